From an optimization exercise on the open Yosys and OpenROAD flow, aimed at a short achievable clock period and few clock cycles; shortcuts taken in it are not production practice. RTL that was checked went through simulation tests only; none was proved equivalent to the original. The runs stand in the order in which they began. Some may have run side by side, so a run need not build on the results above it, and the first need not be the original design. Not every run is shown, and edits may drop behaviour that the tests do not exercise. The RTL of run 2 was laid out without a check of its function. No activity file was given, so power comes from the tool's default toggle rates.

$ cat design/flow/design.v
`timescale 1ns / 1ps
module PC (
    input  wire         clk_i  ,
    input  wire         rst_i ,
    input  wire [31:0]  npc_i,
    input  wire         back_i,
    input  wire         keep_i,
    output reg  [31:0]   pc_o,
    output wire [31:0]   pc4_o
);
wire [31:0]   din;
assign  din = back_i ? npc_i : pc_o + 4;
assign  pc4_o = pc_o + 4;
    always @ (posedge clk_i or posedge rst_i) begin
        if (rst_i) begin
            pc_o <= -4;
        end else if (keep_i == 0) begin
            pc_o <= din;
        end
    end
endmodule
`timescale 1ns / 1ps
module IFETCH(
    input  wire         clk_i,
    input  wire         rst_i,
    input  wire [31:0]  npc_i,
    input  wire         back_i,
    input  wire         keep_i,
    output wire [31:0]  pc4_if_o,
    output wire [31:0]  pc_if_o
);
PC U_pc(
    .clk_i(clk_i),
    .rst_i(rst_i),
    .npc_i(npc_i),
    .back_i(back_i),
    .keep_i(keep_i),
    .pc_o(pc_if_o),
    .pc4_o(pc4_if_o)
);
endmodule
`timescale 1ns / 1ps
module IF_ID(
    input  wire         clk_i  ,
    input  wire         rst_i ,
    input  wire [1:0]   data_ctrl_i,
    input  wire [31:0]  pc4_i,
    input  wire [31:0]  inst_i,
    output reg  [31:0]  inst_o,
    output reg  [31:0]  pc4_o
);
always @(posedge clk_i or posedge rst_i) begin
    if (rst_i) begin
        inst_o <= 32'b0;
        pc4_o <= 32'b0;
    end else begin
        case(data_ctrl_i)
            2'b00: begin
                inst_o <= inst_i;
                pc4_o <= pc4_i;
            end
            2'b10: begin
                inst_o <= 32'b0;
                pc4_o <= 32'b0;
            end
            2'b01: begin
            end
            default: begin
                inst_o <= 32'b0;
                pc4_o <= 32'b0;
            end
        endcase
    end
end
endmodule
`timescale 1ns / 1ps
module CONTROLLER(
    input wire [31:0] irom_i,  
    output reg [2:0] npc_op_o, 
    output reg rf_we_o, 
    output reg [1:0] rf_sel_o, 
    output reg [3:0] ext_op_o,  
    output reg [3:0] alu_op_o,  
    output reg [1:0] alu_b_sel_o,  
    output reg ram_op_o  
);
wire [2:0] fun3;
wire [6:0] fun7;
wire [6:0] opcode;
assign fun3 = irom_i[14:12];
assign fun7 = irom_i[31:25];
assign opcode = irom_i[6:0];
always @(*) begin
    if (opcode == 7'b0110011) begin
        alu_op_o = {fun7[5], fun3};
    end else if (opcode == 7'b0010011) begin
        if (fun3 == 3'b101 | fun3 == 3'b001)   alu_op_o = {fun7[5], fun3};
        else alu_op_o = {1'b0, fun3};
    end else if (opcode == 7'b1100011) begin
        alu_op_o = 4'b1000;
    end else begin
        alu_op_o = 4'b0000;
    end 
    case (opcode)
        7'b0110011: begin
            npc_op_o = 3'b000;
            rf_we_o = 1'b1;
            rf_sel_o = 2'b00;
            ext_op_o = 4'b1111;
            alu_b_sel_o = 2'b00;
            ram_op_o = 1'b0;
        end
        7'b0010011: begin
            npc_op_o = 3'b000;
            rf_we_o = 1'b1;
            rf_sel_o = 2'b00;
            ext_op_o = 4'b0000;
            alu_b_sel_o = 2'b01;
            ram_op_o = 1'b0;
        end
        7'b0000011: begin
            npc_op_o = 3'b000;
            rf_we_o = 1'b1;
            rf_sel_o = 2'b01;
            ext_op_o = 4'b0000;
            alu_b_sel_o = 2'b01;
            ram_op_o = 1'b0;
        end
        7'b1100111: begin
            npc_op_o = 3'b011;
            rf_we_o = 1'b1;
            rf_sel_o = 2'b10;
            ext_op_o = 4'b0000;
            alu_b_sel_o = 2'b01;
            ram_op_o = 1'b0;
        end
        7'b0100011: begin
            npc_op_o = 3'b000;
            rf_we_o = 1'b0;
            rf_sel_o = 2'b11;
            ext_op_o = 4'b0001;
            alu_b_sel_o = 2'b01;
            ram_op_o = 1'b1;
        end
        7'b1100011: begin
            case(fun3)
                3'b000: begin
                    npc_op_o = 3'b100;
                end
                3'b001: begin
                    npc_op_o = 3'b101;
                end
                3'b100: begin
                    npc_op_o = 3'b110;
                end
                3'b101: begin
                    npc_op_o = 3'b111;
                end
                default: begin
                    npc_op_o = 3'b000;
                end
            endcase
            rf_we_o = 1'b0;
            rf_sel_o = 2'b11;
            ext_op_o = 4'b0010;
            alu_b_sel_o = 2'b00;
            ram_op_o = 1'b0;
        end
        7'b0110111: begin
            npc_op_o = 3'b000;
            rf_we_o = 1'b1;
            rf_sel_o = 2'b11;
            ext_op_o = 4'b0011;
            alu_b_sel_o = 2'b01;
            ram_op_o = 1'b0;
        end
        7'b1101111: begin
            npc_op_o = 3'b001;
            rf_we_o = 1'b1;
            rf_sel_o = 2'b10;
            ext_op_o = 4'b0100;
            alu_b_sel_o = 2'b01;
            ram_op_o = 1'b0;
        end
        default: begin
            npc_op_o = 3'b000;
            rf_we_o = 1'b0;
            rf_sel_o = 2'b11;
            ext_op_o = 4'b1111;
            alu_b_sel_o = 2'b00;
            ram_op_o = 1'b0;
        end
    endcase
end
endmodule
`timescale 1ns / 1ps
module RF(
    input  wire  [4:0]  rR1_i,
    input  wire  [4:0]  rR2_i, 
    input  wire  [4:0]  wR_i,
    input  wire  WE_i,
    input  wire [31:0]  Wd_i,
    input  wire  clk_i,
    output reg [31:0]  rD1_o,
    output reg [31:0]  rD2_o
);
reg [31:0] rf [31:0]; 
always @(*) begin
    case (rR1_i)
        5'b00000: rD1_o = 32'b0;
        5'b00001: rD1_o = rf[1];
        5'b00010: rD1_o = rf[2];
        5'b00011: rD1_o = rf[3];
        5'b00100: rD1_o = rf[4];
        5'b00101: rD1_o = rf[5];
        5'b00110: rD1_o = rf[6];
        5'b00111: rD1_o = rf[7];
        5'b01000: rD1_o = rf[8];
        5'b01001: rD1_o = rf[9];
        5'b01010: rD1_o = rf[10];
        5'b01011: rD1_o = rf[11];
        5'b01100: rD1_o = rf[12];
        5'b01101: rD1_o = rf[13];
        5'b01110: rD1_o = rf[14];
        5'b01111: rD1_o = rf[15];
        5'b10000: rD1_o = rf[16];
        5'b10001: rD1_o = rf[17];
        5'b10010: rD1_o = rf[18];
        5'b10011: rD1_o = rf[19];
        5'b10100: rD1_o = rf[20];
        5'b10101: rD1_o = rf[21];
        5'b10110: rD1_o = rf[22];
        5'b10111: rD1_o = rf[23];
        5'b11000: rD1_o = rf[24];
        5'b11001: rD1_o = rf[25];
        5'b11010: rD1_o = rf[26];
        5'b11011: rD1_o = rf[27];
        5'b11100: rD1_o = rf[28];
        5'b11101: rD1_o = rf[29];
        5'b11110: rD1_o = rf[30];
        5'b11111: rD1_o = rf[31];
        default: rD1_o = 32'b0;  
    endcase
    case (rR2_i)
        5'b00000: rD2_o = 32'b0;
        5'b00001: rD2_o = rf[1];
        5'b00010: rD2_o = rf[2];
        5'b00011: rD2_o = rf[3];
        5'b00100: rD2_o = rf[4];
        5'b00101: rD2_o = rf[5];
        5'b00110: rD2_o = rf[6];
        5'b00111: rD2_o = rf[7];
        5'b01000: rD2_o = rf[8];
        5'b01001: rD2_o = rf[9];
        5'b01010: rD2_o = rf[10];
        5'b01011: rD2_o = rf[11];
        5'b01100: rD2_o = rf[12];
        5'b01101: rD2_o = rf[13];
        5'b01110: rD2_o = rf[14];
        5'b01111: rD2_o = rf[15];
        5'b10000: rD2_o = rf[16];
        5'b10001: rD2_o = rf[17];
        5'b10010: rD2_o = rf[18];
        5'b10011: rD2_o = rf[19];
        5'b10100: rD2_o = rf[20];
        5'b10101: rD2_o = rf[21];
        5'b10110: rD2_o = rf[22];
        5'b10111: rD2_o = rf[23];
        5'b11000: rD2_o = rf[24];
        5'b11001: rD2_o = rf[25];
        5'b11010: rD2_o = rf[26];
        5'b11011: rD2_o = rf[27];
        5'b11100: rD2_o = rf[28];
        5'b11101: rD2_o = rf[29];
        5'b11110: rD2_o = rf[30];
        5'b11111: rD2_o = rf[31];
        default: rD2_o = 32'b0;  
    endcase
end
always @(posedge clk_i) begin
    if (WE_i && wR_i != 0) begin 
        case (wR_i)
            5'b00000: ;  
            5'b00001: rf[1] <= Wd_i;
            5'b00010: rf[2] <= Wd_i;
            5'b00011: rf[3] <= Wd_i;
            5'b00100: rf[4] <= Wd_i;
            5'b00101: rf[5] <= Wd_i;
            5'b00110: rf[6] <= Wd_i;
            5'b00111: rf[7] <= Wd_i;
            5'b01000: rf[8] <= Wd_i;
            5'b01001: rf[9] <= Wd_i;
            5'b01010: rf[10] <= Wd_i;
            5'b01011: rf[11] <= Wd_i;
            5'b01100: rf[12] <= Wd_i;
            5'b01101: rf[13] <= Wd_i;
            5'b01110: rf[14] <= Wd_i;
            5'b01111: rf[15] <= Wd_i;
            5'b10000: rf[16] <= Wd_i;
            5'b10001: rf[17] <= Wd_i;
            5'b10010: rf[18] <= Wd_i;
            5'b10011: rf[19] <= Wd_i;
            5'b10100: rf[20] <= Wd_i;
            5'b10101: rf[21] <= Wd_i;
            5'b10110: rf[22] <= Wd_i;
            5'b10111: rf[23] <= Wd_i;
            5'b11000: rf[24] <= Wd_i;
            5'b11001: rf[25] <= Wd_i;
            5'b11010: rf[26] <= Wd_i;
            5'b11011: rf[27] <= Wd_i;
            5'b11100: rf[28] <= Wd_i;
            5'b11101: rf[29] <= Wd_i;
            5'b11110: rf[30] <= Wd_i;
            5'b11111: rf[31] <= Wd_i;
            default:;
        endcase
    end
end
endmodule
`timescale 1ns / 1ps
module SEXT(
    input  wire [31:0]  din_i, 
    input  wire [3:0]   sext_op_i, 
    output reg  [31:0]  ext_o 
);
always @(*) begin
    case (sext_op_i)
        4'b0000: begin
            ext_o = {{20{din_i[31]}}, din_i[31:20]};  
        end
        4'b0001: begin
            ext_o = {{20{din_i[31]}}, din_i[31:25], din_i[11:7]}; 
        end
        4'b0010: begin
            ext_o = {{20{din_i[31]}},din_i[7],din_i[30:25], din_i[11:8], 1'b0}; 
        end
        4'b0011: begin
            ext_o = {din_i[31:12], 12'b0}; 
        end
        4'b0100: begin
            ext_o = {{12{din_i[31]}}, din_i[19:12], din_i[20], din_i[30:21], 1'b0}; 
        end
        default: begin
            ext_o = 32'b0;  
        end
    endcase
end
endmodule
`timescale 1ns / 1ps
module IDECODE(
    input wire WE_i,
    input wire clk_i,
    input wire [31:0] inst_i,
    input wire [31:0] Wd_i,
    input wire [4:0] wR_i,
    output wire [31:0] rA_o,
    output wire [31:0] rB_o,
    output wire [31:0] imm_o,
    output wire [1:0] rf_sel_o,
    output wire [2:0] npc_op_o,
    output wire rf_we_o,
    output wire dram_we_o,
    output wire [3:0] alu_op_i,
    output wire [4:0] wR_o,
    output wire [31:0] rD2_o
);
wire [1:0] alu_b_sel;
wire [3:0] sext_op;
assign wR_o = inst_i[11:7];
assign rB_o = (alu_b_sel == 2'b00) ? rD2_o : imm_o;
CONTROLLER U_CTRL(
    .irom_i(inst_i),
    .alu_b_sel_o(alu_b_sel),
    .rf_we_o(rf_we_o),
    .rf_sel_o(rf_sel_o),
    .ram_op_o(dram_we_o),
    .alu_op_o(alu_op_i),
    .ext_op_o(sext_op),
    .npc_op_o(npc_op_o)
);
RF U_rf(
    .rR1_i(inst_i[19:15]),
    .rR2_i(inst_i[24:20]),
    .wR_i(wR_i),
    .WE_i(WE_i),
    .Wd_i(Wd_i),
    .clk_i(clk_i),
    .rD1_o(rA_o),
    .rD2_o(rD2_o)
);
SEXT U_ext(
    .din_i(inst_i),
    .sext_op_i(sext_op),
    .ext_o(imm_o)
);
endmodule
`timescale 1ns / 1ps
module ID_EX(
    input  wire         clk_i  ,
    input  wire         rst_i ,
    input  wire [1:0]   data_ctrl_i,
    input  wire [31:0]  pc4_i,
    input  wire [1:0]   rf_sel_i,
    input  wire         rf_we_i,
    input  wire         dram_we_i,
    input  wire [3:0]   alu_op_i,
    input  wire [31:0]  rA_i,
    input  wire [31:0]  rB_i,
    input  wire [31:0]  rD2_i,
    input  wire [31:0]  imm_i,
    input  wire [2:0] npc_op_i,
    input  wire [4:0]  wR_i,
    output reg  [31:0]  pc4_o,
    output reg  [1:0]   rf_sel_o,
    output reg          rf_we_o,
    output reg          dram_we_o,
    output reg  [3:0]   alu_op_o,
    output reg  [31:0]  rA_o,
    output reg  [31:0]  rB_o,
    output reg  [31:0]  rD2_o,
    output reg  [31:0]  imm_o,
    output reg  [2:0]   npc_op_o,
    output reg  [4:0]   wR_o
);
always @(posedge clk_i or posedge rst_i) begin
    if (rst_i) begin
        pc4_o <= 32'b0;
        rf_sel_o <= 2'b11;
        rf_we_o <= 1'b0;
        dram_we_o <= 1'b0;
        alu_op_o <= 4'b0;
        rA_o <= 32'b0;
        rB_o <= 32'b0;
        rD2_o <= 32'b0;
        imm_o <= 32'b0;
        npc_op_o <= 3'b000;
        wR_o <= 5'b0;
    end else begin
        case(data_ctrl_i)
            2'b00: begin
                pc4_o <= pc4_i;
                rf_sel_o <= rf_sel_i;
                rf_we_o <= rf_we_i;
                dram_we_o <= dram_we_i;
                alu_op_o <= alu_op_i;
                rA_o <= rA_i;
                rB_o <= rB_i;
                rD2_o <= rD2_i;
                imm_o <= imm_i;
                npc_op_o <= npc_op_i;
                wR_o <= wR_i;
            end
            2'b10: begin
                pc4_o <= 32'b0;
                rf_sel_o <= 2'b11;
                rf_we_o <= 1'b0;
                dram_we_o <= 1'b0;
                alu_op_o <= 4'b0;
                rA_o <= 32'b0;
                rB_o <= 32'b0;
                rD2_o <= 32'b0;
                imm_o <= 32'b0;
                npc_op_o <= 3'b000;
                wR_o <= 5'b0;
            end
            2'b01: begin
            end
            default: begin
                pc4_o <= 32'b0;
                rf_sel_o <= 2'b11;
                rf_we_o <= 1'b0;
                dram_we_o <= 1'b0;
                alu_op_o <= 4'b0;
                rA_o <= 32'b0;
                rB_o <= 32'b0;
                rD2_o <= 32'b0;
                imm_o <= 32'b0; 
                npc_op_o <= 3'b000;
                wR_o <= 5'b0;
            end
        endcase
    end
end
endmodule
`timescale 1ns / 1ps
module ALU(
    input wire [31:0] alu_a_i,
    input wire [31:0] alu_b_i,
    input wire [3:0] alu_op_i,
    output reg [31:0] alu_c_o,
    output reg zero_o,  
    output reg neg_o    
);
always @(*) begin
    case (alu_op_i)
        4'b0000: begin
            alu_c_o = alu_a_i + alu_b_i; 
        end
        4'b1000: begin
            alu_c_o = alu_a_i - alu_b_i; 
        end
        4'b0111: begin
            alu_c_o = alu_a_i & alu_b_i;  
        end
        4'b0110: begin
            alu_c_o = alu_a_i | alu_b_i;  
        end
        4'b0100: begin
            alu_c_o = alu_a_i ^ alu_b_i; 
        end
        4'b0001: begin
            alu_c_o = alu_a_i << alu_b_i[4:0]; 
        end
        4'b0101: begin
            alu_c_o = alu_a_i >> alu_b_i[4:0]; 
        end
        4'b1101:begin
            alu_c_o = ($signed(alu_a_i)) >>> alu_b_i[4:0]; 
        end
        default: begin
            alu_c_o = 32'b0;  
        end
    endcase
    zero_o = (alu_c_o == 32'b0); 
    neg_o = alu_c_o[31]; 
end
endmodule
`timescale 1ns / 1ps
module NPC(
    input wire [3:0] npc_op_i,
    input wire [31:0] pc4_i,
    input wire [31:0] jalr_i,
    input wire [31:0] offset_i,
    input wire zero_i,
    input wire neg_i,
    output wire [31:0] npc_o,
    output wire back_o
);
wire [31:0] pc;
assign pc = pc4_i - 4;
assign back_o = (npc_op_i == 3'b011) ? 1'b1 :
                 (npc_op_i == 3'b001) ? 1'b1 : 
                 (npc_op_i == 3'b100 && zero_i) ? 1'b1 :
                 (npc_op_i == 3'b101 && !zero_i) ? 1'b1 :
                 (npc_op_i == 3'b110 && neg_i) ? 1'b1 :
                 (npc_op_i == 3'b111 && !neg_i) ? 1'b1 : 1'b0;
assign npc_o = (npc_op_i == 3'b011) ? jalr_i :
                (npc_op_i == 3'b001) ? offset_i+pc :
                (npc_op_i == 3'b100 && zero_i) ? offset_i+pc :
                (npc_op_i == 3'b101 && !zero_i) ? offset_i+pc :
                (npc_op_i == 3'b110 && neg_i) ? offset_i+pc :
                (npc_op_i == 3'b111 && !neg_i) ? offset_i+pc :
                32'b0;
endmodule
`timescale 1ns / 1ps
module EX(
    input wire [31:0] rA_i,
    input wire [31:0] rB_i,
    input wire [2:0] npc_op_i,
    input wire [3:0] alu_op_i,
    input wire [31:0] pc4_i,
    input wire [31:0] imm_i,
    output wire [31:0] npc_o,
    output wire back_o,
    output wire [31:0] alu_c_o
);
wire zero;
wire neg;
NPC U_npc(
    .npc_op_i(npc_op_i),
    .pc4_i(pc4_i),
    .jalr_i(alu_c_o),
    .offset_i(imm_i),
    .zero_i(zero),
    .neg_i(neg),
    .npc_o(npc_o),
    .back_o(back_o)
);
ALU U_alu(
    .alu_a_i(rA_i),
    .alu_b_i(rB_i),
    .alu_op_i(alu_op_i),
    .alu_c_o(alu_c_o),
    .zero_o(zero),
    .neg_o(neg)
);
endmodule
`timescale 1ns / 1ps
module EX_MEM(
    input  wire         clk_i  ,
    input  wire         rst_i ,
    input  wire [1:0]   data_ctrl_i,
    input  wire [31:0]  pc4_i,
    input  wire [1:0]   rf_sel_i,
    input  wire rf_we_i,
    input  wire         dram_we_i,
    input  wire [31:0]  alu_c_i,
    input  wire [31:0]  rD2_i,
    input  wire [31:0]  imm_i,
    input  wire [4:0]   wR_i,
    output reg  [31:0]  pc4_o,
    output reg  [1:0]   rf_sel_o,
    output reg          rf_we_o,
    output reg          dram_we_o,
    output reg [31:0]  alu_c_o,
    output reg [31:0]  rD2_o,
    output reg [31:0]  imm_o,
    output reg [4:0]   wR_o
);
always @(posedge clk_i or posedge rst_i) begin
    if (rst_i) begin
        pc4_o <= 32'b0;
        rf_sel_o <= 2'b0;
        rf_we_o <= 1'b0;
        dram_we_o <= 1'b0;
        alu_c_o <= 32'b0;
        rD2_o <= 32'b0;
        imm_o <= 32'b0;
        wR_o <= 5'b0;
    end else begin
        case(data_ctrl_i)
            2'b00: begin
                pc4_o <= pc4_i;
                rf_sel_o <= rf_sel_i;
                rf_we_o <= rf_we_i;
                dram_we_o <= dram_we_i;
                alu_c_o <= alu_c_i;
                rD2_o <= rD2_i;
                imm_o <= imm_i;
                wR_o <= wR_i;
            end
            2'b10: begin
                pc4_o <= 32'b0;
                rf_sel_o <= 2'b0;
                rf_we_o <= 1'b0;
                dram_we_o <= 1'b0;
                alu_c_o <= 32'b0;
                rD2_o <= 32'b0;
                imm_o <= 32'b0;
                wR_o <= 5'b0;
            end
            2'b01: begin
            end
            default: begin
                pc4_o <= 32'b0;
                rf_sel_o <= 2'b0;
                rf_we_o <= 1'b0;
                dram_we_o <= 1'b0;
                alu_c_o <= 32'b0;
                rD2_o <= 32'b0;
                imm_o <= 32'b0;
                wR_o <= 5'b0;
            end
        endcase
    end
end
endmodule
`timescale 1ns / 1ps
module MEM_WB(
    input  wire         clk_i  ,
    input  wire         rst_i ,
    input  wire [1:0]   data_ctrl_i,
    input  wire [31:0]  pc4_i,
    input  wire [1:0]   rf_sel_i,
    input  wire         rf_we_i,
    input  wire [31:0]  dram_rdata_i,
    input  wire [31:0]  alu_c_i,
    input  wire [31:0]  imm_i,
    input  wire [4:0]   wR_i,
    output reg  [31:0]  pc4_o,
    output reg  [1:0]   rf_sel_o,
    output reg          rf_we_o,
    output reg [31:0]  dram_rdata_o,
    output reg [31:0]  alu_c_o,
    output reg [31:0]  imm_o,
    output reg [4:0]   wR_o
);
always @(posedge clk_i or posedge rst_i) begin
    if (rst_i) begin
        pc4_o <= 32'b0;
        rf_sel_o <= 2'b0;
        rf_we_o <= 1'b0;
        dram_rdata_o <= 32'b0;
        alu_c_o <= 32'b0;
        imm_o <= 32'b0;
        wR_o <= 5'b0;
    end else begin
        case(data_ctrl_i)
            2'b00: begin
                pc4_o <= pc4_i;
                rf_sel_o <= rf_sel_i;
                rf_we_o <= rf_we_i;
                dram_rdata_o <= dram_rdata_i;
                alu_c_o <= alu_c_i;
                imm_o <= imm_i;
                wR_o <= wR_i;
            end
            2'b10: begin
                pc4_o <= 32'b0;
                rf_sel_o <= 2'b0;
                rf_we_o <= 1'b0;
                dram_rdata_o <= 32'b0;
                alu_c_o <= 32'b0;
                imm_o <= 32'b0;
                wR_o <= 5'b0;
            end
            2'b01: begin
            end
            default: begin
                pc4_o <= 32'b0;
                rf_sel_o <= 2'b0;
                rf_we_o <= 1'b0;
                dram_rdata_o <= 32'b0;
                alu_c_o <= 32'b0;
                imm_o <= 32'b0;
                wR_o <= 5'b0; 
            end
        endcase
    end
end
endmodule
`timescale 1ns / 1ps
module WB(
    input wire [1:0] rf_sel_i,
    input wire       rf_we_i,
    input wire [31:0] pc4_i,
    input wire [31:0] dram_rdata_i,
    input wire [31:0] alu_c_i,
    input wire [31:0] imm_i,
    output wire [31:0] we_data_o
);
assign we_data_o = (rf_sel_i == 2'b00) ? alu_c_i :
                   (rf_sel_i == 2'b01) ? dram_rdata_i :
                   (rf_sel_i == 2'b10) ? pc4_i :
                   (rf_sel_i == 2'b11) ? imm_i : 32'b0;
endmodule
`timescale 1ns / 1ps
module PIPE_CTRL(
    input  wire [4:0]   WB_wR_i,
    input  wire [4:0]   EX_wR_i,
    input  wire [4:0]   MEM_wR_i,
    input  wire [31:0]  ID_irom_i,
    input  wire         back_i,
    input  wire         WB_rf_we_i,
    input  wire         EX_rf_we_i,
    input  wire         MEM_rf_we_i,
    output reg  [1:0]  IF_ID_data_ctrl_o,
    output reg  [1:0]  ID_EX_data_ctrl_o,
    output reg  [1:0]  EX_MEM_data_ctrl_o,
    output reg  [1:0]  MEM_WB_data_ctrl_o,
    output reg         keep_o
);
wire [4:0] rR1 , rR2;
assign rR1 = ID_irom_i[19:15];
assign rR2 = ID_irom_i[24:20];
always @(*) begin
    if (back_i) begin
        keep_o = 1'b0;
        IF_ID_data_ctrl_o = 2'b10;
        ID_EX_data_ctrl_o = 2'b10;
        EX_MEM_data_ctrl_o = 2'b00;
        MEM_WB_data_ctrl_o = 2'b00;
    end else if ((rR1 == WB_wR_i || rR2 == WB_wR_i) && WB_wR_i != 5'b0 && WB_rf_we_i) begin
        keep_o = 1'b1;
        IF_ID_data_ctrl_o = 2'b01;
        ID_EX_data_ctrl_o = 2'b01;
        EX_MEM_data_ctrl_o = 2'b01;
        MEM_WB_data_ctrl_o = 2'b10;
    end else if ((rR1 == MEM_wR_i || rR2 == MEM_wR_i) && MEM_wR_i != 5'b0 && MEM_rf_we_i) begin
        keep_o = 1'b1;
        IF_ID_data_ctrl_o = 2'b01;
        ID_EX_data_ctrl_o = 2'b01;
        EX_MEM_data_ctrl_o = 2'b10;
        MEM_WB_data_ctrl_o = 2'b00;
    end else if ((rR1 == EX_wR_i || rR2 == EX_wR_i) && EX_wR_i != 5'b0 && EX_rf_we_i) begin
        keep_o = 1'b1;
        IF_ID_data_ctrl_o = 2'b01;
        ID_EX_data_ctrl_o = 2'b10;
        EX_MEM_data_ctrl_o = 2'b00;
        MEM_WB_data_ctrl_o = 2'b00;
    end else begin
        keep_o = 1'b0;
        IF_ID_data_ctrl_o = 2'b00;
        ID_EX_data_ctrl_o = 2'b00;
        EX_MEM_data_ctrl_o = 2'b00;
        MEM_WB_data_ctrl_o = 2'b00;
    end
end
endmodule
`timescale 1ns / 1ps
module myCPU (
    input  wire         cpu_rst,
    input  wire         cpu_clk,
    output wire [15:0]  inst_addr,
    input  wire [31:0]  inst,
    output wire [31:0]  Bus_addr,
    input  wire [31:0]  Bus_rdata,
    output wire         Bus_we,
    output wire [31:0]  Bus_wdata
    , 
    output wire         debug_wb_have_inst,
    output wire [31:0]  debug_wb_pc,
    output              debug_wb_ena,
    output wire [ 4:0]  debug_wb_reg,
    output wire [31:0]  debug_wb_value
);
wire [31:0] IF_pc;
wire [31:0] IF_inst;
wire back;
wire [31:0] npc;
wire [31:0] IF_pc4;
wire keep;
wire [31:0] ID_pc4;
wire [31:0] ID_inst;
wire [1:0] ID_rf_sel;
wire ID_rf_we;
wire ID_dram_we;
wire [3:0] ID_alu_op;
wire [4:0] ID_wR;
wire [31:0] ID_rA;
wire [31:0] ID_rB;
wire [31:0] ID_rD2;
wire [31:0] ID_imm;
wire [2:0] ID_npc_op;
wire [31:0] EX_pc4;
wire [1:0] EX_rf_sel;
wire EX_rf_we;
wire EX_dram_we;
wire [3:0] EX_alu_op;
wire [4:0] EX_wR;
wire [31:0] EX_rA;
wire [31:0] EX_rB;
wire [31:0] EX_rD2;
wire [31:0] EX_imm;
wire [2:0] EX_npc_op;
wire [31:0] Ex_alu_c;
wire [31:0] MEM_pc4;
wire [1:0] MEM_rf_sel;
wire MEM_rf_we;
wire MEM_dram_we;
wire [31:0] MEM_alu_c;
wire [31:0] MEM_rD2;
wire [31:0] MEM_imm;
wire [4:0] MEM_wR;
wire [31:0] MEM_rdata;
wire [31:0]  WB_pc4;
wire [1:0] WB_rf_sel;
wire WB_rf_we;
wire [31:0] WB_dram_rdata;
wire [31:0] WB_alu_c;
wire [31:0] WB_imm;
wire [4:0] WB_wR;
wire [31:0] WB_data;
wire [1:0]    IF_ID_data_ctrl;
wire [1:0]    ID_EX_data_ctrl;
wire [1:0]    EX_MEM_data_ctrl;
wire [1:0]    MEM_WB_data_ctrl;
assign IF_inst = inst;
assign inst_addr = IF_pc[15:2]; 
assign Bus_addr = MEM_alu_c;
assign Bus_wdata = MEM_rD2;
assign Bus_we = MEM_dram_we;
assign MEM_rdata = Bus_rdata;
IFETCH U_ifetch(
    .clk_i(cpu_clk),
    .rst_i(cpu_rst),
    .npc_i(npc),
    .back_i(back),
    .keep_i(keep),
    .pc4_if_o(IF_pc4),
    .pc_if_o(IF_pc)
);
IF_ID U_if_id(
    .clk_i(cpu_clk),
    .rst_i(cpu_rst),
    .data_ctrl_i(IF_ID_data_ctrl),
    .pc4_i(IF_pc4),
    .inst_i(IF_inst),
    .inst_o(ID_inst),
    .pc4_o(ID_pc4)
);
IDECODE U_idecode(
    .WE_i(WB_rf_we),
    .clk_i(cpu_clk),
    .inst_i(ID_inst),
    .Wd_i(WB_data),
    .wR_i(WB_wR),
    .rA_o(ID_rA),
    .rB_o(ID_rB),
    .imm_o(ID_imm),
    .rf_sel_o(ID_rf_sel),
    .rf_we_o(ID_rf_we),
    .dram_we_o(ID_dram_we),
    .alu_op_i(ID_alu_op),
    .wR_o(ID_wR),
    .rD2_o(ID_rD2),
    .npc_op_o(ID_npc_op)
);
ID_EX U_id_ex(
    .clk_i(cpu_clk),
    .rst_i(cpu_rst),
    .data_ctrl_i(ID_EX_data_ctrl),
    .pc4_i(ID_pc4),
    .rf_sel_i(ID_rf_sel),
    .rf_we_i(ID_rf_we),
    .dram_we_i(ID_dram_we),
    .alu_op_i(ID_alu_op),
    .rA_i(ID_rA),
    .rB_i(ID_rB),
    .rD2_i(ID_rD2),
    .imm_i(ID_imm),
    .wR_i(ID_wR),
    .npc_op_i(ID_npc_op),
    .pc4_o(EX_pc4),
    .rf_sel_o(EX_rf_sel),
    .rf_we_o(EX_rf_we),
    .dram_we_o(EX_dram_we),
    .alu_op_o(EX_alu_op),
    .rA_o(EX_rA),
    .rB_o(EX_rB),
    .rD2_o(EX_rD2),
    .imm_o(EX_imm),
    .wR_o(EX_wR),
    .npc_op_o(EX_npc_op)
);
EX U_ex(
    .rA_i(EX_rA),
    .rB_i(EX_rB),
    .npc_op_i(EX_npc_op),
    .alu_op_i(EX_alu_op),
    .pc4_i(EX_pc4),
    .imm_i(EX_imm),
    .npc_o(npc),
    .back_o(back),
    .alu_c_o(Ex_alu_c)
);
EX_MEM U_ex_mem(
    .clk_i(cpu_clk),
    .rst_i(cpu_rst),
    .data_ctrl_i(EX_MEM_data_ctrl),
    .pc4_i(EX_pc4),
    .rf_sel_i(EX_rf_sel),
    .rf_we_i(EX_rf_we),
    .dram_we_i(EX_dram_we),
    .alu_c_i(Ex_alu_c),
    .rD2_i(EX_rD2),
    .imm_i(EX_imm),
    .wR_i(EX_wR),
    .pc4_o(MEM_pc4),
    .rf_sel_o(MEM_rf_sel),
    .rf_we_o(MEM_rf_we),
    .dram_we_o(MEM_dram_we),
    .alu_c_o(MEM_alu_c),
    .rD2_o(MEM_rD2),
    .imm_o(MEM_imm),
    .wR_o(MEM_wR)
);
MEM_WB U_mem_wb(
    .clk_i(cpu_clk),
    .rst_i(cpu_rst),
    .data_ctrl_i(MEM_WB_data_ctrl),
    .pc4_i(MEM_pc4),
    .rf_sel_i(MEM_rf_sel),
    .rf_we_i(MEM_rf_we),
    .dram_rdata_i(MEM_rdata),
    .alu_c_i(MEM_alu_c),
    .imm_i(MEM_imm),
    .wR_i(MEM_wR),
    .pc4_o(WB_pc4),
    .rf_sel_o(WB_rf_sel),
    .rf_we_o(WB_rf_we),
    .dram_rdata_o(WB_dram_rdata),
    .alu_c_o(WB_alu_c),
    .imm_o(WB_imm),
    .wR_o(WB_wR)
);
WB U_wb(
    .rf_sel_i(WB_rf_sel),
    .pc4_i(WB_pc4),
    .dram_rdata_i(WB_dram_rdata),
    .alu_c_i(WB_alu_c),
    .imm_i(WB_imm),
    .rf_we_i(WB_rf_we),
    .we_data_o(WB_data)
);
PIPE_CTRL U_pipe_ctrl(
    .WB_wR_i(WB_wR),
    .WB_rf_we_i(WB_rf_we),
    .EX_wR_i(EX_wR),
    .EX_rf_we_i(EX_rf_we),
    .MEM_wR_i(MEM_wR),
    .MEM_rf_we_i(MEM_rf_we),
    .back_i(back),
    .ID_irom_i(ID_inst),
    .IF_ID_data_ctrl_o(IF_ID_data_ctrl),
    .ID_EX_data_ctrl_o(ID_EX_data_ctrl),
    .EX_MEM_data_ctrl_o(EX_MEM_data_ctrl),
    .MEM_WB_data_ctrl_o(MEM_WB_data_ctrl),
    .keep_o(keep)
);
    assign debug_wb_have_inst = (WB_pc4 == 32'b0) ? ((WB_wR == 5'b0) ? 1'b0 : 1'b1) : 1'b1;
    assign debug_wb_pc        = WB_pc4-4;
    assign debug_wb_ena       = WB_rf_we;
    assign debug_wb_reg       = WB_wR;
    assign debug_wb_value     = WB_data;
endmodule
$ cat design/flow/config.mk
export PLATFORM = sky130hd
export DESIGN_NAME = myCPU
export DESIGN_NICKNAME = myCPU
export VERILOG_FILES = /design/flow/design.v
export SDC_FILE = /design/flow/constraint.sdc
export NUM_CORES = 4
export LEC_CHECK = 0
export CAP_MARGIN = 20
export CORE_MARGIN = 2
export CORE_UTILIZATION = 30
export PLACE_DENSITY = 0.5
export SLEW_MARGIN = 20
$ cat design/flow/run.sh
#!/bin/bash
# synth_recipe.tcl (not shown) runs the flow's synth.tcl, then flattens the netlist and writes it again
# the make line also repeats each setting of config.mk as NAME=value (left out here)
make -C /OpenROAD-flow-scripts/flow DESIGN_CONFIG=/design/flow/config.mk WORK_HOME=/design/flow/orfs CLKGATE_MAP_FILE= SYNTH_SCRIPT=/design/flow/synth_recipe.tcl finish
$ cat design/flow/constraint.sdc
create_clock -name core_clock -period 9.0 [get_ports {cpu_clk}]
set_input_delay 1.8000 -clock core_clock [delete_from_list [all_inputs] [get_ports {cpu_clk}]]
set_output_delay 1.8000 -clock core_clock [all_outputs]
set_load 0.01 [all_outputs]
==> results of run 1 <==
## cell type report
| type | count | area [sq um] |
|---|---|---|
| inverter | 214 | 807 |
| multi-input combinational | 3936 | 30200 |
| tap | 3348 | 4190 |
| clock buffer | 208 | 4460 |
| clock inverter | 93 | 1160 |
| fill | 24300 | 163000 |
| antenna | 13 | 32.5 |
| sequential | 1537 | 43500 |
| timing repair buffer | 441 | 4080 |
## cell usage after synthesis (13+ instances only)
cell type                   count  area [sq um]
sky130_fd_sc_hd__and3_1        42           263
sky130_fd_sc_hd__a211o_1       14           123
sky130_fd_sc_hd__dfrtp_1      513         12800
sky130_fd_sc_hd__dfstp_2       32           841
sky130_fd_sc_hd__mux2_2        21           236
sky130_fd_sc_hd__mux4_2       104          2340
sky130_fd_sc_hd__o22ai_1       95           594
sky130_fd_sc_hd__xor2_1        79           692
sky130_fd_sc_hd__a222oi_1      67           671
sky130_fd_sc_hd__a2111oi_0     16           140
sky130_fd_sc_hd__o31ai_1       21           158
sky130_fd_sc_hd__o21ai_0      161           806
sky130_fd_sc_hd__ha_1         161          2010
sky130_fd_sc_hd__or2_2         19           119
sky130_fd_sc_hd__nand4_1      137           857
sky130_fd_sc_hd__edfxtp_1     992         29800
sky130_fd_sc_hd__nand2b_1      28           175
sky130_fd_sc_hd__xnor2_1      100           876
sky130_fd_sc_hd__o211ai_1      20           150
sky130_fd_sc_hd__nor3_1        95           475
sky130_fd_sc_hd__a21oi_1      182           911
sky130_fd_sc_hd__nor4_1        31           194
sky130_fd_sc_hd__or3_1         28           175
sky130_fd_sc_hd__and2_1       154           963
sky130_fd_sc_hd__a22o_1       391          3420
sky130_fd_sc_hd__nand3_1      173           866
sky130_fd_sc_hd__a22oi_1      476          3570
sky130_fd_sc_hd__o21a_1        14           105
sky130_fd_sc_hd__nor2b_1       15          93.8
sky130_fd_sc_hd__nand3b_1      16           120
sky130_fd_sc_hd__inv_1        211           792
sky130_fd_sc_hd__a31oi_1       31           194
sky130_fd_sc_hd__o2bb2ai_1     15           131
sky130_fd_sc_hd__buf_1         30           113
sky130_fd_sc_hd__buf_2        112           561
sky130_fd_sc_hd__or4_1         39           293
sky130_fd_sc_hd__nor2_1       349          1310
sky130_fd_sc_hd__a221oi_1     224          1960
sky130_fd_sc_hd__nand2_1      241           905
sky130_fd_sc_hd__a211oi_1      63           473
sky130_fd_sc_hd__clkbuf_1     333          1250
sky130_fd_sc_hd__o32ai_1       13           114
sky130_fd_sc_hd__a21o_1        25           188
sky130_fd_sc_hd__mux2i_1      108          1080
sky130_fd_sc_hd__buf_4         35           263
## how the worst max path moves through the flow
stage	from	endpoint	slack, ns	depth (start not counted)
2_1_floorplan	cpu_rst	U_ex_mem.alu_c_o[0]$_DFFE_PP0P_	-0.19	1
3_3_place_gp	U_id_ex.rB_o[1]$_DFFE_PP0P_	U_id_ex.rA_o[15]$_DFFE_PP0P_	1.02	22
3_5_place_dp	U_id_ex.rB_o[1]$_DFFE_PP0P_	U_id_ex.rA_o[23]$_DFFE_PP0P_	1.12	22
4_1_cts	U_id_ex.rB_o[1]$_DFFE_PP0P_	U_id_ex.rA_o[6]$_DFFE_PP0P_	1.11	22
5_1_grt	U_id_ex.rB_o[1]$_DFFE_PP0P_	U_id_ex.rA_o[6]$_DFFE_PP0P_	0.40	22
6_report	U_id_ex.rB_o[1]$_DFFE_PP0P_	U_id_ex.rA_o[23]$_DFFE_PP0P_	0.76	22
## per-stage QoR
stage	TNS [ns]	utilization, %	power, uW
after floorplan	-96.33	-	12900
after global placement	0	32.9	16400
after detailed placement	0	32.9	16300
after CTS	0	35.2	23500
after global routing	0	35.2	24400
final	0	35.2	23700
## metal layers
layer | vias to the layer above | GRT usage [%]
met5 | - | 0
met4 | 18 | 15.9
met3 | 1358 | 9.84
met2 | 5410 | 44.3
met1 | 32600 | 39.8
li1 | 24800 | -
## power breakdown
part	switching, uW	leakage, uW	internal, uW
Sequential	1040	0.0157	8260
Combinational	4480	0.0134	2720
Clock	3110	0.00275	4070
## cell families after synthesis
kind of cell	after synthesis	synth area share, %
AND/OR/NAND/NOR	1416	9.57
adder cells (fa/ha/maj)	163	2.71
XOR/XNOR	179	2.07
buffers and inverters	726	3.97
other	1	0.00495
flip-flops	1537	57.4
multiplexers	238	4.90
AO/OA/AOI/OAI	1938	19.4
## critical path, cell delays in order, from the launching register on
cell and delay, ns:
sky130_fd_sc_hd__dfrtp_4 0.49, sky130_fd_sc_hd__inv_2 0.28, sky130_fd_sc_hd__ha_1 0.27, sky130_fd_sc_hd__nand3_1 0.11, sky130_fd_sc_hd__nor4_1 0.41, sky130_fd_sc_hd__nand2_1 0.26
sky130_fd_sc_hd__or3_1 0.39, sky130_fd_sc_hd__o41ai_1 0.48, sky130_fd_sc_hd__xnor2_1 0.22, sky130_fd_sc_hd__ha_1 0.44, sky130_fd_sc_hd__a21oi_1 0.30, sky130_fd_sc_hd__o21a_1 0.27
sky130_fd_sc_hd__o22ai_1 0.11, sky130_fd_sc_hd__a32o_1 0.22, sky130_fd_sc_hd__or4_1 0.38, sky130_fd_sc_hd__nand4b_1 0.35, sky130_fd_sc_hd__or4_1 0.61, sky130_fd_sc_hd__or4_4 0.51
sky130_fd_sc_hd__nor4_4 0.44, sky130_fd_sc_hd__a2111oi_2 0.18, sky130_fd_sc_hd__buf_12 0.26, sky130_fd_sc_hd__o21ai_1 0.73, sky130_fd_sc_hd__o21ai_0 0.20
==> qor_table.md, run 1 <==
| Result | This run | Unit |
|:---|:---|:---|
| Number of endpoints with negative hold slack in the final report | 0 | - |
| Maximum number of pins on one net before global-route repair | 173 | - |
| Synth Area per Inst | 12.2 | sq um |
| Area of the die | 257000 | sq um |
| Number of remaining DRC errors | 0 | - |
| Met2 routed wirelength | 168000 | um |
| Number of clock buffers inserted by TritonCTS | 164 | - |
| Total of hold buffers inserted after clock tree synthesis | 0 | - |
| Terminating pin of the worst hold path | U_mem_wb.rf_sel_o[1]$_DFF_PP0_ | - |
| Commonest non-fill, non-tap cell in the layout | sky130_fd_sc_hd__edfxtp_1 | - |
| Pwr Density | 268 | nW/um^2 |
| Count of vias placed by the detailed router | 64200 | - |
| Via/cell ratio | 6.56 | - |
| Clock-pin slew on the worst setup and hold paths | 0.06 | ns |
| Routability Congestion | 0.971 | - |
| Fin area | 88400 | sq um |
| Count of cells resized by post-cts repair | 0 | - |
| Most flop-heavy register | U_idecode.U_rf.rf | - |
| WHS | 0.455 | ns |
| Relative slew margins | 13.9 | % |
| Latest clock arrival within the worst-skew pair | 0.87 | ns |
| Synth Cell Area | 75800 | sq um |
| Antenna violations before repair | 26 | - |
| WL final | 402000 | um |
| Fraction of synthesis flops using an asynchronous set or reset pin | 35.5 | % |
| Fraction of layout cells with a size suffix above 1 | 12.4 | % |
| Post-Place Cell Area | 82700 | sq um |
| Primary flip-flop cell chosen by synthesis mapping | sky130_fd_sc_hd__edfxtp_1 | - |
| Top routing layer in use | met5 | - |
| I/O pins | 218 | - |
| Share of the clock period used by the worst path after layout | 91.6 | % |
| Number of optimization iterations in the first detailed-route pass | 10 | - |
| Vias in the first global route | 60800 | - |
| Cells after synthesis | 6198 | - |
| Number of buffers on the longest clock path | 3 | - |
| # setup viols final | 0 | - |
| Total number of nets in the final design | 6523 | - |
| HPWL after DPL | 245000 | um |
| CP required | 9.64 | ns |
| Final count of pins violating max slew | 0 | - |
| Yosys synthesis warning count | 12 | - |
| Slew at the pin closest to its max-slew limit | 1.29 | ns |
| Peak supply drop | 0.000228 | V |
| Sequential-to-total area share from yosys stat | 57.4 | % |
| End of the worst register-to-register path | U_id_ex.rA_o[23]$_DFFE_PP0P_ | - |
| Arrival time at the worst endpoint | 8.88 | ns |
| Type of the setup path with the least slack | reg2reg | - |
| Maximum fanout along the worst path | 67 | - |
| Origin of the worst min-delay path | U_ex_mem.rf_sel_o[1]$_DFFE_PP0P_ | - |
| Top library cells by usage in the layout, fill and taps aside | sky130_fd_sc_hd__edfxtp_1 (992), sky130_fd_sc_hd__dfrtp_1 (507), sky130_fd_sc_hd__a22oi_1 (476) | - |
| Max-Cap Viols | 0 | - |
| FF-to-FF setup slack | 0.76 | ns |
| Type of element capturing the critical path | register | - |
| Unrepaired setup endpoints after global routing | no | - |
| Flip-flop count of the largest register after layout | 992 | - |
| Critical Path Start Type | register | - |
| Port Buffers | 215 | - |
| DIE WIDTH | 507 | um |
| Clock tree root buffer cell | sky130_fd_sc_hd__clkbuf_16 | - |
| Clock Skew | 0.106 | ns |
| Metal1 wirelength | 152000 | um |
| Final WS setup | 0.760 | ns |
| Count of standard-cell rows | 184 | - |
| Routed WL per cell | 41.0 | um |
| Number of DRC violations after detailed-routing iteration 0 | 12100 | - |
| Worst min-delay path class | reg2reg | - |
| Number of instances in the placed design | 9474 | - |
| Worst R2R Path Depth | 22 | - |
| Outcome | complete, no violations | - |
| Routed Antenna Nets | 0 | - |
| CTS tree | yes | - |
| Post-layout minimum cycle time | 8.24 | ns |
| Post-Place Setup Slack | 1.12 | ns |
| Core area | 251000 | sq um |
| All-Layer GR Usage | 30.3 | % |
| Number of flops mapped to enable cells by yosys | 992 | - |
| GRT overflow | 0 | - |
| Metal3 WL | 54200 | um |
| Total number of H-tree levels | 4 | - |
| Global-route wire length before repair | 537000 | um |
| Vertical die dimension | 507 | um |
| Clk sinks | 1537 | - |
| Source of the worst register-to-register timing path | U_id_ex.rB_o[1]$_DFFE_PP0P_ | - |
| Layout-stage area growth over the synthesis result | 16.6 | % |
| Yosys cell types | 94 | - |
| Effective utilization at floorplan | 30.2 | % |
| Depth of the worst hold-timing path | 1 | - |
| Post-CTS repair timing setup buffer count | 0 | - |
| Highest attainable clock frequency | 121 | MHz |
| Total of flip-flops plus latches after synthesis | 1537 | - |
| Leak Pwr | 0.0318 | uW |
| Filler-free cell count of the finished design | 9790 | - |
Testbench counts, summed over its fixed seeds: cycles 367,666.
==> run 2: changes to the inputs <==
==> design/flow/design.v (replaced) <==
`timescale 1ns / 1ps
module myCPU (
    input  wire         cpu_rst,
    input  wire         cpu_clk,
    output wire [15:0]  inst_addr,
    input  wire [31:0]  inst,
    output wire [31:0]  Bus_addr,
    input  wire [31:0]  Bus_rdata,
    output wire         Bus_we,
    output wire [31:0]  Bus_wdata
    , 
    output wire         debug_wb_have_inst,
    output wire [31:0]  debug_wb_pc,
    output              debug_wb_ena,
    output wire [ 4:0]  debug_wb_reg,
    output wire [31:0]  debug_wb_value
);
reg  [31:0] pc;
reg         e_valid;
reg  [31:0] e_pc;
reg  [31:0] e_pc4;
reg  [31:0] e_a;         
reg  [31:0] e_b;         
reg  [31:0] e_sd;        
reg  [31:0] e_imm;       
reg  [31:0] e_tgt;       
reg  [4:0]  e_rd;
reg         e_we;        
reg         e_ld, e_st;
reg         e_s_add, e_s_sub, e_s_and, e_s_or, e_s_xor, e_s_sll, e_s_srl, e_s_sra;
reg         e_s_link, e_s_imm;
reg         e_jalr, e_beq, e_bne, e_blt, e_bge;
reg         e_pred;      
reg         m_valid;
reg  [31:0] m_pc;
reg  [31:0] m_res;       
reg  [31:0] m_addr;
reg  [31:0] m_sd;
reg  [4:0]  m_rd;
reg         m_we, m_ld, m_st;
reg  [31:0] rf [1:31];
reg         w_ena;
reg         w_have;
reg  [31:0] w_pc;
reg  [4:0]  w_reg;
reg  [31:0] w_val;
wire [31:0] m_val = m_ld ? Bus_rdata : m_res;
wire        m_wen = m_valid & m_we & (m_rd != 5'd0);
assign Bus_addr  = m_addr;
assign Bus_wdata = m_sd;
assign Bus_we    = m_valid & m_st;
always @(posedge cpu_clk) begin
    if (m_wen) rf[m_rd] <= m_val;
end
wire [31:0] sum  = e_a + e_b;
wire [31:0] diff = e_a - e_b;
wire        eq   = (e_a == e_b);
wire [4:0]  sh   = e_b[4:0];
wire [31:0] sra  = $signed(e_a) >>> sh;
wire [31:0] e_res =
      ({32{e_s_add}} & sum)
    | ({32{e_s_sub}} & diff)
    | ({32{e_s_and}} & (e_a & e_b))
    | ({32{e_s_or }} & (e_a | e_b))
    | ({32{e_s_xor}} & (e_a ^ e_b))
    | ({32{e_s_sll}} & (e_a << sh))
    | ({32{e_s_srl}} & (e_a >> sh))
    | ({32{e_s_sra}} & sra)
    | ({32{e_s_link}} & e_pc4)
    | ({32{e_s_imm }} & e_imm);
wire        e_fwd   = e_valid & e_we & (e_rd != 5'd0);
wire        br_take = (e_beq & eq) | (e_bne & ~eq) | (e_blt & diff[31]) | (e_bge & ~diff[31]);
wire        e_isbr  = e_beq | e_bne | e_blt | e_bge;
wire        e_redir = e_valid & (e_jalr | (e_isbr & (br_take ^ e_pred)));
wire [31:0] e_npc   = e_jalr ? sum : (br_take ? e_tgt : e_pc4);
wire [6:0] opc = inst[6:0];
wire [2:0] f3  = inst[14:12];
wire [4:0] rs1 = inst[19:15];
wire [4:0] rs2 = inst[24:20];
wire [4:0] rd  = inst[11:7];
wire d_r    = (opc == 7'b0110011);
wire d_i    = (opc == 7'b0010011);
wire d_ld   = (opc == 7'b0000011);
wire d_jalr = (opc == 7'b1100111);
wire d_st   = (opc == 7'b0100011);
wire d_br   = (opc == 7'b1100011);
wire d_lui  = (opc == 7'b0110111);
wire d_jal  = (opc == 7'b1101111);
wire [3:0] aop = d_r ? {inst[30], f3} :
                 d_i ? {((f3 == 3'b101) | (f3 == 3'b001)) & inst[30], f3} : 4'b0000;
wire d_alu = d_r | d_i;
wire [31:0] imm_i = {{20{inst[31]}}, inst[31:20]};
wire [31:0] imm_s = {{20{inst[31]}}, inst[31:25], inst[11:7]};
wire [31:0] imm_b = {{20{inst[31]}}, inst[7], inst[30:25], inst[11:8], 1'b0};
wire [31:0] imm_u = {inst[31:12], 12'b0};
wire [31:0] imm_j = {{12{inst[31]}}, inst[19:12], inst[20], inst[30:21], 1'b0};
wire [31:0] imm = (d_i | d_ld | d_jalr) ? imm_i :
                  d_st  ? imm_s :
                  d_br  ? imm_b :
                  d_lui ? imm_u :
                  d_jal ? imm_j : 32'b0;
wire [31:0] d_pc4 = pc + 32'd4;
wire [31:0] d_tgt = pc + imm;
wire        d_brk = d_br & ((f3 == 3'b000) | (f3 == 3'b001) |
                            (f3 == 3'b100) | (f3 == 3'b101));
wire use1 = d_r | d_i | d_ld | d_st | d_br | d_jalr;
wire use2 = d_r | d_st | d_br;
wire stall = e_valid & e_ld & (e_rd != 5'd0) &
             ((use1 & (e_rd == rs1)) | (use2 & (e_rd == rs2)));
wire d_pred  = d_jal | (d_brk & inst[31]);
wire [31:0] rf1 = (rs1 == 5'd0) ? 32'b0 : rf[rs1];
wire [31:0] rf2 = (rs2 == 5'd0) ? 32'b0 : rf[rs2];
wire [31:0] v1  = (e_fwd && e_rd == rs1) ? e_res :
                  (m_wen && m_rd == rs1) ? m_val : rf1;
wire [31:0] v2  = (e_fwd && e_rd == rs2) ? e_res :
                  (m_wen && m_rd == rs2) ? m_val : rf2;
assign inst_addr = {2'b00, pc[15:2]};
always @(posedge cpu_clk or posedge cpu_rst) begin
    if (cpu_rst) begin
        pc      <= 32'b0;
        e_valid <= 1'b0;
        m_valid <= 1'b0;
    end else begin
        pc      <= e_redir ? e_npc : stall ? pc : d_pred ? d_tgt : d_pc4;
        e_valid <= ~e_redir & ~stall;
        m_valid <= e_valid;
    end
end
always @(posedge cpu_clk) begin
    e_pc     <= pc;
    e_pc4    <= d_pc4;
    e_a      <= v1;
    e_b      <= (d_r | d_br) ? v2 : imm;
    e_sd     <= v2;
    e_imm    <= imm;
    e_tgt    <= d_tgt;
    e_rd     <= rd;
    e_we     <= d_alu | d_ld | d_jalr | d_lui | d_jal;
    e_ld     <= d_ld;
    e_st     <= d_st;
    e_s_add  <= d_alu & (aop == 4'b0000);
    e_s_sub  <= d_alu & (aop == 4'b1000);
    e_s_and  <= d_alu & (aop == 4'b0111);
    e_s_or   <= d_alu & (aop == 4'b0110);
    e_s_xor  <= d_alu & (aop == 4'b0100);
    e_s_sll  <= d_alu & (aop == 4'b0001);
    e_s_srl  <= d_alu & (aop == 4'b0101);
    e_s_sra  <= d_alu & (aop == 4'b1101);
    e_s_link <= d_jal | d_jalr;
    e_s_imm  <= d_lui;
    e_jalr   <= d_jalr;
    e_beq    <= d_br & (f3 == 3'b000);
    e_bne    <= d_br & (f3 == 3'b001);
    e_blt    <= d_br & (f3 == 3'b100);
    e_bge    <= d_br & (f3 == 3'b101);
    e_pred   <= d_pred;
end
always @(posedge cpu_clk) begin
    m_pc   <= e_pc;
    m_res  <= e_res;
    m_addr <= sum;
    m_sd   <= e_sd;
    m_rd   <= e_rd;
    m_we   <= e_we;
    m_ld   <= e_ld;
    m_st   <= e_st;
end
always @(posedge cpu_clk or posedge cpu_rst) begin
    if (cpu_rst) begin
        w_ena  <= 1'b0;
        w_have <= 1'b0;
    end else begin
        w_ena  <= m_valid & m_we;
        w_have <= m_valid;
    end
end
always @(posedge cpu_clk) begin
    w_pc  <= m_pc;
    w_reg <= m_rd;
    w_val <= m_val;
end
    assign debug_wb_have_inst = w_have;
    assign debug_wb_pc        = w_pc;
    assign debug_wb_ena       = w_ena;
    assign debug_wb_reg       = w_reg;
    assign debug_wb_value     = w_val;
endmodule
--- a/design/flow/config.mk
+++ b/design/flow/config.mk
@@ -9,4 +9,5 @@
 export CORE_MARGIN = 2
 export CORE_UTILIZATION = 30
 export PLACE_DENSITY = 0.5
+export SETUP_SLACK_MARGIN = 5
 export SLEW_MARGIN = 20
==> run 2 against run 1 <==
Still clean. Maximum frequency rose by 74%. Worst setup slack better by 3.5 ns. Via count decreased by 19%. Cell count down 7.5%. Global-route usage down 5.5 points. Synthesized cell count is 14% lower. Sequential cell count shrank 58. Critical endpoint is now pc[25]$_DFFE_PP0P_.
==> qor_table.md, run 2 <==
| Result | This run | Unit | vs previous |
|:---|:---|:---|:---|
| Clk sinks | 1479 | - | -3.8% |
| # setup viols final | 0 | - | unchanged |
| Fin area | 89300 | sq um | +1.0% |
| Latest clock arrival within the worst-skew pair | 0.86 | ns | about the same |
| Worst min-delay path class | reg2reg | - |  |
| Primary flip-flop cell chosen by synthesis mapping | sky130_fd_sc_hd__edfxtp_1 | - |  |
| Type of element capturing the critical path | register | - |  |
| Synth area leader | sky130_fd_sc_hd__edfxtp_1 | - |  |
| Final count of pins violating max slew | 0 | - | unchanged |
| Clock tree root buffer cell | sky130_fd_sc_hd__clkbuf_16 | - |  |
| Yosys cell types | 109 | - | +16% |
| Number of flops mapped to enable cells by yosys | 992 | - | unchanged |
| Layout-stage area growth over the synthesis result | 24.0 | % |  |
| Port Buffers | 215 | - | unchanged |
| HPWL after DPL | 199000 | um | -19% |
| Largest cells by area after synthesis | sky130_fd_sc_hd__edfxtp_1 (41%), sky130_fd_sc_hd__mux4_2 (15%), sky130_fd_sc_hd__dfxtp_1 (13%) | - |  |
| Vertical die dimension | 494 | um | -2.5% |
| Share of the clock period used by the worst path after layout | 52.5 | % | -39 points |
| Routability Congestion | 0.996 | - | +2.5% |
| Clock power share | 38.2 | % | +7.8 points |
| Core area | 238000 | sq um | -5.1% |
| I/O pins | 218 | - | unchanged |
| Synth Cell Area | 72000 | sq um | -5.0% |
| Kind of cell adding the most delay to the critical path | compound AO/OA/AOI/OAI gates | - |  |
| Switching share of total power | 28.6 | % | -7.9 points |
| Number of buffers on the longest clock path | 3 | - | unchanged |
| Type of the setup path with the least slack | in2reg | - |  |
| Depth of the worst hold-timing path | 0 | - | -1 |
| Pwr Density | 199 | nW/um^2 | -26% |
| Gate power share | 17.4 | % | -13 points |
| Cell types with the highest counts after synthesis | sky130_fd_sc_hd__edfxtp_1 (992), sky130_fd_sc_hd__mux4_2 (465), sky130_fd_sc_hd__dfxtp_1 (451) | - |  |
| Worst Path Buf+Inv | 5 | - | +3 |
| Met2 routed wirelength | 142000 | um | -16% |
| Total number of nets in the final design | 5935 | - | -9.0% |
| Total of flip-flops plus latches after synthesis | 1479 | - | -3.8% |
| Slowest stage delay, CP | 0.30 | ns | -0.43 ns |
| Slew at the pin closest to its max-slew limit | 1.19 | ns | -0.104 ns |
| Commonest non-fill, non-tap cell in the layout | sky130_fd_sc_hd__edfxtp_1 | - |  |
| Leak Pwr | 0.0318 | uW | about the same |
| Total number of H-tree levels | 4 | - | unchanged |
| Area of the die | 244000 | sq um | -5.0% |
| Global-route wire length before repair | 422000 | um | -21% |
| Most flop-heavy register | rf | - |  |
| Post-layout minimum cycle time | 4.72 | ns | -3.52 ns |
| Power after layout | 17800 | uW | -25% |
| Sequential-to-total area share from yosys stat | 55.2 | % | -2.2 points |
| Critical Path Start Type | input pin | - |  |
| Flip-flop and latch area | 39800 | sq um | -8.5% |
| Share of the synthesized area in the top cell type | 41.4 | % | +2.1 points |
| Highest attainable clock frequency | 212 | MHz | +74% |
| All-Layer GR Usage | 24.8 | % | -5.5 points |
| Number of DRC violations after detailed-routing iteration 0 | 6157 | - | -49% |
| Synth Area per Inst | 13.5 | sq um | +11% |
| Cells traversed along the worst timing path | buf_12 -> nand4b_1 -> buf_6 -> nor3_4 -> o21bai_4 -> nor2b_4 -> buf_8 -> buf_6 -> a21oi_4 -> ha_4 -> nand2_2 -> o211ai_1 -> a221oi_2 -> o211ai_1 -> buf_4 -> a41oi_4 -> a21oi_2 -> o21a_1 -> nor2_2 -> xnor2_1 -> mux2_4 -> a221o_1 | - |  |
| Top routing layer in use | met5 | - |  |
| Arrival time at the worst endpoint | 5.43 | ns | -3.45 ns |
| Filler-free cell count of the finished design | 9051 | - | -7.5% |
| Effective utilization at floorplan | 30.2 | % | +0.034 points |
| Via/cell ratio | 5.77 | - | -12% |
| Outcome | complete, no violations | - |  |
| Clock Skew | 0.0530 | ns | -0.0531 ns |
| Routed WL per cell | 34.4 | um | -16% |
| Slowest CP cell | sky130_fd_sc_hd__a221o_1 | - |  |
| Setup TNS | 0 | ns | unchanged |
| WL final | 311000 | um | -23% |
| Unrepaired setup endpoints after global routing | yes | - |  |
| Antenna violations before repair | 29 | - | +12% |
| Cell depth of the worst setup path | 22 | - | unchanged |
| FF-to-FF setup slack | 4.73 | ns | +3.97 ns |
| Peak supply drop | 0.000223 | V | -2.6% |
| DIE WIDTH | 494 | um | -2.5% |
| Cells after synthesis | 5314 | - | -14% |
| Number of remaining DRC errors | 0 | - | unchanged |
| Sequential cell fraction of total power | 44.4 | % | +5.1 points |
| Routed Antenna Nets | 0 | - | unchanged |
| Metal1 wirelength | 125000 | um | -18% |
| Count of vias placed by the detailed router | 52200 | - | -19% |
| Metal3 WL | 25800 | um | -53% |
| Psw | 5080 | uW | -41% |
| WHS | 0.314 | ns | -0.141 ns |
| Maximum number of pins on one net before global-route repair | 57 | - | -67% |
| CTS tree | yes | - |  |
| Cell Int Power | 12700 | uW | -15% |
| Maximum fanout along the worst path | 7 | - | -90% |
| Worst R2R Path Depth | 16 | - | -27% |
| Vias in the first global route | 50600 | - | -17% |
| Fillers | 22700 | - | -6.6% |
| Number of endpoints with negative hold slack in the final report | 0 | - | unchanged |
| Max-Cap Viols | 0 | - | unchanged |
| Number of instances in the placed design | 8459 | - | -11% |
| Fraction of layout cells with a size suffix above 1 | 29.1 | % | +17 points |
| Top-count cell post-synth | sky130_fd_sc_hd__edfxtp_1 | - |  |
| Count of standard-cell rows | 179 | - | -2.7% |
| Top library cells by usage in the layout, fill and taps aside | sky130_fd_sc_hd__edfxtp_1 (992), sky130_fd_sc_hd__mux4_2 (465), sky130_fd_sc_hd__dfxtp_1 (418) | - |  |
| Multi-input combinational cell area | 32600 | sq um | +7.9% |
| Yosys synthesis warning count | 1 | - | -11 |
| Number of clock buffers inserted by TritonCTS | 166 | - | +1.2% |
| Flip-flop count of the largest register after layout | 992 | - | unchanged |
| CP required | 9.71 | ns | +0.07 ns |
| GRT overflow | 0 | - | unchanged |
| Clock-pin slew on the worst setup and hold paths | 0.06 | ns | about the same |
| Fraction of synthesis flops using an asynchronous set or reset pin | 2.43 | % | -33 points |
| Relative slew margins | 20.9 | % | +7.0 points |
| Post-Place Cell Area | 78100 | sq um | -5.5% |
| Number of optimization iterations in the first detailed-route pass | 6 | - | -4 |
[run 2: layout make-up]
cell class,count,area share (%)
diodes,9,0.0252
clock inverters,90,0.932
well taps,3167,4.44
inverters,180,0.821
multi-input cells,3272,36.5
flip-flops and latches,1479,44.6
clock buffers,216,5.10
repair buffers,638,7.63
[run 2: final timing paths]
kind,startpoint,to
worst max-delay path,inst[4],pc[25]$_DFFE_PP0P_
worst min-delay path,m_pc[21]$_DFF_P_,w_pc[21]$_DFF_P_
worst max register to register,e_b[23]$_DFF_P_,pc[14]$_DFFE_PP0P_
worst min register to register,m_pc[21]$_DFF_P_,w_pc[21]$_DFF_P_
max in group asynchronous,cpu_rst,w_have$_DFF_PP0_
min in group asynchronous,cpu_rst,pc[4]$_DFFE_PP0P_
[run 2: stage by stage]
step	worst slack [ns]	utilization (%)
after floorplan	3.70	-
after global placement	1.93	32.8
after detailed placement	1.90	32.8
after CTS	4.35	36.7
after global routing	4.15	37.5
final	4.28	37.5
[run 2: worst register-to-register path: stages, from the launching register on]
cell	delay [ns]
sky130_fd_sc_hd__dfxtp_4	0.40
sky130_fd_sc_hd__inv_4	0.07
sky130_fd_sc_hd__ha_4	0.27
sky130_fd_sc_hd__or4_4	0.55
sky130_fd_sc_hd__nand2b_4	0.19
sky130_fd_sc_hd__nor4_4	0.55
sky130_fd_sc_hd__mux2i_2	0.37
sky130_fd_sc_hd__nand3b_1	0.16
sky130_fd_sc_hd__a211oi_4	0.35
sky130_fd_sc_hd__nor2_8	0.05
sky130_fd_sc_hd__buf_6	0.13
sky130_fd_sc_hd__xor2_4	0.16
sky130_fd_sc_hd__a211oi_4	0.09
sky130_fd_sc_hd__buf_6	0.18
sky130_fd_sc_hd__buf_12	0.15
sky130_fd_sc_hd__a21o_1	0.15
sky130_fd_sc_hd__a221o_1	0.33
[run 2: routing by layer]
layer,track usage (%),up-vias
met3,4.94,608
met4,12.7,14
met2,38.8,2660
met1,32.5,27300
li1,-,21600
met5,0,-
[run 2: repair_timing]
action                                  4_1_cts  5_1_grt
endpoints found under the setup margin      183       98
endpoints found under the hold margin         0        0
pin swaps                                    86      124
gates resized for setup                     488      217
hold buffers                                  0        0
setup buffers                               157       92
cloned                                       23        5
[run 2: logic make-up (layout without fill, tap and decap cells)]
kind of cell,Yosys count,after routing,share of synthesized area [%]
xor+xnor,123,123,1.51
fa+ha+maj,132,132,2.33
compound gates,1183,1184,10.8
flops,1479,1479,55.2
buf+inv,570,1124,3.40
simple gates,911,916,5.79
mux,915,915,21.0
other cells,1,11,0.00521
[run 2: power by group through the flow]
stage               Sequential (uW)  Combinational (uW)  Clock, uW
CTS                            7900                2880       6910
global placement               8040                2580          0
global route                   7930                3220       7180
floorplan                      7920                1480          0
detailed placement             8040                2580          0
finish                         7910                3100       6800
==> run 3: changes to the inputs <==
--- a/design/flow/design.v
+++ b/design/flow/design.v
@@ -1,3 +1,33 @@
+`timescale 1ns / 1ps
+module ADD #(parameter W = 32, parameter L = 5) (    
+    input  wire [W-1:0] a,
+    input  wire [W-1:0] b,
+    input  wire         ci,
+    output wire [W-1:0] y,
+    output wire         co
+);
+wire [W-1:0] p0 = a ^ b;
+wire [W-1:0] g [0:L];
+wire [W-1:0] p [0:L];
+assign g[0] = {a[W-1:1] & b[W-1:1], (a[0] & b[0]) | (p0[0] & ci)};
+assign p[0] = p0;
+genvar k, i;
+generate
+    for (k = 0; k < L; k = k + 1) begin : g_lvl
+        for (i = 0; i < W; i = i + 1) begin : g_bit
+            if (i >= (1 << k)) begin : g_op
+                assign g[k+1][i] = g[k][i] | (p[k][i] & g[k][i-(1<<k)]);
+                assign p[k+1][i] = p[k][i] & p[k][i-(1<<k)];
+            end else begin : g_pass
+                assign g[k+1][i] = g[k][i];
+                assign p[k+1][i] = p[k][i];
+            end
+        end
+    end
+endgenerate
+assign y  = p0 ^ {g[L][W-2:0], ci};
+assign co = g[L][W-1];
+endmodule
 `timescale 1ns / 1ps
 module myCPU (
     input  wire         cpu_rst,
@@ -16,19 +46,23 @@
     output wire [31:0]  debug_wb_value
 );
 reg  [31:0] pc;
+reg  [15:2] pc_ia;       
 reg         e_valid;
 reg  [31:0] e_pc;
 reg  [31:0] e_pc4;
 reg  [31:0] e_a;         
 reg  [31:0] e_b;         
+reg  [31:0] e_sa;        
+reg  [4:0]  e_sh;        
+reg  [31:0] e_ca, e_cb;  
 reg  [31:0] e_sd;        
 reg  [31:0] e_imm;       
-reg  [31:0] e_tgt;       
+reg  [31:0] e_k;         
 reg  [4:0]  e_rd;
 reg         e_we;        
 reg         e_ld, e_st;
-reg         e_s_add, e_s_sub, e_s_and, e_s_or, e_s_xor, e_s_sll, e_s_srl, e_s_sra;
-reg         e_s_link, e_s_imm;
+reg         e_s_add, e_s_sub, e_s_and, e_s_or, e_s_xor, e_s_sll, e_s_sr, e_s_sra;
+reg         e_s_k;
 reg         e_jalr, e_beq, e_bne, e_blt, e_bge;
 reg         e_pred;      
 reg         m_valid;
@@ -38,6 +72,7 @@
 reg  [31:0] m_sd;
 reg  [4:0]  m_rd;
 reg         m_we, m_ld, m_st;
+reg  [31:1] m_wsel;      
 reg  [31:0] rf [1:31];
 reg         w_ena;
 reg         w_have;
@@ -49,30 +84,38 @@
 assign Bus_addr  = m_addr;
 assign Bus_wdata = m_sd;
 assign Bus_we    = m_valid & m_st;
-always @(posedge cpu_clk) begin
-    if (m_wen) rf[m_rd] <= m_val;
-end
-wire [31:0] sum  = e_a + e_b;
-wire [31:0] diff = e_a - e_b;
-wire        eq   = (e_a == e_b);
-wire [4:0]  sh   = e_b[4:0];
-wire [31:0] sra  = $signed(e_a) >>> sh;
+genvar gi;
+generate
+    for (gi = 1; gi < 32; gi = gi + 1) begin : g_rf
+        always @(posedge cpu_clk) begin
+            if (m_wsel[gi]) rf[gi] <= m_val;
+        end
+    end
+endgenerate
+wire [31:0] a    = e_a;
+wire [31:0] b    = e_b;
+wire [31:0] sum, diff, e_tgt, cdiff;
+ADD #(32, 5) u_sum  (.a(a), .b(b),  .ci(1'b0), .y(sum),  .co());
+ADD #(32, 5) u_diff (.a(a), .b(~b), .ci(1'b1), .y(diff), .co());
+ADD #(32, 5) u_tgt  (.a(e_pc), .b(e_imm), .ci(1'b0), .y(e_tgt), .co());
+ADD #(32, 5) u_cmp  (.a(e_ca), .b(~e_cb), .ci(1'b1), .y(cdiff), .co());
+wire        eq   = (e_ca == e_cb);
+wire [32:0] srx  = {e_s_sra & e_sa[31], e_sa};
+wire [32:0] sr   = $signed(srx) >>> e_sh;
 wire [31:0] e_res =
       ({32{e_s_add}} & sum)
     | ({32{e_s_sub}} & diff)
-    | ({32{e_s_and}} & (e_a & e_b))
-    | ({32{e_s_or }} & (e_a | e_b))
-    | ({32{e_s_xor}} & (e_a ^ e_b))
-    | ({32{e_s_sll}} & (e_a << sh))
-    | ({32{e_s_srl}} & (e_a >> sh))
-    | ({32{e_s_sra}} & sra)
-    | ({32{e_s_link}} & e_pc4)
-    | ({32{e_s_imm }} & e_imm);
+    | ({32{e_s_and}} & (a & b))
+    | ({32{e_s_or }} & (a | b))
+    | ({32{e_s_xor}} & (a ^ b))
+    | ({32{e_s_sll}} & (e_sa << e_sh))
+    | ({32{e_s_sr }} & sr[31:0])
+    | ({32{e_s_k  }} & e_k);
 wire        e_fwd   = e_valid & e_we & (e_rd != 5'd0);
-wire        br_take = (e_beq & eq) | (e_bne & ~eq) | (e_blt & diff[31]) | (e_bge & ~diff[31]);
+wire        br_take = (e_beq & eq) | (e_bne & ~eq) | (e_blt & cdiff[31]) | (e_bge & ~cdiff[31]);
 wire        e_isbr  = e_beq | e_bne | e_blt | e_bge;
 wire        e_redir = e_valid & (e_jalr | (e_isbr & (br_take ^ e_pred)));
-wire [31:0] e_npc   = e_jalr ? sum : (br_take ? e_tgt : e_pc4);
+wire [31:0] e_npc   = e_jalr ? sum : (e_pred ? e_pc4 : e_tgt);
 wire [6:0] opc = inst[6:0];
 wire [2:0] f3  = inst[14:12];
 wire [4:0] rs1 = inst[19:15];
@@ -89,6 +132,7 @@
 wire [3:0] aop = d_r ? {inst[30], f3} :
                  d_i ? {((f3 == 3'b101) | (f3 == 3'b001)) & inst[30], f3} : 4'b0000;
 wire d_alu = d_r | d_i;
+wire d_shift = d_alu & ((aop == 4'b0001) | (aop == 4'b0101) | (aop == 4'b1101));
 wire [31:0] imm_i = {{20{inst[31]}}, inst[31:20]};
 wire [31:0] imm_s = {{20{inst[31]}}, inst[31:25], inst[11:7]};
 wire [31:0] imm_b = {{20{inst[31]}}, inst[7], inst[30:25], inst[11:8], 1'b0};
@@ -99,41 +143,60 @@
                   d_br  ? imm_b :
                   d_lui ? imm_u :
                   d_jal ? imm_j : 32'b0;
-wire [31:0] d_pc4 = pc + 32'd4;
-wire [31:0] d_tgt = pc + imm;
+wire [31:2] pc4_hi;
+ADD #(30, 5) u_pc4 (.a(pc[31:2]), .b(30'd0), .ci(1'b1), .y(pc4_hi), .co());
+wire [31:0] d_pc4 = {pc4_hi, pc[1:0]};
+wire [7:0]   imm8 = inst[3] ? imm_j[7:0] : imm_b[7:0];
+wire         near = inst[3] ? (imm_j[20:7] == {14{inst[31]}}) : (imm_b[12:7] == {6{inst[31]}});
+wire [8:0]   lo8;
+wire [31:8]  h8_i, h8_d;
+ADD #(8, 3)  u_lo8 (.a(pc[7:0]),  .b(imm8),        .ci(1'b0), .y(lo8[7:0]), .co(lo8[8]));
+ADD #(24, 5) u_h8i (.a(pc[31:8]), .b(24'd0),       .ci(1'b1), .y(h8_i), .co());
+ADD #(24, 5) u_h8d (.a(pc[31:8]), .b({24{1'b1}}),  .ci(1'b0), .y(h8_d), .co());
+wire [31:0]  d_tgt = {(lo8[8] == inst[31]) ? pc[31:8] : lo8[8] ? h8_i : h8_d, lo8[7:0]};
 wire        d_brk = d_br & ((f3 == 3'b000) | (f3 == 3'b001) |
                             (f3 == 3'b100) | (f3 == 3'b101));
 wire use1 = d_r | d_i | d_ld | d_st | d_br | d_jalr;
 wire use2 = d_r | d_st | d_br;
 wire stall = e_valid & e_ld & (e_rd != 5'd0) &
              ((use1 & (e_rd == rs1)) | (use2 & (e_rd == rs2)));
-wire d_pred  = d_jal | (d_brk & inst[31]);
+wire d_pred  = near & (d_jal | (d_brk & inst[31]));
 wire [31:0] rf1 = (rs1 == 5'd0) ? 32'b0 : rf[rs1];
 wire [31:0] rf2 = (rs2 == 5'd0) ? 32'b0 : rf[rs2];
-wire [31:0] v1  = (e_fwd && e_rd == rs1) ? e_res :
-                  (m_wen && m_rd == rs1) ? m_val : rf1;
-wire [31:0] v2  = (e_fwd && e_rd == rs2) ? e_res :
-                  (m_wen && m_rd == rs2) ? m_val : rf2;
-assign inst_addr = {2'b00, pc[15:2]};
+wire        f1  = e_fwd & (e_rd == rs1);
+wire        f2  = e_fwd & (e_rd == rs2);
+wire [31:0] v1  = f1 ? e_res : (m_wen && m_rd == rs1) ? m_val : rf1;
+wire [31:0] v2  = f2 ? e_res : (m_wen && m_rd == rs2) ? m_val : rf2;
+wire        bim = ~(d_r | d_br);    
+assign inst_addr = {2'b00, pc_ia};
+wire [31:0] pc_nx = e_redir ? e_npc : stall ? pc : d_pred ? d_tgt : d_pc4;
 always @(posedge cpu_clk or posedge cpu_rst) begin
     if (cpu_rst) begin
         pc      <= 32'b0;
+        pc_ia   <= 14'b0;
         e_valid <= 1'b0;
         m_valid <= 1'b0;
+        m_wsel  <= 31'b0;
     end else begin
-        pc      <= e_redir ? e_npc : stall ? pc : d_pred ? d_tgt : d_pc4;
+        pc      <= pc_nx;
+        pc_ia   <= pc_nx[15:2];
         e_valid <= ~e_redir & ~stall;
         m_valid <= e_valid;
+        m_wsel  <= e_fwd ? (32'd1 << e_rd) >> 1 : 31'b0;
     end
 end
 always @(posedge cpu_clk) begin
     e_pc     <= pc;
     e_pc4    <= d_pc4;
     e_a      <= v1;
-    e_b      <= (d_r | d_br) ? v2 : imm;
+    e_b      <= bim ? imm : v2;
+    e_sa     <= d_shift ? v1 : 32'b0;
+    e_sh     <= d_shift ? (bim ? imm[4:0] : v2[4:0]) : 5'b0;
+    e_ca     <= d_br ? v1 : 32'b0;
+    e_cb     <= d_br ? v2 : 32'b0;
+    e_k      <= d_lui ? imm : d_pc4;
     e_sd     <= v2;
     e_imm    <= imm;
-    e_tgt    <= d_tgt;
     e_rd     <= rd;
     e_we     <= d_alu | d_ld | d_jalr | d_lui | d_jal;
     e_ld     <= d_ld;
@@ -144,10 +207,9 @@
     e_s_or   <= d_alu & (aop == 4'b0110);
     e_s_xor  <= d_alu & (aop == 4'b0100);
     e_s_sll  <= d_alu & (aop == 4'b0001);
-    e_s_srl  <= d_alu & (aop == 4'b0101);
+    e_s_sr   <= d_alu & ((aop == 4'b0101) | (aop == 4'b1101));
     e_s_sra  <= d_alu & (aop == 4'b1101);
-    e_s_link <= d_jal | d_jalr;
-    e_s_imm  <= d_lui;
+    e_s_k    <= d_jal | d_jalr | d_lui;
     e_jalr   <= d_jalr;
     e_beq    <= d_br & (f3 == 3'b000);
     e_bne    <= d_br & (f3 == 3'b001);
==> run 3 against run 2 <==
Still clean on timing, DRC and antenna. Sequential power increased by 5.6%. Combinational power down 21%. Utilization shrank 0.43 points. Clock power grew 16%. Critical path type unchanged. Highest routed layer unchanged.
==> qor_table.md, run 3 <==
| Result | This run | Unit | vs previous |
|:---|:---|:---|:---|
| CP required | 9.75 | ns | +0.04 ns |
| Clock tree root buffer cell | sky130_fd_sc_hd__clkbuf_16 | - |  |
| Slowest CP cell | sky130_fd_sc_hd__and3_4 | - |  |
| Fraction of synthesis flops using an asynchronous set or reset pin | 4.16 | % | +1.7 points |
| # setup viols final | 0 | - | unchanged |
| Port Buffers | 215 | - | unchanged |
| Flip-flop count of the largest register after layout | 992 | - | unchanged |
| Area of the die | 248000 | sq um | +1.9% |
| Outcome | complete, no violations | - |  |
| WL final | 393000 | um | +26% |
| WHS | 0.325 | ns | +0.0106 ns |
| Number of DRC violations after detailed-routing iteration 0 | 12600 | - | +100% |
| Synth Area per Inst | 11.7 | sq um | -14% |
| Number of instances in the placed design | 9437 | - | +12% |
| Number of buffers on the longest clock path | 3 | - | unchanged |
| Post-layout minimum cycle time | 4.10 | ns | -0.627 ns |
| Relative slew margins | 20.0 | % | -0.89 points |
| Share of the clock period used by the worst path after layout | 45.5 | % | -7.0 points |
| Routed WL per cell | 39.4 | um | +15% |
| Routed Antenna Nets | 0 | - | unchanged |
| Yosys synthesis warning count | 38 | - | +37 |
| Arrival time at the worst endpoint | 4.84 | ns | -0.59 ns |
| Share of the synthesized area in the top cell type | 40.6 | % | -0.76 points |
| Latest clock arrival within the worst-skew pair | 0.86 | ns | about the same |
| Vias in the first global route | 61000 | - | +21% |
| Top routing layer in use | met5 | - |  |
| Antenna violations before repair | 37 | - | +28% |
| Primary flip-flop cell chosen by synthesis mapping | sky130_fd_sc_hd__edfxtp_1 | - |  |
| Slowest stage delay, CP | 0.49 | ns | +0.19 ns |
| Number of optimization iterations in the first detailed-route pass | 11 | - | +5 |
| I/O pins | 218 | - | unchanged |
| Unrepaired setup endpoints after global routing | yes | - |  |
| Multi-input combinational cell area | 30500 | sq um | -6.4% |
| Count of standard-cell rows | 181 | - | +1.1% |
| Top library cells by usage in the layout, fill and taps aside | sky130_fd_sc_hd__edfxtp_1 (992), sky130_fd_sc_hd__a22oi_1 (802), sky130_fd_sc_hd__dfxtp_1 (543) | - |  |
| Filler-free cell count of the finished design | 9978 | - | +10% |
| Worst min-delay path class | reg2reg | - |  |
| DIE WIDTH | 498 | um | +0.92% |
| Clock Skew | 0.0567 | ns | +0.00369 ns |
| Leak Pwr | 0.0323 | uW | +1.5% |
| Final count of pins violating max slew | 0 | - | unchanged |
| Synth area leader | sky130_fd_sc_hd__edfxtp_1 | - |  |
| Pwr Density | 208 | nW/um^2 | +4.2% |
| Max-Cap Viols | 0 | - | unchanged |
| All-Layer GR Usage | 30.3 | % | +5.6 points |
| Number of clock buffers inserted by TritonCTS | 179 | - | +7.8% |
| Post-Place Cell Area | 79700 | sq um | +2.0% |
| Largest cells by area after synthesis | sky130_fd_sc_hd__edfxtp_1 (41%), sky130_fd_sc_hd__dfxtp_1 (15%), sky130_fd_sc_hd__a22oi_1 (8.3%) | - |  |
| Fillers | 23700 | - | +4.1% |
| Synth Cell Area | 73300 | sq um | +1.9% |
| Effective utilization at floorplan | 30.1 | % | -0.058 points |
| Fraction of layout cells with a size suffix above 1 | 18.3 | % | -11 points |
| Core area | 243000 | sq um | +2.1% |
| CTS tree | yes | - |  |
| Commonest non-fill, non-tap cell in the layout | sky130_fd_sc_hd__edfxtp_1 | - |  |
| Type of the setup path with the least slack | in2reg | - |  |
| Metal3 WL | 50900 | um | +98% |
| Type of element capturing the critical path | register | - |  |
| Clk sinks | 1610 | - | +8.9% |
| Layout-stage area growth over the synthesis result | 22.9 | % |  |
| Maximum number of pins on one net before global-route repair | 68 | - | +19% |
| Routability Congestion | 0.960 | - | -3.6% |
| Fin area | 90100 | sq um | +0.90% |
| Cells after synthesis | 6290 | - | +18% |
| Maximum fanout along the worst path | 8 | - | +1 |
| Number of remaining DRC errors | 0 | - | unchanged |
| Total number of H-tree levels | 4 | - | unchanged |
| Via/cell ratio | 6.49 | - | +13% |
| Total of flip-flops plus latches after synthesis | 1610 | - | +8.9% |
| Number of flops mapped to enable cells by yosys | 992 | - | unchanged |
| Global-route wire length before repair | 524000 | um | +24% |
| Cell types with the highest counts after synthesis | sky130_fd_sc_hd__edfxtp_1 (992), sky130_fd_sc_hd__a22oi_1 (806), sky130_fd_sc_hd__dfxtp_1 (551) | - |  |
| Metal1 wirelength | 143000 | um | +15% |
| Met2 routed wirelength | 168000 | um | +18% |
| Critical Path Start Type | input pin | - |  |
| Number of endpoints with negative hold slack in the final report | 0 | - | unchanged |
| Clock-pin slew on the worst setup and hold paths | 0.06 | ns | about the same |
| Yosys cell types | 105 | - | -3.7% |
| Cells traversed along the worst timing path | clkdlybuf4s15_2 -> buf_12 -> nor2b_2 -> and3_4 -> a22oi_1 -> and4_1 -> nand4_1 -> nor3_4 -> o31a_1 -> mux2_2 -> a21oi_2 | - |  |
| Slew at the pin closest to its max-slew limit | 1.20 | ns | +0.0104 ns |
| Vertical die dimension | 498 | um | +0.92% |
| Sequential-to-total area share from yosys stat | 58.0 | % | +2.8 points |
| Power after layout | 18700 | uW | +5.1% |
| Setup TNS | 0 | ns | unchanged |
| Most flop-heavy register | rf | - |  |
| Count of vias placed by the detailed router | 64700 | - | +24% |
| GRT overflow | 0 | - | unchanged |
| Highest attainable clock frequency | 244 | MHz | +15% |
| HPWL after DPL | 244000 | um | +23% |
| Peak supply drop | 0.000192 | V | -14% |
| Top-count cell post-synth | sky130_fd_sc_hd__edfxtp_1 | - |  |
| Flip-flop and latch area | 42500 | sq um | +6.9% |
| Total number of nets in the final design | 6839 | - | +15% |
[run 3: cell types whose count changed after synthesis, sizes merged, moves of 38 or more]
cell | before | now
o21ai | 274 | 213
dfxtp | 451 | 551
a22oi | 79 | 806
a211oi | 34 | 110
nand2 | 223 | 342
mux2i | 350 | 74
nor3 | 74 | 138
ha | 129 | 167
clkbuf | 217 | 372
nand4 | 20 | 152
mux4 | 465 | 75
and2 | 15 | 113
buf | 173 | 86
nand3 | 45 | 136
[run 3: metrics by stage]
| stage | setup slack, ns | utilization (%) |
|---|---|---|
| after floorplan | 4.53 | - |
| after global placement | 2.28 | 32.7 |
| after detailed placement | 2.13 | 32.8 |
| after CTS | 4.96 | 36.8 |
| after global routing | 4.95 | 37.0 |
| final | 4.90 | 37.0 |
[run 3: timing repair]
action / in CTS / in global routing
hold buffers: 0 / 0
resized for setup: 440 / 118
setup buffers: 164 / 8
gates cloned: 9 / 4
endpoints found under the setup margin: 259 / 176
pin swaps: 78 / 29
[run 3: final timing paths]
path	start	cells past startpoint	slack, ns	end
setup / recovery	inst[24]	11	4.90	e_b[14]$_DFF_P_
setup reg to reg	e_a[9]$_DFF_P_	10	4.98	e_b[23]$_DFF_P_
hold / removal	m_pc[21]$_DFF_P_	0	0.32	w_pc[21]$_DFF_P_
hold reg to reg	m_pc[21]$_DFF_P_	0	0.32	w_pc[21]$_DFF_P_
max in group asynchronous	cpu_rst	3	6.99	m_wsel[22]$_DFF_PP0_
min in group asynchronous	cpu_rst	3	1.46	w_have$_DFF_PP0_
[run 3: kinds of logic (layout without fill, tap and decap cells)]
kind of cell	count (synthesis)	count (layout)	share of synthesized area, %
compound gates	1977	1977	19.2
flops	1610	1610	58.0
simple gates	1517	1523	10.3
buf+inv	667	1128	3.63
mux	224	224	4.48
fa+ha+maj	171	171	2.96
xor+xnor	123	123	1.47
other cells	1	20	0.00511
[run 3: routing by layer]
layer | vias to the layer above | track usage (%)
met5 | - | 0
li1 | 25100 | -
met3 | 1583 | 9.79
met4 | 18 | 18.6
met2 | 5818 | 45.6
met1 | 32200 | 37.8
[run 3: cell type report]
type | count | share of cell area (%)
inverters | 209 | 0.874
well taps | 3202 | 4.45
flip-flops and latches | 1610 | 47.2
clock buffers | 229 | 5.37
diodes | 18 | 0.0500
repair buffers | 582 | 6.57
multi-input cells | 4020 | 33.8
clock inverters | 108 | 1.64
[run 3: critical path: cells and delay by family]
family / cells / cell delay, ns
multiplexers: 1 / 0.40
AO/OA/AOI/OAI: 3 / 0.75
buffers and inverters: 2 / 0.42
AND/OR/NAND/NOR: 5 / 1.42
[run 3: where the power goes]
part | internal, uW | switching [uW] | leakage, uW
clock | 4600 | 3310 | 0.00305
combinational | 880 | 1570 | 0.0143
sequential | 8080 | 271 | 0.0149
Testbench counts for the RTL of run 3, summed over its fixed seeds: cycles 193,069.
==> run 4: changes to the inputs <==
--- a/design/flow/design.v
+++ b/design/flow/design.v
@@ -48,6 +48,7 @@
 reg  [31:0] pc;
 reg  [15:2] pc_ia;       
 reg         e_valid;
+reg         rp;          
 reg  [31:0] e_pc;
 reg  [31:0] e_pc4;
 reg  [31:0] e_a;         
@@ -146,14 +147,16 @@
 wire [31:2] pc4_hi;
 ADD #(30, 5) u_pc4 (.a(pc[31:2]), .b(30'd0), .ci(1'b1), .y(pc4_hi), .co());
 wire [31:0] d_pc4 = {pc4_hi, pc[1:0]};
-wire [7:0]   imm8 = inst[3] ? imm_j[7:0] : imm_b[7:0];
 wire         near = inst[3] ? (imm_j[20:7] == {14{inst[31]}}) : (imm_b[12:7] == {6{inst[31]}});
-wire [8:0]   lo8;
+wire [8:0]   lob, loj;
 wire [31:8]  h8_i, h8_d;
-ADD #(8, 3)  u_lo8 (.a(pc[7:0]),  .b(imm8),        .ci(1'b0), .y(lo8[7:0]), .co(lo8[8]));
+ADD #(8, 3)  u_lob (.a(pc[7:0]),  .b(imm_b[7:0]),  .ci(1'b0), .y(lob[7:0]), .co(lob[8]));
+ADD #(8, 3)  u_loj (.a(pc[7:0]),  .b(imm_j[7:0]),  .ci(1'b0), .y(loj[7:0]), .co(loj[8]));
 ADD #(24, 5) u_h8i (.a(pc[31:8]), .b(24'd0),       .ci(1'b1), .y(h8_i), .co());
 ADD #(24, 5) u_h8d (.a(pc[31:8]), .b({24{1'b1}}),  .ci(1'b0), .y(h8_d), .co());
-wire [31:0]  d_tgt = {(lo8[8] == inst[31]) ? pc[31:8] : lo8[8] ? h8_i : h8_d, lo8[7:0]};
+wire [31:0]  tgb = {(lob[8] == inst[31]) ? pc[31:8] : lob[8] ? h8_i : h8_d, lob[7:0]};
+wire [31:0]  tgj = {(loj[8] == inst[31]) ? pc[31:8] : loj[8] ? h8_i : h8_d, loj[7:0]};
+wire [31:0]  d_tgt = inst[3] ? tgj : tgb;
 wire        d_brk = d_br & ((f3 == 3'b000) | (f3 == 3'b001) |
                             (f3 == 3'b100) | (f3 == 3'b101));
 wire use1 = d_r | d_i | d_ld | d_st | d_br | d_jalr;
@@ -169,18 +172,20 @@
 wire [31:0] v2  = f2 ? e_res : (m_wen && m_rd == rs2) ? m_val : rf2;
 wire        bim = ~(d_r | d_br);    
 assign inst_addr = {2'b00, pc_ia};
-wire [31:0] pc_nx = e_redir ? e_npc : stall ? pc : d_pred ? d_tgt : d_pc4;
+wire [31:0] pc_nx = e_redir ? e_npc : rp ? e_pc : d_pred ? d_tgt : d_pc4;
 always @(posedge cpu_clk or posedge cpu_rst) begin
     if (cpu_rst) begin
         pc      <= 32'b0;
         pc_ia   <= 14'b0;
         e_valid <= 1'b0;
+        rp      <= 1'b0;
         m_valid <= 1'b0;
         m_wsel  <= 31'b0;
     end else begin
         pc      <= pc_nx;
         pc_ia   <= pc_nx[15:2];
-        e_valid <= ~e_redir & ~stall;
+        e_valid <= ~e_redir & ~stall & ~rp;
+        rp      <= stall & ~rp;
         m_valid <= e_valid;
         m_wsel  <= e_fwd ? (32'd1 << e_rd) >> 1 : 31'b0;
     end
==> design/flow/flow/run.sh (new file) <==
#!/bin/bash
set -euo pipefail
cd "$(dirname "$0")/.."
bash standard.sh SETUP_SLACK_MARGIN=6.5 finish > standard.log 2>&1
==> design/flow/standard.sh (new file) <==
#!/bin/bash
# synth_recipe.tcl (not shown) runs the flow's synth.tcl, then flattens the netlist and writes it again
# the make line also repeats each setting of config.mk as NAME=value (left out here)
make -C /OpenROAD-flow-scripts/flow DESIGN_CONFIG=/design/flow/config.mk WORK_HOME=/design/flow/orfs CLKGATE_MAP_FILE= SYNTH_SCRIPT=/design/flow/synth_recipe.tcl "${@:-finish}"
--- a/design/flow/config.mk
+++ b/design/flow/config.mk
@@ -8,6 +8,5 @@
 export CAP_MARGIN = 20
 export CORE_MARGIN = 2
 export CORE_UTILIZATION = 30
-export PLACE_DENSITY = 0.5
-export SETUP_SLACK_MARGIN = 5
+export PLACE_DENSITY = 0.4
 export SLEW_MARGIN = 20
removed: design/flow/run.sh
==> run 4 against run 3 <==
Largest cell class unchanged. Combinational power up 61%. Clock-buffer cell count fell by 8. Synthesized area is 0.87% lower. First-iteration DRC count decreased by 8.4%. Via count rose by 6.2%. Clock skew shrank 0.0032 ns. Global-route usage rose by 5.4 points. Critical path depth rose by 3.
==> qor_table.md, run 4 <==
| Result | This run | Unit | vs previous |
|:---|:---|:---|:---|
| Outcome | complete, no violations | - |  |
| Global-route wire length before repair | 594000 | um | +13% |
| Commonest non-fill, non-tap cell in the layout | sky130_fd_sc_hd__edfxtp_1 | - |  |
| Type of element capturing the critical path | register | - |  |
| Filler-free cell count of the finished design | 10800 | - | +7.9% |
| DIE WIDTH | 496 | um | -0.43% |
| Number of buffers on the longest clock path | 3 | - | unchanged |
| WL final | 458000 | um | +17% |
| Slew at the pin closest to its max-slew limit | 1.26 | ns | +0.0618 ns |
| Power after layout | 20500 | uW | +9.4% |
| Highest attainable clock frequency | 264 | MHz | +8.2% |
| WHS | 0.312 | ns | -0.0124 ns |
| Layout-stage area growth over the synthesis result | 46.6 | % |  |
| Number of clock buffers inserted by TritonCTS | 184 | - | +2.8% |
| Count of standard-cell rows | 180 | - | -0.55% |
| Max-Cap Viols | 0 | - | unchanged |
| Number of endpoints with negative hold slack in the final report | 0 | - | unchanged |
| Worst setup path start | inst[21] | - |  |
| Maximum fanout along the worst path | 6 | - | -2 |
| HPWL after DPL | 274000 | um | +12% |
| Pwr Density | 192 | nW/um^2 | -7.5% |
| Setup TNS | 0 | ns | unchanged |
| Type of the setup path with the least slack | in2reg | - |  |
| Yosys synthesis warning count | 38 | - | unchanged |
| Relative slew margins | 16.1 | % | -3.9 points |
| Number of remaining DRC errors | 0 | - | unchanged |
| Largest cells by area after synthesis | sky130_fd_sc_hd__edfxtp_1 (41%), sky130_fd_sc_hd__dfxtp_1 (15%), sky130_fd_sc_hd__a22oi_1 (8.5%) | - |  |
| CP required | 9.80 | ns | +0.05 ns |
| Unrepaired setup endpoints after global routing | yes | - |  |
| Share of the clock period used by the worst path after layout | 42.1 | % | -3.5 points |
| Leak Pwr | 0.0391 | uW | +21% |
| Synth Area per Inst | 11.7 | sq um | +0.10% |
| Clk sinks | 1611 | - | +0.062% |
| Synth area leader | sky130_fd_sc_hd__edfxtp_1 | - |  |
| Area of the die | 246000 | sq um | -0.86% |
| Fraction of layout cells with a size suffix above 1 | 41.6 | % | +23 points |
| Total number of nets in the final design | 7633 | - | +12% |
| Post-layout minimum cycle time | 3.79 | ns | -0.311 ns |
| Most flop-heavy register | rf | - |  |
| Via/cell ratio | 6.39 | - | -1.6% |
| Count of vias placed by the detailed router | 68700 | - | +6.2% |
| Final count of pins violating max slew | 0 | - | unchanged |
| Switching share of total power | 29.3 | % | +1.8 points |
| Fraction of synthesis flops using an asynchronous set or reset pin | 4.22 | % | +0.059 points |
| Maximum number of pins on one net before global-route repair | 57 | - | -16% |
| # setup viols final | 0 | - | unchanged |
| Final WS setup | 5.21 | ns | +0.311 ns |
| Port Buffers | 215 | - | unchanged |
| Top library cells by usage in the layout, fill and taps aside | sky130_fd_sc_hd__edfxtp_1 (992), sky130_fd_sc_hd__a22oi_1 (633), sky130_fd_sc_hd__buf_4 (561) | - |  |
| CTS tree | yes | - |  |
| Total of flip-flops plus latches after synthesis | 1611 | - | +0.062% |
| Clock power share | 39.0 | % | -3.3 points |
| Share of the synthesized area in the top cell type | 41.0 | % | +0.36 points |
| Vertical die dimension | 496 | um | -0.43% |
| Latest clock arrival within the worst-skew pair | 0.89 | ns | +0.03 ns |
| Sequential cell fraction of total power | 41.7 | % | -2.9 points |
| All-Layer GR Usage | 35.7 | % | +5.4 points |
| Clock Skew | 0.0535 | ns | -0.00317 ns |
| Number of flops mapped to enable cells by yosys | 992 | - | unchanged |
| Synth Cell Area | 72700 | sq um | -0.87% |
| Cell types with the highest counts after synthesis | sky130_fd_sc_hd__edfxtp_1 (992), sky130_fd_sc_hd__a22oi_1 (820), sky130_fd_sc_hd__dfxtp_1 (551) | - |  |
| Number of optimization iterations in the first detailed-route pass | 11 | - | unchanged |
| Critical Path Start Type | input pin | - |  |
| Yosys cell types | 95 | - | -9.5% |
| Cell Int Power | 14500 | uW | +6.7% |
| Effective utilization at floorplan | 30.2 | % | +0.044 points |
| Source of the worst register-to-register timing path | e_b[11]$_DFF_P_ | - |  |
| Vias in the first global route | 64700 | - | +6.1% |
| Flip-flop count of the largest register after layout | 992 | - | unchanged |
| Sequential-to-total area share from yosys stat | 58.5 | % | +0.54 points |
| Antenna violations before repair | 30 | - | -19% |
| Peak supply drop | 0.000190 | V | -0.95% |
| Total of hold buffers inserted after clock tree synthesis | 0 | - | unchanged |
| Clock tree root buffer cell | sky130_fd_sc_hd__clkbuf_16 | - |  |
| Number of instances in the placed design | 9430 | - | -0.074% |
| Origin of the worst min-delay path | m_pc[12]$_DFF_P_ | - |  |
| Gate power share | 19.3 | % | +6.2 points |
| Number of DRC violations after detailed-routing iteration 0 | 11500 | - | -8.4% |
| Primary flip-flop cell chosen by synthesis mapping | sky130_fd_sc_hd__edfxtp_1 | - |  |
| Cells after synthesis | 6229 | - | -0.97% |
| Routability Congestion | 0.955 | - | -0.60% |
| Arrival time at the worst endpoint | 4.59 | ns | -0.25 ns |
| Clock-pin slew on the worst setup and hold paths | 0.06 | ns | about the same |
| Worst min-delay path class | reg2reg | - |  |
| Psw | 6010 | uW | +17% |
| Routed WL per cell | 42.6 | um | +8.1% |
| GRT overflow | 0 | - | unchanged |
| Top-count cell post-synth | sky130_fd_sc_hd__edfxtp_1 | - |  |
| Core area | 241000 | sq um | -1.0% |
| I/O pins | 218 | - | unchanged |
| Total number of H-tree levels | 4 | - | unchanged |
| Routed Antenna Nets | 0 | - | unchanged |
| Post-Place Setup Slack | 2.37 | ns | +0.237 ns |
## run 4: cell count changes after synthesis, sizes merged, moves of 17 or more
| cell | before | now |
|---|---|---|
| buf | 86 | 146 |
| nand2 | 342 | 386 |
| a221oi | 75 | 51 |
| o21ai | 213 | 230 |
| and2 | 113 | 94 |
| clkbuf | 372 | 293 |
| a211oi | 110 | 68 |
| a31oi | 36 | 17 |
| nand3 | 136 | 107 |
| xnor2 | 73 | 99 |
| nor2 | 387 | 439 |
| and3 | 45 | 21 |
## run 4: final timing paths
check                      cells past startpoint               endpoint  slack, ns
max                                           14        e_b[23]$_DFF_P_       5.21
min in group asynchronous                      2   m_wsel[16]$_DFF_PP0_       1.42
max reg2reg                                   13    e_sa[20]$_SDFF_PN0_       5.47
min reg2reg                                    0       w_pc[12]$_DFF_P_       0.31
max in group asynchronous                      3  pc_ia[11]$_DFFE_PP0P_       6.76
min                                            0       w_pc[12]$_DFF_P_       0.31
## run 4: what timing repair did
item | 4_1_cts | 5_1_grt
gates resized for setup | 2475 | 505
buffers inserted | 713 | 175
cloned | 59 | 13
pin swaps | 533 | 362
setup endpoints to repair | 652 | 597
## run 4: power groups by stage
stage	logic, uW	clock network, uW	registers (uW)
after floorplan	1500	0	8510
after global placement	2570	0	8710
after detailed placement	2570	0	8710
after CTS	3590	8060	8530
after global routing	4070	8360	8550
final	3950	7990	8540
## run 4: critical path, cell delays in order
cell and delay [ns]:
sky130_fd_sc_hd__buf_16 0.13, sky130_fd_sc_hd__buf_8 0.14, sky130_fd_sc_hd__buf_8 0.11, sky130_fd_sc_hd__or3b_4 0.42, sky130_fd_sc_hd__buf_6 0.15, sky130_fd_sc_hd__nor2_4 0.27
sky130_fd_sc_hd__buf_12 0.22, sky130_fd_sc_hd__buf_4 0.14, sky130_fd_sc_hd__a22oi_1 0.06, sky130_fd_sc_hd__nand4_1 0.11, sky130_fd_sc_hd__or4_4 0.15, sky130_fd_sc_hd__o211ai_1 0.36
sky130_fd_sc_hd__a22o_1 0.36, sky130_fd_sc_hd__mux2i_1 0.13
## run 4: logic make-up (layout without fill, tap and decap cells)
logic type	count (synthesis)	in the layout	synth area share, %
compound gates	1912	1913	18.6
flops	1611	1611	58.5
simple gates	1520	1530	10.0
buf+inv	657	1966	3.81
mux	204	204	4.21
fa+ha+maj	176	176	3.08
xor+xnor	148	148	1.78
other cells	1	30	0.00516
## run 4: routing by layer
metal / part of all wire [%] / track usage (%) / up-vias
met5: 0.016 / 0 / -
met4: 9.5 / 26.8 / 8
met3: 11 / 9.97 / 1886
met2: 44 / 54.9 / 5827
met1: 36 / 42.7 / 34500
li1: - / - / 26500
## run 4: cell type report
cell class	count	area [sq um]
clock buffer	221	4930
sequential	1611	42800
fill	21900	134000
timing repair buffer	1402	16800
antenna	28	70.1
timing repair inverter	2	10.0
multi-input combinational	3973	35700
clock inverter	124	1420
inverter	217	862
tap	3185	3990
## run 4: through the flow
stage / instance area [sq um] / utilization [%]
after floorplan: 75900 / -
after global placement: 80800 / 33.6
after detailed placement: 80900 / 33.6
after CTS: 103000 / 42.6
after global routing: 106000 / 44.2
final: 107000 / 44.3
Testbench counts for the RTL of run 4, summed over its fixed seeds: cycles 194,943.
==> run 5: changes to the inputs <==
--- a/design/flow/design.v
+++ b/design/flow/design.v
@@ -72,7 +72,8 @@
 reg  [31:0] m_addr;
 reg  [31:0] m_sd;
 reg  [4:0]  m_rd;
-reg         m_we, m_ld, m_st;
+reg         m_we, m_ld;
+reg         m_bwe;       
 reg  [31:1] m_wsel;      
 reg  [31:0] rf [1:31];
 reg         w_ena;
@@ -84,7 +85,7 @@
 wire        m_wen = m_valid & m_we & (m_rd != 5'd0);
 assign Bus_addr  = m_addr;
 assign Bus_wdata = m_sd;
-assign Bus_we    = m_valid & m_st;
+assign Bus_we    = m_bwe;
 genvar gi;
 generate
     for (gi = 1; gi < 32; gi = gi + 1) begin : g_rf
@@ -180,6 +181,7 @@
         e_valid <= 1'b0;
         rp      <= 1'b0;
         m_valid <= 1'b0;
+        m_bwe   <= 1'b0;
         m_wsel  <= 31'b0;
     end else begin
         pc      <= pc_nx;
@@ -187,6 +189,7 @@
         e_valid <= ~e_redir & ~stall & ~rp;
         rp      <= stall & ~rp;
         m_valid <= e_valid;
+        m_bwe   <= e_valid & e_st;
         m_wsel  <= e_fwd ? (32'd1 << e_rd) >> 1 : 31'b0;
     end
 end
@@ -230,7 +233,6 @@
     m_rd   <= e_rd;
     m_we   <= e_we;
     m_ld   <= e_ld;
-    m_st   <= e_st;
 end
 always @(posedge cpu_clk or posedge cpu_rst) begin
     if (cpu_rst) begin
--- a/design/flow/config.mk
+++ b/design/flow/config.mk
@@ -7,6 +7,6 @@
 export LEC_CHECK = 0
 export CAP_MARGIN = 20
 export CORE_MARGIN = 2
-export CORE_UTILIZATION = 30
+export CORE_UTILIZATION = 25
 export PLACE_DENSITY = 0.4
 export SLEW_MARGIN = 20
==> run 5 against run 4 <==
Clock skew up 0.031 ns. Maximum frequency up 2.7%. Largest power group unchanged. Global-route usage down 6.8 points. Synthesized area about the same.
==> qor_table.md, run 5 <==
| Result | This run | Unit | vs previous |
|:---|:---|:---|:---|
| WL final | 453000 | um | -1.1% |
| Vertical die dimension | 543 | um | +9.5% |
| Post-Place Cell Area | 81200 | sq um | +0.41% |
| Sequential-to-total area share from yosys stat | 58.5 | % | about the same |
| Setup TNS | 0 | ns | unchanged |
| Antenna violations before repair | 41 | - | +37% |
| Fillers | 27800 | - | +27% |
| Cells after synthesis | 6229 | - | unchanged |
| Count of vias placed by the detailed router | 68300 | - | -0.61% |
| Top library cells by usage in the layout, fill and taps aside | sky130_fd_sc_hd__edfxtp_1 (992), sky130_fd_sc_hd__a22oi_1 (663), sky130_fd_sc_hd__buf_4 (554) | - |  |
| Number of endpoints with negative hold slack in the final report | 0 | - | unchanged |
| Maximum number of pins on one net before global-route repair | 56 | - | -1.8% |
| Maximum fanout along the worst path | 6 | - | unchanged |
| Top-count cell post-synth | sky130_fd_sc_hd__edfxtp_1 | - |  |
| Primary flip-flop cell chosen by synthesis mapping | sky130_fd_sc_hd__edfxtp_1 | - |  |
| Source of the worst register-to-register timing path | e_cb[25]$_SDFF_PN0_ | - |  |
| HPWL after DPL | 273000 | um | -0.50% |
| Synth Area per Inst | 11.7 | sq um | about the same |
| Port Buffers | 215 | - | unchanged |
| Routability Congestion | 0.951 | - | -0.37% |
| End of the worst register-to-register path | pc[28]$_DFFE_PP0P_ | - |  |
| Layout-stage area growth over the synthesis result | 47.1 | % |  |
| Max-Cap Viols | 0 | - | unchanged |
| Synth area leader | sky130_fd_sc_hd__edfxtp_1 | - |  |
| Critical Path Start Type | input pin | - |  |
| Number of DRC violations after detailed-routing iteration 0 | 11200 | - | -2.6% |
| Core area | 289000 | sq um | +20% |
| Synth Cell Area | 72700 | sq um | about the same |
| Total number of nets in the final design | 7588 | - | -0.59% |
| Share of the clock period used by the worst path after layout | 41.0 | % | -1.1 points |
| Commonest non-fill, non-tap cell in the layout | sky130_fd_sc_hd__edfxtp_1 | - |  |
| CTS tree | yes | - |  |
| Worst min-delay path class | reg2reg | - |  |
| Pwr Density | 194 | nW/um^2 | +1.0% |
| Total of hold buffers inserted after clock tree synthesis | 0 | - | unchanged |
| Total number of H-tree levels | 4 | - | unchanged |
| DIE WIDTH | 543 | um | +9.5% |
| Most flop-heavy register | rf | - |  |
| Origin of the worst min-delay path | m_pc[19]$_DFF_P_ | - |  |
| Arrival time at the worst endpoint | 4.48 | ns | -0.11 ns |
| Vias in the first global route | 64000 | - | -1.1% |
| Worst R2R Path Depth | 13 | - | unchanged |
| Final count of pins violating max slew | 0 | - | unchanged |
| Routed Antenna Nets | 0 | - | unchanged |
| Count of standard-cell rows | 197 | - | +9.4% |
| Effective utilization at floorplan | 25.2 | % | -5.0 points |
| All-Layer GR Usage | 29.0 | % | -6.8 points |
| Fin area | 107000 | sq um | +0.33% |
| Type of the setup path with the least slack | in2reg | - |  |
| Leak Pwr | 0.0388 | uW | -0.73% |
| Outcome | complete, no violations | - |  |
| Number of buffers on the longest clock path | 4 | - | +1 |
| Number of clock buffers inserted by TritonCTS | 195 | - | +6.0% |
| I/O pins | 218 | - | unchanged |
| Fraction of layout cells with a size suffix above 1 | 41.5 | % | -0.11 points |
| Latest clock arrival within the worst-skew pair | 0.91 | ns | +0.02 ns |
| Multi-input combinational cell area | 35600 | sq um | -0.28% |
| Yosys cell types | 95 | - | unchanged |
| Number of optimization iterations in the first detailed-route pass | 13 | - | +2 |
| Slowest stage delay, CP | 0.61 | ns | +0.19 ns |
| Cell types with the highest counts after synthesis | sky130_fd_sc_hd__edfxtp_1 (992), sky130_fd_sc_hd__a22oi_1 (820), sky130_fd_sc_hd__dfxtp_1 (550) | - |  |
| Post-layout minimum cycle time | 3.69 | ns | -0.0980 ns |
| Total of flip-flops plus latches after synthesis | 1611 | - | unchanged |
| Peak supply drop | 0.000159 | V | -16% |
| Routed WL per cell | 39.7 | um | -6.9% |
| # setup viols final | 0 | - | unchanged |
| Clock-pin slew on the worst setup and hold paths | 0.06 | ns | about the same |
| Highest attainable clock frequency | 271 | MHz | +2.7% |
| GRT overflow | 0 | - | unchanged |
| Yosys synthesis warning count | 38 | - | unchanged |
| Largest cells by area after synthesis | sky130_fd_sc_hd__edfxtp_1 (41%), sky130_fd_sc_hd__dfxtp_1 (15%), sky130_fd_sc_hd__a22oi_1 (8.5%) | - |  |
| Terminating pin of the worst hold path | w_pc[19]$_DFF_P_ | - |  |
| Clk sinks | 1611 | - | unchanged |
| Cells traversed along the worst timing path | buf_16 -> or3b_4 -> buf_6 -> nor2_4 -> buf_12 -> buf_8 -> a222oi_1 -> nand3_1 -> nor4_4 -> nor2_2 -> a211oi_2 -> a21oi_2 -> and2_4 | - |  |
| Depth of the worst hold-timing path | 0 | - | unchanged |
| Flip-flop count of the largest register after layout | 992 | - | unchanged |
| Flip-flop and latch area | 42800 | sq um | about the same |
| Global-route wire length before repair | 584000 | um | -1.7% |
| Slew at the pin closest to its max-slew limit | 1.22 | ns | -0.0442 ns |
| Share of the synthesized area in the top cell type | 41.0 | % | about the same |
| Unrepaired setup endpoints after global routing | yes | - |  |
| Relative slew margins | 19.0 | % | +2.9 points |
| Number of remaining DRC errors | 0 | - | unchanged |
| Number of flops mapped to enable cells by yosys | 992 | - | unchanged |
| Slowest CP cell | sky130_fd_sc_hd__a222oi_1 | - |  |
| FF-to-FF setup slack | 5.52 | ns | +0.05 ns |
| Type of element capturing the critical path | register | - |  |
| Fraction of synthesis flops using an asynchronous set or reset pin | 4.28 | % | +0.062 points |
| Clock Skew | 0.0841 | ns | +0.0306 ns |
| Via/cell ratio | 5.98 | - | -6.4% |
| Area of the die | 295000 | sq um | +20% |
| Clock tree root buffer cell | sky130_fd_sc_hd__clkbuf_16 | - |  |
| CP required | 9.80 | ns | about the same |
-- run 5: changes by cell type in the layout (fill, tap and decap cells not counted), sizes merged, moves of 2 or more --
| cell | before | now |
|---|---|---|
| nand3 | 109 | 107 |
| buf | 1342 | 1291 |
| clkinv | 72 | 56 |
| bufbuf | 9 | 4 |
| inv | 223 | 216 |
| diode | 28 | 47 |
| clkinvlp | 25 | 17 |
| dlygate4sd2 | 2 | 0 |
| clkbuf | 236 | 275 |
| bufinv | 23 | 28 |
-- run 5: repair_timing --
| item | in CTS | in global routing |
|---|---|---|
| endpoints found under the setup margin | 705 | 615 |
| pin swaps | 480 | 382 |
| buffers inserted | 645 | 232 |
| gates resized for setup | 2447 | 582 |
| cloned | 40 | 21 |
-- run 5: layer usage --
layer,up-vias,share of wire [%],global-route usage [%]
met5,-,0.071,0.877
met4,10,8.9,19.0
met3,1808,11,7.83
met2,5977,43,44.8
met1,34200,36,35.3
li1,26400,-,-
-- run 5: worst max-delay path by stage --
stage,cells after the start,start,endpoint,slack [ns]
after floorplan,12,inst[9],pc[28]$_DFFE_PP0P_,5.16
after global routing,15,inst[22],e_b[7]$_DFF_P_,5.31
after global placement,11,inst[23],e_b[29]$_DFF_P_,2.24
after CTS,13,inst[22],e_b[22]$_DFF_P_,5.48
final,13,inst[16],e_sa[9]$_SDFF_PN0_,5.31
after detailed placement,11,inst[23],e_b[29]$_DFF_P_,2.17
-- run 5: layout make-up --
cell class / instances / share of cell area, %
repair buffers: 1354 / 15.1
flip-flops and latches: 1611 / 40.0
diodes: 47 / 0.110
multi-input cells: 3966 / 33.3
repair inverters: 1 / 0.00468
inverters: 217 / 0.820
well taps: 3880 / 4.54
clock buffers: 249 / 4.92
clock inverters: 99 / 1.19
-- run 5: cell families (layout without fill, tap and decap cells) --
logic type	after synthesis	count (layout)	synth area share, %
adder cells (fa/ha/maj)	176	176	3.08
AO/OA/AOI/OAI	1912	1912	18.6
other	1	49	0.00516
multiplexers	204	204	4.21
AND/OR/NAND/NOR	1520	1524	10.0
flip-flops	1611	1611	58.5
buffers and inverters	657	1920	3.81
XOR/XNOR	148	148	1.78
-- run 5: report_power, final --
group / switching (uW) / internal [uW]
clock: 3400 / 4910
combinational: 2270 / 1660
sequential: 339 / 8190
-- run 5: critical path, delay by kind of cell --
family | cells | cell delay, ns
AOI/OAI and AO/OA | 3 | 1.04
buffers and inverters | 4 | 0.48
and+or+nand+nor | 6 | 1.13
-- run 5: metrics by stage --
step | setup slack [ns] | std cells | total power, uW | utilization [%] | hold slack [ns]
finish | 5.31 | 11400 | 20800 | 37.0 | 0.324
global route | 5.31 | 11400 | 21300 | 37.0 | 0.329
CTS | 5.48 | 11100 | 20500 | 35.2 | 0.325
floorplan | 5.16 | 6230 | 10000 | - | 0.310
global placement | 2.24 | 10100 | 11300 | 28.1 | 0.311
detailed placement | 2.17 | 10100 | 11300 | 28.1 | 0.312
Testbench counts for the RTL of run 5, summed over its fixed seeds: cycles 194,943.
==> run 6: changes to the inputs <==
--- a/design/flow/config.mk
+++ b/design/flow/config.mk
@@ -8,5 +8,5 @@
 export CAP_MARGIN = 20
 export CORE_MARGIN = 2
 export CORE_UTILIZATION = 25
-export PLACE_DENSITY = 0.4
+export PLACE_DENSITY = 0.35
 export SLEW_MARGIN = 20
==> run 6 against run 5 <==
Largest cell class unchanged. Synthesized cell count did not move. Critical path depth rose by 1. Worst setup slack got worse by 0.086 ns. Total power rose by 0.15%. Sequential share of layout area fell by 0.56 points. Utilization rose by 0.53 points. Global-route usage rose by 2.6 points. Clock power fell by 1%. Clock-buffer cell count rose by 7. Synthesized area did not move. Clock skew rose by 0.011 ns. Via count fell by 0.36%. Critical endpoint is now e_sh[0]$_SDFF_PN0_.
==> qor_table.md, run 6 <==
| Result | This run | Unit | vs previous |
|:---|:---|:---|:---|
| Vertical die dimension | 543 | um | unchanged |
| Primary flip-flop cell chosen by synthesis mapping | sky130_fd_sc_hd__edfxtp_1 | - |  |
| Cells traversed along the worst timing path | buf_6 -> buf_12 -> nand2b_4 -> buf_8 -> buf_12 -> nor2_4 -> clkbuf_16 -> a22oi_2 -> nand4_1 -> nor4_4 -> a2bb2oi_2 -> o21ai_4 -> a21o_1 -> and2_1 | - |  |
| WL final | 485000 | um | +7.1% |
| Type of the setup path with the least slack | in2reg | - |  |
| Maximum fanout along the worst path | 7 | - | +1 |
| Number of endpoints with negative hold slack in the final report | 0 | - | unchanged |
| Fin area | 108000 | sq um | +1.4% |
| Clk sinks | 1611 | - | unchanged |
| Slowest stage delay, CP | 0.67 | ns | +0.06 ns |
| Count of vias placed by the detailed router | 68100 | - | -0.36% |
| Routed Antenna Nets | 0 | - | unchanged |
| Total number of H-tree levels | 4 | - | unchanged |
| Number of optimization iterations in the first detailed-route pass | 9 | - | -4 |
| Critical Path Start Type | input pin | - |  |
| Arrival time at the worst endpoint | 4.54 | ns | +0.06 ns |
| Peak supply drop | 0.000141 | V | -11% |
| Largest cells by area after synthesis | sky130_fd_sc_hd__edfxtp_1 (41%), sky130_fd_sc_hd__dfxtp_1 (15%), sky130_fd_sc_hd__a22oi_1 (8.5%) | - |  |
| Via/cell ratio | 5.92 | - | -1.1% |
| Final count of pins violating max slew | 0 | - | unchanged |
| Worst min-delay path class | reg2reg | - |  |
| Post-Place Cell Area | 81300 | sq um | +0.12% |
| Number of remaining DRC errors | 0 | - | unchanged |
| Compound-Gate Fraction of Synth Area | 18.6 | % | unchanged |
| Commonest non-fill, non-tap cell in the layout | sky130_fd_sc_hd__edfxtp_1 | - |  |
| Sequential-to-total area share from yosys stat | 58.5 | % | unchanged |
| Multi-input combinational cell area | 35700 | sq um | +0.41% |
| Clock tree root buffer cell | sky130_fd_sc_hd__clkbuf_16 | - |  |
| Clock-pin slew on the worst setup and hold paths | 0.08 | ns | +0.02 ns |
| Synth Cell Area | 72700 | sq um | unchanged |
| Flip-flop and latch area | 42800 | sq um | about the same |
| Pwr Density | 192 | nW/um^2 | -1.3% |
| Total of flip-flops plus latches after synthesis | 1611 | - | unchanged |
| Synth area leader | sky130_fd_sc_hd__edfxtp_1 | - |  |
| Power after layout | 20800 | uW | +0.15% |
| Routed WL per cell | 42.2 | um | +6.3% |
| Number of DRC violations after detailed-routing iteration 0 | 10900 | - | -2.3% |
| Share of the synthesized area in the top cell type | 41.0 | % | unchanged |
| # setup viols final | 0 | - | unchanged |
| Port Buffers | 215 | - | unchanged |
| Fraction of synthesis flops using an asynchronous set or reset pin | 4.28 | % | unchanged |
| GRT overflow | 0 | - | unchanged |
| Highest attainable clock frequency | 265 | MHz | -2.3% |
| Effective utilization at floorplan | 25.2 | % | unchanged |
| Top library cells by usage in the layout, fill and taps aside | sky130_fd_sc_hd__edfxtp_1 (992), sky130_fd_sc_hd__a22oi_1 (656), sky130_fd_sc_hd__buf_4 (577) | - |  |
| Relative slew margins | 18.5 | % | -0.52 points |
| Unrepaired setup endpoints after global routing | yes | - |  |
| Number of flops mapped to enable cells by yosys | 992 | - | unchanged |
| Mux contribution to synthesized area | 4.21 | % | unchanged |
| Layout-stage area growth over the synthesis result | 49.2 | % |  |
| Global-route wire length before repair | 626000 | um | +7.2% |
| Share of the clock period used by the worst path after layout | 41.9 | % | +0.96 points |
| Main combinational cell family by area after synthesis | compound AO/OA/AOI/OAI gates | - |  |
| DIE WIDTH | 543 | um | unchanged |
| Count of standard-cell rows | 197 | - | unchanged |
| Area of the die | 295000 | sq um | unchanged |
| Top-count cell post-synth | sky130_fd_sc_hd__edfxtp_1 | - |  |
| Synth Area in XOR/XNOR | 1.78 | % | unchanged |
| Total number of nets in the final design | 7697 | - | +1.4% |
| Fraction of layout cells with a size suffix above 1 | 42.8 | % | +1.3 points |
| Cell repeated most along the worst path | sky130_fd_sc_hd__buf_12 | - |  |
| Leak Pwr | 0.0395 | uW | +1.8% |
| Slew at the pin closest to its max-slew limit | 1.22 | ns | +0.00775 ns |
| Post-layout minimum cycle time | 3.77 | ns | +0.0861 ns |
| Clock Skew | 0.0950 | ns | +0.0109 ns |
| Simple-gate portion of the synthesized area | 10.0 | % | unchanged |
| Fillers | 27800 | - | -0.032% |
| Number of buffers on the longest clock path | 4 | - | unchanged |
| Vias in the first global route | 64800 | - | +1.2% |
| Maximum number of pins on one net before global-route repair | 63 | - | +13% |
| Slowest CP cell | sky130_fd_sc_hd__nor4_4 | - |  |
| Yosys synthesis warning count | 38 | - | unchanged |
| CP required | 9.77 | ns | -0.03 ns |
| Synth Area per Inst | 11.7 | sq um | unchanged |
| Number of clock buffers inserted by TritonCTS | 194 | - | -0.51% |
| All-Layer GR Usage | 31.6 | % | +2.6 points |
| Post-Place Setup Slack | 1.95 | ns | -0.218 ns |
| Yosys cell types | 95 | - | unchanged |
| Cells after synthesis | 6229 | - | unchanged |
| Routability Congestion | 0.914 | - | -3.9% |
| Most flop-heavy register | rf | - |  |
| Adder and majority cell fraction of the synthesized area | 3.08 | % | unchanged |
| Core area | 289000 | sq um | unchanged |
| Antenna violations before repair | 29 | - | -29% |
| HPWL after DPL | 291000 | um | +6.8% |
| CTS tree | yes | - |  |
| Latest clock arrival within the worst-skew pair | 0.93 | ns | +0.02 ns |
| Cell types with the highest counts after synthesis | sky130_fd_sc_hd__edfxtp_1 (992), sky130_fd_sc_hd__a22oi_1 (820), sky130_fd_sc_hd__dfxtp_1 (550) | - |  |
| Type of element capturing the critical path | register | - |  |
| Outcome | complete, no violations | - |  |
| Final WS setup | 5.23 | ns | -0.0861 ns |
| I/O pins | 218 | - | unchanged |
| Setup TNS | 0 | ns | unchanged |
| Flip-flop count of the largest register after layout | 992 | - | unchanged |
| Max-Cap Viols | 0 | - | unchanged |
## run 6: timing repair
action	4_1_cts	5_1_grt
gates cloned	58	8
resized for setup	2516	627
hold buffers	0	0
pin swaps	462	403
buffers inserted	770	199
endpoints found under the setup margin	739	544
## run 6: report_power, final
part	switching, uW	internal, uW
Clock	3420	4770
Sequential	352	8190
Combinational	2330	1730
## run 6: critical path, delay by kind of cell
kind / cells / cell delay [ns]
simple gates: 5 / 1.28
compound gates: 4 / 0.72
buf+inv: 5 / 0.69
## run 6: final cells by class
cell class / instances / share of cell area [%]
Antenna cell: 18 / 0.0415
Clock buffer: 256 / 5.06
Clock inverter: 91 / 0.900
Inverter: 217 / 0.807
Multi-Input combinational cell: 3968 / 32.9
Sequential cell: 1611 / 39.5
Tap cell: 3880 / 4.48
Timing Repair Buffer: 1463 / 16.3
## run 6: worst paths after layout
path / cells after the start / startpoint / slack, ns / endpoint
max in group asynchronous: 3 / cpu_rst / 6.74 / rp$_DFF_PP0_
max reg2reg: 15 / e_b[0]$_DFF_P_ / 5.43 / e_b[20]$_DFF_P_
min in group asynchronous: 2 / cpu_rst / 1.24 / m_wsel[15]$_DFF_PP0_
max: 14 / inst[22] / 5.23 / e_sh[0]$_SDFF_PN0_
min: 0 / e_sd[12]$_DFF_P_ / 0.31 / m_sd[12]$_DFF_P_
min reg2reg: 0 / e_sd[12]$_DFF_P_ / 0.31 / m_sd[12]$_DFF_P_
## run 6: through the flow
stage | cells | utilization [%] | hold WS (ns)
after detailed placement | 10100 | 28.2 | 0.312
final | 11500 | 37.6 | 0.313
after global placement | 10100 | 28.1 | 0.312
after floorplan | 6230 | - | 0.310
after CTS | 11300 | 36.0 | 0.325
after global routing | 11500 | 37.6 | 0.326
## run 6: logic make-up after synthesis
logic type | after synthesis
other | 1
AO/OA/AOI/OAI | 1912
flip-flops | 1611
multiplexers | 204
AND/OR/NAND/NOR | 1520
XOR/XNOR | 148
adder cells (fa/ha/maj) | 176
buffers and inverters | 657
## run 6: per-layer routing
layer	vias up	GRT usage, %	part of all wire, %	wire [um]
li1	26600	-	-	-
met1	34700	38.4	37	182000
met2	5158	50.0	45	217000
met3	1633	7.61	9.7	47000
met4	14	20.0	8.0	38900
met5	-	0.0162	0.032	156
==> run 7: changes to the inputs <==
==> design/flow/flow/run.sh (replaced) <==
#!/bin/bash
set -euo pipefail
cd "$(dirname "$0")/.."
bash standard.sh SETUP_SLACK_MARGIN=7.0 finish > standard.log 2>&1
--- a/design/flow/config.mk
+++ b/design/flow/config.mk
@@ -8,5 +8,5 @@
 export CAP_MARGIN = 20
 export CORE_MARGIN = 2
 export CORE_UTILIZATION = 25
-export PLACE_DENSITY = 0.35
+export PLACE_DENSITY = 0.4
 export SLEW_MARGIN = 20
==> run 7 against run 6 <==
Synthesized cell count unchanged. Sequential power is 0.5% higher. First-iteration DRC count increased by 22%. Die area unchanged. Combinational power increased by 6.2%. Sequential share of layout area down 0.56 points. Non-clock buffer count rose by 56. Highest routed layer unchanged. Via count increased by 3.2%. Sequential cell count stayed put. Clock skew up 0.0087 ns. Largest power group unchanged. Critical endpoint is now e_sh[3]$_SDFF_PN0_. Total power grew 1.8%. Critical path depth fell by 1.
==> qor_table.md, run 7 <==
| Result | This run | Unit | vs previous |
|:---|:---|:---|:---|
| Sequential-to-total area share from yosys stat | 58.5 | % | unchanged |
| Clock power share | 39.1 | % | -0.3 points |
| Clock Skew | 0.104 | ns | +0.00868 ns |
| Clk sinks | 1611 | - | unchanged |
| Most flop-heavy register | rf | - |  |
| Total number of nets in the final design | 7790 | - | +1.2% |
| Final count of pins violating max slew | 0 | - | unchanged |
| Peak supply drop | 0.000166 | V | +18% |
| Type of the setup path with the least slack | in2reg | - |  |
| Routability Congestion | 0.932 | - | +1.9% |
| Yosys synthesis warning count | 38 | - | unchanged |
| Metal1 wirelength | 171000 | um | -6.0% |
| Share of the synthesized area in the top cell type | 41.0 | % | unchanged |
| Total of hold buffers inserted after clock tree synthesis | 0 | - | unchanged |
| Largest cells by area after synthesis | sky130_fd_sc_hd__edfxtp_1 (41%), sky130_fd_sc_hd__dfxtp_1 (15%), sky130_fd_sc_hd__a22oi_1 (8.5%) | - |  |
| Gate power share | 20.4 | % | +0.9 points |
| Via/cell ratio | 6.04 | - | +2.1% |
| I/O pins | 218 | - | unchanged |
| Total of flip-flops plus latches after synthesis | 1611 | - | unchanged |
| Critical Path Start Type | input pin | - |  |
| Maximum fanout along the worst path | 7 | - | unchanged |
| Worst min-delay path class | reg2reg | - |  |
| Post-layout minimum cycle time | 3.74 | ns | -0.0337 ns |
| Number of DRC violations after detailed-routing iteration 0 | 13300 | - | +22% |
| Layout-stage area growth over the synthesis result | 51.5 | % |  |
| WL final | 477000 | um | -1.6% |
| Unrepaired setup endpoints after global routing | yes | - |  |
| HPWL after DPL | 266000 | um | -8.6% |
| Top routing layer in use | met5 | - |  |
| Fraction of synthesis flops using an asynchronous set or reset pin | 4.28 | % | unchanged |
| Effective utilization at floorplan | 25.2 | % | unchanged |
| Top-count cell post-synth | sky130_fd_sc_hd__edfxtp_1 | - |  |
| Post-Place Cell Area | 81900 | sq um | +0.66% |
| Total number of H-tree levels | 4 | - | unchanged |
| Maximum number of pins on one net before global-route repair | 68 | - | +7.9% |
| Routed Antenna Nets | 0 | - | unchanged |
| Share of the clock period used by the worst path after layout | 41.6 | % | -0.37 points |
| Slew at the pin closest to its max-slew limit | 1.27 | ns | +0.0489 ns |
| Power after layout | 21200 | uW | +1.8% |
| Number of optimization iterations in the first detailed-route pass | 11 | - | +2 |
| Number of remaining DRC errors | 0 | - | unchanged |
| Top library cells by usage in the layout, fill and taps aside | sky130_fd_sc_hd__edfxtp_1 (992), sky130_fd_sc_hd__a22oi_1 (654), sky130_fd_sc_hd__buf_4 (606) | - |  |
| Number of clock buffers inserted by TritonCTS | 195 | - | +0.52% |
| Fraction of layout cells with a size suffix above 1 | 44.7 | % | +2.0 points |
| Count of standard-cell rows | 197 | - | unchanged |
| Highest attainable clock frequency | 267 | MHz | +0.90% |
| Leak Pwr | 0.0402 | uW | +1.7% |
| Count of vias placed by the detailed router | 70300 | - | +3.2% |
| Number of endpoints with negative hold slack in the final report | 0 | - | unchanged |
| Number of buffers on the longest clock path | 4 | - | unchanged |
| Cells after synthesis | 6229 | - | unchanged |
| Commonest non-fill, non-tap cell in the layout | sky130_fd_sc_hd__edfxtp_1 | - |  |
| Pwr Density | 192 | nW/um^2 | +0.23% |
| Max-Cap Viols | 0 | - | unchanged |
| Global-route wire length before repair | 613000 | um | -2.1% |
| Outcome | complete, no violations | - |  |
| Arrival time at the worst endpoint | 4.59 | ns | +0.05 ns |
| Metal3 WL | 59400 | um | +26% |
| Flip-flop count of the largest register after layout | 992 | - | unchanged |
| Fin area | 110000 | sq um | +1.6% |
| Antenna violations before repair | 51 | - | +76% |
| Routed WL per cell | 41.0 | um | -2.7% |
| Sequential cell fraction of total power | 40.5 | % | -0.6 points |
| Met2 routed wirelength | 202000 | um | -7.2% |
| Switching share of total power | 29.3 | % | -0.063 points |
| Synth area leader | sky130_fd_sc_hd__edfxtp_1 | - |  |
| # setup viols final | 0 | - | unchanged |
| Vias in the first global route | 65400 | - | +1.1% |
| Vertical die dimension | 543 | um | unchanged |
| Type of element capturing the critical path | register | - |  |
| Yosys cell types | 95 | - | unchanged |
| Psw | 6200 | uW | +1.6% |
| Clock tree root buffer cell | sky130_fd_sc_hd__clkbuf_16 | - |  |
| Latest clock arrival within the worst-skew pair | 0.94 | ns | about the same |
| Synth Cell Area | 72700 | sq um | unchanged |
| All-Layer GR Usage | 30.7 | % | -0.82 points |
| Area of the die | 295000 | sq um | unchanged |
| Core area | 289000 | sq um | unchanged |
| Setup TNS | 0 | ns | unchanged |
| DIE WIDTH | 543 | um | unchanged |
| Number of flops mapped to enable cells by yosys | 992 | - | unchanged |
| Cell types with the highest counts after synthesis | sky130_fd_sc_hd__edfxtp_1 (992), sky130_fd_sc_hd__a22oi_1 (820), sky130_fd_sc_hd__dfxtp_1 (550) | - |  |
| Port Buffers | 215 | - | unchanged |
| CP required | 9.85 | ns | +0.08 ns |
| Relative slew margins | 15.2 | % | -3.3 points |
| Clock-pin slew on the worst setup and hold paths | 0.06 | ns | -0.02 ns |
| Primary flip-flop cell chosen by synthesis mapping | sky130_fd_sc_hd__edfxtp_1 | - |  |
| CTS tree | yes | - |  |
| GRT overflow | 0 | - | unchanged |
| Cell Int Power | 15000 | uW | +1.9% |
| FF-to-FF setup slack | 5.46 | ns | +0.03 ns |
| Synth Area per Inst | 11.7 | sq um | unchanged |
## run 7: final timing paths
| path | startpoint | endpoint | cells after the start |
|---|---|---|---|
| setup reg to reg | e_cb[14]$_SDFF_PN0_ | pc[28]$_DFFE_PP0P_ | 15 |
| setup / recovery | inst[21] | e_sh[3]$_SDFF_PN0_ | 13 |
| min in group asynchronous | cpu_rst | w_ena$_DFF_PP0_ | 2 |
| hold reg to reg | m_pc[22]$_DFF_P_ | w_pc[22]$_DFF_P_ | 0 |
| max in group asynchronous | cpu_rst | pc[23]$_DFFE_PP0P_ | 3 |
| hold / removal | m_pc[22]$_DFF_P_ | w_pc[22]$_DFF_P_ | 0 |
## run 7: logic make-up after synthesis
family | synth area share [%]
AO/OA/AOI/OAI | 18.6
flip-flops | 58.5
AND/OR/NAND/NOR | 10.0
buffers and inverters | 3.81
multiplexers | 4.21
adder cells (fa/ha/maj) | 3.08
XOR/XNOR | 1.78
other | 0.00516
## run 7: layout make-up
| cell class | count | area, sq um |
|---|---|---|
| well taps | 3880 | 4850 |
| inverters | 217 | 930 |
| clock buffers | 246 | 5200 |
| fillers | 27400 | 179000 |
| clock inverters | 108 | 1270 |
| repair inverters | 3 | 20.0 |
| multi-input cells | 4001 | 36600 |
| flip-flops and latches | 1611 | 42900 |
| repair buffers | 1519 | 18200 |
| diodes | 48 | 120 |
## run 7: routing by layer
metal | vias up | GRT usage (%)
met5 | - | 0
met4 | 16 | 21.6
met3 | 1951 | 10.2
met2 | 6125 | 46.2
met1 | 35300 | 36.9
li1 | 26900 | -
## run 7: stage by stage
step | util (%) | hold slack [ns] | std cells | worst slack (ns)
final | 38.2 | 0.309 | 11600 | 5.26
after global routing | 38.1 | 0.324 | 11600 | 5.27
after CTS | 36.1 | 0.321 | 11300 | 5.33
after detailed placement | 28.4 | 0.312 | 10100 | 2.22
after global placement | 28.3 | 0.311 | 10100 | 2.25
after floorplan | - | 0.310 | 6230 | 5.16
## run 7: worst max-delay path, stage by stage
cell and delay, ns:
sky130_fd_sc_hd__buf_16 0.12, sky130_fd_sc_hd__buf_4 0.14, sky130_fd_sc_hd__or3_4 0.43, sky130_fd_sc_hd__nor2_4 0.30
sky130_fd_sc_hd__buf_6 0.27, sky130_fd_sc_hd__a22oi_1 0.13, sky130_fd_sc_hd__nand4_1 0.13, sky130_fd_sc_hd__nor2_2 0.07
sky130_fd_sc_hd__a211oi_4 0.53, sky130_fd_sc_hd__a211oi_2 0.10, sky130_fd_sc_hd__a21o_1 0.22, sky130_fd_sc_hd__o21ai_2 0.15
sky130_fd_sc_hd__and2_1 0.13
## run 7: repair_timing
| action | CTS | global route |
|---|---|---|
| setup buffers | 740 | 296 |
| cloned | 88 | 15 |
| resized for setup | 2574 | 718 |
| endpoints found under the setup margin | 1643 | 693 |
| pin swaps | 460 | 446 |
## run 7: power by group through the flow
stage / Combinational, uW / Clock [uW] / Sequential, uW
6_report: 4310 / 8270 / 8580
5_1_grt: 4450 / 8620 / 8600
4_1_cts: 3770 / 8330 / 8570
3_5_place_dp: 2640 / 0 / 8720
3_3_place_gp: 2630 / 0 / 8720
2_1_floorplan: 1540 / 0 / 8530

## separate check: timing with driven ports
How much do the figures lean on ideal ports? The routed layouts below were timed once more, with nothing changed but the port constraints.
Step 1 assumes that a clkbuf_16 drives the clock port and a buf_2 every other input.
Step 2, shift: input delay + t, output delay - t, t = (earliest + latest rising clock arrival at the registers) / 2. This alone moves slack from input paths to output paths.
Three values: ideal, step 1, step 2; two values: the first two.
run	t (ns)	setup slack, ns	worst setup path at the end
run 1	0.903	0.760 / 0.760 / 0.760	register to register
run 2	0.923	4.276 / 4.299 / 3.376	input to register
run 3	0.932	4.903 / 4.978 / 4.046	input to register
run 4	0.964	5.214 / 5.249 / 4.285	input to register
run 5	0.974	5.312 / 5.226 / 4.252	input to register
run 6	0.982	5.226 / 5.271 / 4.289	input to register
run 7	0.993	5.259 / 5.226 / 4.233	input to register
After both steps every run listed still meets setup and hold. For run 5, which loses most, drivers alone change the setup slack by -0.086 ns; drivers and shift together by -1.060 ns.
